Source: an optimization exercise on an open RTL-to-GDS flow (aim: small area and a short achievable clock period). Production flows keep margins and buffers that such runs may drop.
Only simulation tests tie the RTL to the original design; equivalence was not proved.
The runs stand in the order in which they began. Some may have run side by side, so a run need not build on the results above it, and the first need not be the original design.
The series may have gaps, and a smaller design here may also do less where the tests do not look.
Power figures rest on the tool's default switching activity, not on a simulated workload.

[flow/flow/run.sh]
#!/bin/bash
# Standard ORFS layout (standard.sh: standard synthesis, floorplan,
# placement, CTS, routing) with the resizer's setup repair aimed at a
# larger slack margin, so that it sizes the critical paths for speed.
# The clock period and constraints are the standard flow's own.
set -euo pipefail
bash standard.sh SETUP_SLACK_MARGIN=10 finish > standard.log 2>&1
[flow/standard.sh]
#!/bin/bash
# synth_recipe.tcl (not shown) runs the flow's synth.tcl, then flattens the netlist and writes it again
# the make line also repeats each setting of config.mk as NAME=value (left out here)
make -C /OpenROAD-flow-scripts/flow DESIGN_CONFIG=/design/flow/config.mk WORK_HOME=/design/flow/orfs CLKGATE_MAP_FILE= SYNTH_SCRIPT=/design/flow/synth_recipe.tcl "${@:-finish}"
[flow/config.mk]
export PLATFORM = sky130hd
export DESIGN_NAME = CPU
export DESIGN_NICKNAME = CPU
export VERILOG_FILES = /design/flow/design.v
export SDC_FILE = /design/flow/constraint.sdc
export NUM_CORES = 4
export LEC_CHECK = 0
export CAP_MARGIN = 20
export CORE_MARGIN = 2
export CORE_UTILIZATION = 40
export PLACE_DENSITY = 0.6
export SLEW_MARGIN = 20
[flow/constraint.sdc]
create_clock -name core_clock -period 14.0 [get_ports {clk}]
set_input_delay 2.8000 -clock core_clock [delete_from_list [all_inputs] [get_ports {clk}]]
set_output_delay 2.8000 -clock core_clock [all_outputs]
set_load 0.01 [all_outputs]
[flow/design.v]
module controller(input  logic [5:0] op, funct,
                  input  logic       zero,
                  output logic [1:0] memtoreg, 
                  output logic       memwrite,
                  output logic [2:0] int_cause,
                  output logic       cause_write,
                  output logic       exit_kernel,
                  output logic       jump_reg,
                  input  logic       overflow,
                  input  logic       kernel_mode,
                  output logic       write_c0,
                  output logic       alusrc,
                  output logic       regdst, regwrite,
                  output logic       branch,
                  output logic       jump,
                  output logic [2:0] alucontrol);
  logic [1:0] aluop;
  maindec md
            (
                .op             (op),
                .funct          (funct),
                .kernel_mode    (kernel_mode),
                .overflow       (overflow),
                .int_cause      (int_cause),
                .cause_write    (cause_write),
                .exit_kernel    (exit_kernel),
                .jump_reg       (jump_reg),
                .write_c0       (write_c0),
                .memtoreg       (memtoreg), 
                .memwrite       (memwrite), 
                .branch         (branch),
                .alusrc         (alusrc), 
                .regdst         (regdst), 
                .regwrite       (regwrite),
                .jump           (jump),
                .aluop          (aluop)
            );
  aludec  ad(funct, aluop, alucontrol);
endmodule 
module maindec(input  logic [5:0] op,
               input  logic [5:0] funct,
               input  logic       kernel_mode,
               input  logic       overflow,
               output logic [2:0] int_cause,
               output logic       cause_write,
               output logic       exit_kernel,
               output logic       jump_reg,
               output logic       write_c0,
               output logic [1:0] memtoreg, 
               output logic       memwrite, branch, alusrc,
               output logic       regdst, regwrite,
               output logic       jump,
               output logic [1:0] aluop);
  logic [10:0] controls;
  always_comb
    if(overflow)
        int_cause = 3'b001; 
    else if((op == 6'b010000 ||
            op == 6'b111100 ||
            op == 6'b111000) && kernel_mode) 
        int_cause = 3'b010;  
    else  
        case (op)
            6'b000000: case(funct)           
                        6'b000000: int_cause = 0;  
                        6'b100000: int_cause = 0;  
                        6'b100010: int_cause = 0;  
                        6'b100100: int_cause = 0;  
                        6'b100101: int_cause = 0;  
                        6'b101010: int_cause = 0;  
                        default:   int_cause = 3'b011;  
                       endcase  
            6'b100011: int_cause = 0;  
            6'b101011: int_cause = 0;  
            6'b000100: int_cause = 0;  
            6'b001000: int_cause = 0;  
            6'b000010: int_cause = 0;  
            6'b010000: int_cause = 0;  
            6'b111100: int_cause = 0;  
            6'b111000: int_cause = 0;  
            6'b110000: int_cause = 0;  
            6'b110001: int_cause = 0;  
            default:   int_cause = 3'b011;  
        endcase
  assign cause_write = (int_cause != 0) ? 1'b1 : 1'b0;
  assign exit_kernel = (op == 6'b111000) ? 1'b1 : 1'b0;
  assign write_c0    = (op == 6'b111100) ? 1'b1 : 1'b0;
  assign {regwrite, regdst, alusrc, branch, memwrite,
          memtoreg, jump_reg, jump, aluop} = controls;
  always_comb
    case(op)
      6'b000000: controls <= 11'b11000000010;  
      6'b100011: controls <= 11'b10100010000;  
      6'b101011: controls <= 11'b00101000000;  
      6'b000100: controls <= 11'b00010000001;  
      6'b001000: controls <= 11'b10100000000;  
      6'b000010: controls <= 11'b00000000100;  
      6'b010000: if(~kernel_mode)
                    controls <= 11'b11000100000;  
                 else                                            
                    controls <= 0;
      6'b111100: if(~kernel_mode)
                    controls <= 11'b00000000000;  
                 else 
                    controls <= 0;
      6'b111000: if(~kernel_mode)
                    controls <= 11'b00000000000;  
                 else 
                    controls <= 0;
      6'b110000: controls <= 11'b00000001000;  
      6'b110001: controls <= 11'b00000000000;  
      default:   controls <= 11'b00000000000;  
    endcase
endmodule 
module aludec(input  logic [5:0] funct,
              input  logic [1:0] aluop,
              output logic [2:0] alucontrol);
  always_comb
    case(aluop)
      2'b00: alucontrol <= 3'b010;   
      2'b01: alucontrol <= 3'b110;   
      default: case(funct)           
          6'b000000: alucontrol <= 3'b011;  
          6'b100000: alucontrol <= 3'b010;  
          6'b100010: alucontrol <= 3'b110;  
          6'b100100: alucontrol <= 3'b000;  
          6'b100101: alucontrol <= 3'b001;  
          6'b101010: alucontrol <= 3'b111;  
          default:   alucontrol <= 3'bxxx;  
        endcase
    endcase
endmodule 
module alu(
           input  logic        alusrcE,
           input  logic [31:0] a, b,
           input  logic        op_add, op_sub,    
           input  logic        op_arith,          
           input  logic        op_slt, op_sll, op_and, op_or,
           input  logic        invb,              
           input  logic [4:0]  shamt,
           output logic [31:0] result,
           output logic        c31,
           output logic        ov1, ov0);
  logic        nb31, immneg, unused;
  logic [31:0] sum, bx;
  assign bx = invb ? ~b : b;
  assign {c31, sum[30:0], unused} = {1'b0, a[30:0], 1'b1} + {1'b0, bx[30:0], invb};
  assign sum[31] = a[31] ^ bx[31] ^ c31;
  assign nb31 = ~b[31] ^ (b[30:0] == 31'd0);
  assign immneg = alusrcE & b[15];
  always_comb begin
    ov1 = (op_add & (((a[31] | bx[31]) & ~immneg) | (a[31] & immneg & (a[31] ^ bx[31]))))
        | (op_sub & ((a[31] & nb31 & (a[31] ^ bx[31])) | (~a[31] & ~nb31 & (a[31] ~^ bx[31]))));
    ov0 = (op_add & (((a[31] & bx[31]) & ~immneg) | (a[31] & immneg & (a[31] ~^ bx[31]))))
        | (op_sub & ((a[31] & nb31 & (a[31] ~^ bx[31])) | (~a[31] & ~nb31 & (a[31] ^ bx[31]))));
  end
  assign result = ({32{op_sll}}   & (a << shamt))
                | ({32{op_and}}   & (a & b))
                | ({32{op_or}}    & (a | b))
                | ({32{op_arith}} & sum)
                | {31'd0, op_slt & sum[31]};
endmodule  
module regfile(input  logic        clk,
               input  logic        reset,
               input  logic        we3,
               input  logic [4:0]  ra1_next, ra2_next,
               input  logic [4:0]  wa3,
               input  logic [31:0] wd3,
               output logic [31:0] rd1, rd2);
  logic [31:0] rf[31:0];
  logic [31:1] valid, valid_next, wen;
  logic [31:1] en1, en2;
  logic [31:0] dec1, dec2;
  assign dec1 = 32'd1 << ra1_next;
  assign dec2 = 32'd1 << ra2_next;
generate
  for (genvar i = 1; i < 32; i++) begin : g_reg
    assign wen[i] = we3 && wa3 == i;
    assign valid_next[i] = valid[i] | wen[i];
    always_ff @(posedge clk)
        if (wen[i])
            rf[i] <= wd3;
    always_ff @(posedge reset, posedge clk)
        if (reset)
            valid[i] <= 1'b0;
        else
            valid[i] <= valid_next[i];
  end
endgenerate
  always_ff @(posedge clk) begin
    en1 <= dec1[31:1] & valid_next;
    en2 <= dec2[31:1] & valid_next;
  end
  always_comb begin
    rd1 = 32'd0;
    rd2 = 32'd0;
    for (int i = 1; i < 32; i++) begin
      rd1 = rd1 | ({32{en1[i]}} & rf[i]);
      rd2 = rd2 | ({32{en2[i]}} & rf[i]);
    end
  end
endmodule  
module coprocessor_0
(
    input  logic reset,
    input  logic clk,
    input  logic        write_c0M,
    input  logic [31:0] resultM,
    input  logic [4:0]  writeregM,
    input  logic [31:0] pcF,
    input  logic [2:0]  int_cause,
    input  logic        cause_write,
    input  logic [4:0]  rtD,
    output logic [31:0] c0D,
    output logic        kernel_mode, 
    input  logic        exit_kernel
);
logic [2:0]  cause_reg;
logic [31:0] epc, epc_raw;
logic [31:0] point_table;
logic        point_table_valid;
always_ff @(posedge reset, posedge clk)
    if(reset)
        kernel_mode <= 0;
    else if(exit_kernel)
        kernel_mode <= 1;
    else if(cause_write)
        kernel_mode <= 0;
always_ff @(posedge reset, posedge clk)
    if(reset)
        cause_reg <= 0;
    else if(cause_write)
        cause_reg <= int_cause;
always_ff @(posedge clk)
    if(cause_write)
        epc_raw <= pcF;
assign epc = (cause_reg == 3'd0) ? 32'd0
           : epc_raw - ((cause_reg == 3'b001) ? 32'd8 : 32'd4);
always_ff @(posedge clk)
    if(write_c0M && writeregM == 5'b00011)
        point_table <= resultM;
always_ff @(posedge reset, posedge clk)
    if(reset)
        point_table_valid <= 0;
    else if(write_c0M && writeregM == 5'b00011)
        point_table_valid <= 1;
always_comb
    case(rtD)
        5'b00000: c0D = {31'd0, kernel_mode};
        5'b00001: c0D = {29'd0, cause_reg};
        5'b00010: c0D = epc;
        5'b00011: c0D = point_table_valid ? point_table : 32'd0;
        default:  c0D = 0;
    endcase
endmodule  
module CPU
(
    input  logic        reset,
    input  logic        clk,
    output logic [31:0] pc,         
    input  logic [31:0] instr,      
    output logic [31:0] writedata,  
    output logic [31:0] aluout,     
    output logic        memwrite,   
    input  logic [31:0] readdata    
);
logic [31:0] pcF, pcplus4F;
logic stall_F;
logic regwriteD;
logic [1:0] memtoregD;
logic memwriteD;
logic [2:0] alucontrolD;
logic alusrcD;
logic regdstD;
logic jumpD;
logic [31:0] instrD, pcbranchD, signimmD, pcjumpD;
logic [4:0] rsD, rtD, rdD, writeregD;
logic branchD, equalD, pcsrcD;
logic [31:0] rd1D, rd2D;
logic squashedD;
logic [15:0] instrD_hi, instrD_lo;
assign instrD = {instrD_hi, instrD_lo};
logic kernel_mode;
logic [2:0] int_cause;
logic cause_write;
logic exit_kernel;
logic jump_regD;
logic [31:0] c0D;
logic write_c0D;
logic stall_D;
logic clearD;
logic bubble_next;
logic bypassA, bypassB;
logic regwriteE;
logic [1:0] memtoregE;
logic memwriteE;
logic alusrcE;
logic write_c0E;
logic op_addE, op_subE, op_arithE, op_sltE, op_sllE, op_andE, op_orE, invbE;
logic fA_c0E, fA_aluE, fA_rfE;       
logic fB_c0E, fB_aluE, fB_rfE;       
logic fc0_ME;                        
logic [31:0] mux_c0E;
logic c31E, ov1E, ov0E;
logic [2:0] int_causeD;
logic cause_writeD;
logic flushE;
logic overflowE;
logic [15:0] immE;
logic [31:0] signimmE, rd1E, rd2E;
logic [4:0] rtE, writeregE;
logic [31:0] srcAE, srcBE;
logic [31:0] aluoutE, writedataE;
logic [31:0] c0E;
logic regwriteM;
logic [1:0] memtoregM;
logic memwriteM;
logic write_c0M;
logic [31:0] aluoutM, writedataM, resultM;
logic [4:0] writeregM;
logic [31:0] c0M;
logic [31:0] AD_mux_out, BD_mux_out;
logic fwdAD, fwdBD;
logic fwdAE_next, fwdBE_next, c0_next;
logic sel_exc, sel_jr, sel_j, sel_br, sel_p4, sel_hold;
assign sel_exc  = cause_write;
assign sel_jr   = ~cause_write & jump_regD;
assign sel_j    = ~cause_write & jumpD;
assign sel_br   = ~cause_write & ~stall_F & pcsrcD;
assign sel_p4   = ~cause_write & ~jump_regD & ~jumpD & ~stall_F & ~pcsrcD;
assign sel_hold = ~cause_write & ~jump_regD & ~jumpD & stall_F;
always_ff @(posedge reset, posedge clk)
    if(reset)
        pcF <= 0;
    else
        pcF <= ({32{sel_exc}}  & 32'd72)    
             | ({32{sel_jr}}   & AD_mux_out)
             | ({32{sel_j}}    & pcjumpD)
             | ({32{sel_br}}   & pcbranchD)
             | ({32{sel_p4}}   & pcplus4F)
             | ({32{sel_hold}} & pcF);
assign pcplus4F = pcF + 32'd4;
assign clearD = (jump_regD && !stall_D) || jumpD || cause_write || pcsrcD;
always_ff @(posedge reset, posedge clk)
    if(reset) begin
        instrD_hi <= {6'b110001, 10'd0};  
        squashedD     <= 1'b1;
    end
    else if(clearD) begin
        instrD_hi <= {6'b110001, 10'd0};  
        squashedD     <= 1'b1;
    end
    else if(~stall_D) begin
        instrD_hi <= instr[31:16];
        squashedD     <= 1'b0;
    end
logic [4:0] raA_next, raB_next;
assign raA_next = stall_D ? instrD[25:21] : instr[25:21];
assign raB_next = stall_D ? instrD[20:16] : instr[20:16];
always_ff @(posedge clk)
    if(~stall_D)
        instrD_lo <= instr[15:0];
assign signimmD  = {{16{instrD[15]}}, instrD[15:0]};
assign pcbranchD = pcF + {signimmD[29:0], 2'b00};
assign pcjumpD   = {pcF[31:28], instrD[25:0], 2'b00};
assign rsD = instrD[25:21];
assign rtD = instrD[20:16];
assign rdD = instrD[15:11];
assign pcsrcD = equalD & branchD;
assign writeregD = regdstD ? rdD : rtD;
assign fwdAD = rsD != 0 && rsD == writeregM && regwriteM;
assign fwdBD = rtD != 0 && rtD == writeregM && regwriteM;
logic [31:0] fwdM;
assign fwdM = (memtoregM == 2'b10) ? c0M : aluoutM;
assign AD_mux_out = fwdAD ? fwdM : rd1D;
assign BD_mux_out = fwdBD ? fwdM : rd2D;
assign equalD = (AD_mux_out == BD_mux_out);
always_comb
    if (memtoregM == 2'b10)
        resultM = c0M;
    else if(memtoregM == 2'b00)
        resultM = aluoutM;
    else
        resultM = readdata;
assign bypassA = fwdAD;
assign bypassB = fwdBD;
assign bubble_next = flushE || cause_write || squashedD;
always_ff @(posedge reset, posedge clk)
    if(reset) begin
        regwriteE   <= 0;
        memtoregE   <= 0;
        memwriteE   <= 0;
        alusrcE     <= 0;
        write_c0E   <= 0;
        op_addE     <= 0;
        op_subE     <= 0;
        op_arithE   <= 0;
        op_sltE     <= 0;
        op_sllE     <= 0;
        op_andE     <= 0;
        op_orE      <= 0;
        fA_c0E      <= 0;
        fA_aluE     <= 0;
        fA_rfE      <= 0;
        fB_c0E      <= 0;
        fB_aluE     <= 0;
        fB_rfE      <= 0;
        fc0_ME      <= 0;
    end
    else if(bubble_next) begin
        regwriteE   <= 0;
        memtoregE   <= 0;
        memwriteE   <= 0;
        alusrcE     <= 0;
        write_c0E   <= 0;
        op_addE     <= 0;
        op_subE     <= 0;
        op_arithE   <= 0;
        op_sltE     <= 0;
        op_sllE     <= 0;
        op_andE     <= 0;
        op_orE      <= 0;
        fA_c0E      <= 0;
        fA_aluE     <= 0;
        fA_rfE      <= 0;
        fB_c0E      <= 0;
        fB_aluE     <= 0;
        fB_rfE      <= 0;
        fc0_ME      <= 0;
    end
    else begin
        regwriteE   <= regwriteD;
        memtoregE   <= memtoregD;
        memwriteE   <= memwriteD;
        alusrcE     <= alusrcD;
        write_c0E   <= write_c0D;
        op_addE     <= alucontrolD == 3'b010;
        op_subE     <= alucontrolD == 3'b110;
        op_arithE   <= alucontrolD[1:0] == 2'b10;
        op_sltE     <= alucontrolD == 3'b111;
        op_sllE     <= alucontrolD == 3'b011;
        op_andE     <= alucontrolD[1:0] == 2'b00;
        op_orE      <= alucontrolD[1:0] == 2'b01;
        fA_c0E      <= fwdAE_next &  c0_next;
        fA_aluE     <= fwdAE_next & ~c0_next;
        fA_rfE      <= ~fwdAE_next;
        fB_c0E      <= fwdBE_next &  c0_next;
        fB_aluE     <= fwdBE_next & ~c0_next;
        fB_rfE      <= ~fwdBE_next;
        fc0_ME      <= memtoregD == 2'b10 && write_c0E && writeregD == writeregE;
    end
assign fwdAE_next = rsD != 0 && rsD == writeregE && regwriteE;
assign fwdBE_next = rtD != 0 && rtD == writeregE && regwriteE;
assign c0_next    = memtoregE == 2'b10;
always_ff @(posedge clk) begin
    invbE     <= alucontrolD[2];
    rd1E      <= bypassA ? resultM : rd1D;
    rd2E      <= bypassB ? resultM : rd2D;
    rtE       <= rtD;
    writeregE <= writeregD;
    immE      <= instrD[15:0];
    c0E       <= (memtoregD == 2'b10 && write_c0M && writeregD == writeregM) ? c0M : c0D;
end
assign signimmE = {{16{immE[15]}}, immE};
assign mux_c0E = fc0_ME ? c0M : c0E;
assign srcAE = ({32{fA_c0E}}  & c0M)
             | ({32{fA_aluE}} & aluoutM)
             | ({32{fA_rfE}}  & rd1E);
assign writedataE = ({32{fB_c0E}}  & c0M)
                  | ({32{fB_aluE}} & aluoutM)
                  | ({32{fB_rfE}}  & rd2E);
assign srcBE = alusrcE ? signimmE : writedataE;
assign overflowE   = c31E ? ov1E : ov0E;
assign cause_write = c31E ? (ov1E | cause_writeD) : (ov0E | cause_writeD);
assign int_cause   = overflowE ? 3'b001 : int_causeD;
always_ff @(posedge reset, posedge clk)
    if(reset) begin
        regwriteM  <= 0;
        memtoregM  <= 0;
        memwriteM  <= 0;
        write_c0M  <= 0;
        aluoutM    <= 0;
        writedataM <= 0;
    end
    else if(overflowE)begin
        regwriteM  <= 0;
        memtoregM  <= 0;
        memwriteM  <= 0;
        write_c0M  <= 0;
        aluoutM    <= 0;
        writedataM <= 0;
    end
    else begin
        regwriteM  <= regwriteE;
        memtoregM  <= memtoregE;
        memwriteM  <= memwriteE;
        write_c0M  <= write_c0E;
        aluoutM    <= aluoutE;
        writedataM <= writedataE;
    end
always_ff @(posedge clk) begin
    writeregM  <= writeregE;
    c0M        <= mux_c0E;
end
always_comb
    if((rsD == rtE || rtD == rtE)
            && memtoregE == 2'b01)begin
                stall_F = 1;
                stall_D = 1;
                flushE  = 1;
    end
    else if(jump_regD && regwriteE && rsD == writeregE) begin
                stall_F = 0;
                stall_D = 1;
                flushE  = 0;
    end
    else if(branchD   && regwriteE &&
            (writeregE == rsD || writeregE == rtD))begin
                stall_F = 1;
                stall_D = 1;
                flushE  = 1;
    end
    else if(branchD   &&  memtoregM == 2'b01 &&
            (writeregM == rsD || writeregM == rtD))begin
                stall_F = 1;
                stall_D = 1;
                flushE  = 1;
    end
    else begin
        stall_F = 0;
        stall_D = 0;
        flushE  = 0;
    end
assign pc        = pcF;
assign writedata = writedataM;
assign aluout    = aluoutM;
assign memwrite  = memwriteM;
controller ctrl
    (
        .op             (instrD[31:26]),
        .funct          (instrD[5:0]),
        .int_cause      (int_causeD),
        .cause_write    (cause_writeD),
        .exit_kernel    (exit_kernel),
        .jump_reg       (jump_regD),
        .overflow       (1'b0),
        .kernel_mode    (kernel_mode),
        .write_c0       (write_c0D),
        .regwrite       (regwriteD),
        .memtoreg       (memtoregD),
        .memwrite       (memwriteD),
        .alucontrol     (alucontrolD),
        .alusrc         (alusrcD),
        .regdst         (regdstD),
        .branch         (branchD),
        .jump           (jumpD),
        .zero           (1'b0)
    );
coprocessor_0 c0
    (
        .reset          (reset),
        .clk            (clk),
        .write_c0M      (write_c0M),
        .resultM        (resultM),
        .writeregM      (writeregM),
        .pcF            (pcF),
        .int_cause      (int_cause),
        .cause_write    (cause_write),
        .rtD            (rtD),
        .c0D            (c0D),
        .kernel_mode    (kernel_mode),
        .exit_kernel    (exit_kernel)
    );
regfile rf
    (
        .clk            (clk),
        .reset          (reset),
        .we3            (regwriteM),
        .ra1_next       (raA_next),
        .ra2_next       (raB_next),
        .wa3            (writeregM),
        .wd3            (resultM),
        .rd1            (rd1D),
        .rd2            (rd2D)
    );
alu alu_i
    (
        .alusrcE        (alusrcE),
        .a              (srcAE),
        .b              (srcBE),
        .op_add         (op_addE),
        .op_sub         (op_subE),
        .op_arith       (op_arithE),
        .op_slt         (op_sltE),
        .op_sll         (op_sllE),
        .op_and         (op_andE),
        .op_or          (op_orE),
        .invb           (invbE),
        .shamt          (immE[10:6]),
        .result         (aluoutE),
        .c31            (c31E),
        .ov1            (ov1E),
        .ov0            (ov0E)
    );
endmodule  
==> results of run 1 <==
[power breakdown]
part	total [W]	internal, W	switching (W)
logic	0.00186	0.000713	0.00115
clock network	0.00445	0.00258	0.00187
registers	0.00504	0.00482	0.000227
[cell usage after synthesis, types with 73 or more instances]
cell / number / share of area
nand4_1: 168 / 0.016
a221oi_1: 99 / 0.013
xnor2_1: 112 / 0.015
dfrtp_1: 169 / 0.063
mux2i_1: 73 / 0.011
inv_1: 124 / 0.0069
xor2_1: 77 / 0.010
nand2_1: 249 / 0.014
o21ai_0: 102 / 0.0076
a22o_1: 87 / 0.011
nor2_1: 395 / 0.022
edfxtp_1: 1104 / 0.49
dfxtp_1: 190 / 0.057
nand3_1: 139 / 0.010
a21oi_1: 221 / 0.017
nor3_1: 188 / 0.014
a31oi_1: 79 / 0.0074
a222oi_1: 101 / 0.015
buf_1: 73 / 0.0041
a22oi_1: 831 / 0.093
clkbuf_1: 269 / 0.015
[area by class of cell]
cell class,count,area (µm²)
Antenna cell,16,40.0
Clock buffer,202,4330
Clock inverter,94,1160
Fill cell,14432,84600
Inverter,129,531
Multi-Input combinational cell,3545,26000
Sequential cell,1467,41500
Tap cell,2204,2760
Timing Repair Buffer,602,5790
Timing Repair inverter,11,138
[worst min-delay path by stage]
stage / slack, ns / endpoint / from / cells after the start
floorplan: 0.34 / rtE[2] / instrD_hi[2] / 0
global placement: 0.39 / c0M[21] / c0E[21] / 0
detailed placement: 0.39 / c0M[21] / c0E[21] / 0
CTS: 0.40 / c0M[21] / c0E[21] / 0
global route: 0.40 / c0M[21] / c0E[21] / 0
finish: 0.40 / c0M[21] / c0E[21] / 0
[placed cells by master, fill, tap and decap left out, types with 36 or more instances in the layout]
cell             synthesis  routed
buf_6                    4     105
nor2_4                   0      95
a22oi_1                831     819
a31oi_1                 79      49
edfxtp_1              1104    1104
buf_4                    4     350
dfxtp_2                  0      60
ha_1                    64      58
nand2_1                249     237
xor2_1                  77      74
inv_1                  124     117
a21oi_1                221     199
nand4_1                168     168
dfrtp_2                  0      68
mux2i_1                 73      68
a222oi_1               101     101
nor2_1                 395     292
mux2_2                  44      44
xnor2_1                112     104
a22o_1                  87      87
o21ai_0                102      86
nor3_1                 188     176
a21o_1                  37      36
clkbuf_16                0     165
clkdlybuf4s50_1          0      65
nand3_1                139     133
a221oi_1                99      96
dfrtp_1                169     100
and3_1                  64      62
dfxtp_1                190     127
[cells by family after synthesis]
logic type | Yosys count | share of synthesized area
and+or+nand+nor | 1397 | 0.103
DFF | 1467 | 0.616
xor gates and xnor gates | 189 | 0.0247
buffers and inverters | 496 | 0.0288
adders and majority gates | 68 | 0.0128
muxes | 129 | 0.0223
AOI/OAI and AO/OA | 1756 | 0.193
[stage by stage]
stage,cell area [µm²],utilization
floorplan,67200,-
global placement,71900,0.431
detailed placement,71900,0.431
CTS,81000,0.486
global route,82200,0.493
finish,82200,0.493
[per-layer routing]
layer  vias up  global-route usage  share of wire
met4        20               0.293           0.10
met2      6649               0.551           0.40
met3      1937               0.170           0.17
met5         -                   0         0.0015
met1     29597               0.475           0.33
li1      22875                   -              -
[timing repair]
| item | 4_1_cts | 5_1_grt |
|---|---|---|
| gates cloned | 22 | 9 |
| resized for setup | 867 | 151 |
| endpoints found under the setup margin | 404 | 567 |
| hold buffers | 0 | 0 |
| setup buffers | 189 | 43 |
| pin swaps | 128 | 43 |
==> flow_summary.toml, run 1 <==
[route]
drt_first_pass_iters = 13
drc = 0
drt_iter0_drc = 13512
via_per_inst = 7.39
via_count = 61078
avgRoutedWirePerCell_um = 42.3
detail-route-antenna-nets = 0
drt-total-wl_um = 350000

[die]
die_w_um = 413
fp.dieArea_um2 = 171000
fp.dieH_um = 413
start_util = 0.402
rows = 150
io_pins = 163
core_um2 = 167000

[setup_path]
r2r-start = "rf.en1[26]"
path_class = "reg2reg"
crit_slowest_cell = "nor2_1"
worstPathRequired_ns = 14.70
r2r_cells = 13
cp_common_cell = "nand4_1"
crit_family = "simple AND/OR/NAND/NOR gates"
r2r_end = "pcF[27]"
path_cells = "buf_4 -> a22oi_1 -> nand4_1 -> nor2_1 -> a31oi_4 -> xnor2_2 -> nand4_1 -> a2111oi_4 -> nand3_4 -> buf_12 -> and2_1 -> a222oi_1 -> o21ai_0"
crit_path_end_kind = "flip-flop"
r2r_slack_ns = 9.19
cp.arrival_ns = 5.50
worst-path-buf-inv = 2
cp-start-kind = "flip-flop"
critPathCapture = "pcF[27]"
crit_path_max_fanout = 19
crit_start = "rf.en1[26]"
crit_cells = 13
slowest_delay_ns = 0.83

[sta]
hold_violations = 0
fin_crit_ns = 4.81
worst_pin_slew_ns = 1.26
fin_tns_setup_ns = 0
drv_slew = 0
whs_ns = 0.401
setup_ws_ns = 9.19
clock_skew_ns = 0.0732
fmax_mhz = 208
period_share = 0.343
rsz0062_at_grt = "true"
relSlewSlack = 0.149
setup_viol = 0

[layout]
fin_cells = 8270
largest_reg_flops = 992
fin_nets = 6046
synthToLayoutAreaGrowth_pct = 22.7
top_register = "rf.rf"
drive_gt1_frac = 0.219

[logic_synthesis]
syn_inst = 5502
ys_types = 85
yosysWarningCount = 7
ys_seq_elements = 1467
synthArstFlopShare = 0.118
synth-edff-count = 1104
syn-num-nets = 5634
syn_avg_cell_area_um2 = 12.2
syn_area_um2 = 67000
seq_area_frac_synth = 0.616
ys.flop_type = "edfxtp_1"

[placed_design]
portBuffers = 162
place_ws_ns = 7.76
globalplace.congestion = 1.02
place_inst = 7692
dp_hpwl_um = 205000

[global_route]
grt_max_degree = 67
grt_pass1_vias = 56261
antenna_found_initial = 19
globalRouteTotalUtil = 0.392
overflow = 0
grt_first_pass_wirelength_um = 462000

[run]
maxCapViolCount = 0

[clocking]
clock-sinks = 1467
tritoncts = "built"
cts_made_buffers = 158
cts_buffer_depth = 3
insertion_delay_ns = 0.85
cts-htree-levels = 4
root_buffer = "clkbuf_16"
clkTransAtPathRegs_ns = 0.06

[worst_hold_path]
hold_class = "reg2reg"

[pwr]
vdd_ir_drop_max_mv = 0.143
p_total_w = 0.0114
p_per_area_nw_per_um2 = 138
p_leak_nw = 27.9

[run_status]
outcome = "complete, no violations"
==> run 2: changes to the inputs <==
--- a/flow/design.v
+++ b/flow/design.v
@@ -300,6 +300,7 @@
 logic fA_c0E, fA_aluE, fA_rfE;       
 logic fB_c0E, fB_aluE, fB_rfE;       
 logic fc0_ME;                        
+logic fX_c0E, fX_aluE, fX_rfE, fX_immE;  
 logic [31:0] mux_c0E;
 logic c31E, ov1E, ov0E;
 logic [2:0] int_causeD;
@@ -322,37 +323,38 @@
 logic [31:0] AD_mux_out, BD_mux_out;
 logic fwdAD, fwdBD;
 logic fwdAE_next, fwdBE_next, c0_next;
-logic sel_exc, sel_jr, sel_j, sel_br, sel_p4, sel_hold;
-assign sel_exc  = cause_write;
-assign sel_jr   = ~cause_write & jump_regD;
-assign sel_j    = ~cause_write & jumpD;
-assign sel_br   = ~cause_write & ~stall_F & pcsrcD;
-assign sel_p4   = ~cause_write & ~jump_regD & ~jumpD & ~stall_F & ~pcsrcD;
-assign sel_hold = ~cause_write & ~jump_regD & ~jumpD & stall_F;
+logic [31:0] pc_seq, pc_rest;
+logic br_taken;
+assign pc_seq   = jump_regD ? AD_mux_out :
+                  jumpD     ? pcjumpD    :
+                  stall_F   ? pcF        : pcplus4F;
+assign br_taken = pcsrcD & ~stall_F;    
+assign pc_rest  = br_taken ? pcbranchD : pc_seq;
 always_ff @(posedge reset, posedge clk)
     if(reset)
         pcF <= 0;
+    else if(cause_write)
+        pcF <= 32'd72; 
     else
-        pcF <= ({32{sel_exc}}  & 32'd72)    
-             | ({32{sel_jr}}   & AD_mux_out)
-             | ({32{sel_j}}    & pcjumpD)
-             | ({32{sel_br}}   & pcbranchD)
-             | ({32{sel_p4}}   & pcplus4F)
-             | ({32{sel_hold}} & pcF);
+        pcF <= pc_rest;
 assign pcplus4F = pcF + 32'd4;
 assign clearD = (jump_regD && !stall_D) || jumpD || cause_write || pcsrcD;
 always_ff @(posedge reset, posedge clk)
     if(reset) begin
         instrD_hi <= {6'b110001, 10'd0};  
-        squashedD     <= 1'b1;
+        squashedD <= 1'b1;
     end
-    else if(clearD) begin
+    else if(cause_write || pcsrcD) begin
         instrD_hi <= {6'b110001, 10'd0};  
-        squashedD     <= 1'b1;
+        squashedD <= 1'b1;
+    end
+    else if((jump_regD && !stall_D) || jumpD) begin
+        instrD_hi <= {6'b110001, 10'd0};  
+        squashedD <= 1'b1;
     end
     else if(~stall_D) begin
         instrD_hi <= instr[31:16];
-        squashedD     <= 1'b0;
+        squashedD <= 1'b0;
     end
 logic [4:0] raA_next, raB_next;
 assign raA_next = stall_D ? instrD[25:21] : instr[25:21];
@@ -384,7 +386,7 @@
         resultM = readdata;
 assign bypassA = fwdAD;
 assign bypassB = fwdBD;
-assign bubble_next = flushE || cause_write || squashedD;
+assign bubble_next = flushE || squashedD;    
 always_ff @(posedge reset, posedge clk)
     if(reset) begin
         regwriteE   <= 0;
@@ -406,6 +408,35 @@
         fB_aluE     <= 0;
         fB_rfE      <= 0;
         fc0_ME      <= 0;
+        fX_c0E      <= 0;
+        fX_aluE     <= 0;
+        fX_rfE      <= 0;
+        fX_immE     <= 0;
+    end
+    else if(cause_write) begin
+        regwriteE   <= 0;
+        memtoregE   <= 0;
+        memwriteE   <= 0;
+        alusrcE     <= 0;
+        write_c0E   <= 0;
+        op_addE     <= 0;
+        op_subE     <= 0;
+        op_arithE   <= 0;
+        op_sltE     <= 0;
+        op_sllE     <= 0;
+        op_andE     <= 0;
+        op_orE      <= 0;
+        fA_c0E      <= 0;
+        fA_aluE     <= 0;
+        fA_rfE      <= 0;
+        fB_c0E      <= 0;
+        fB_aluE     <= 0;
+        fB_rfE      <= 0;
+        fc0_ME      <= 0;
+        fX_c0E      <= 0;
+        fX_aluE     <= 0;
+        fX_rfE      <= 0;
+        fX_immE     <= 0;
     end
     else if(bubble_next) begin
         regwriteE   <= 0;
@@ -427,6 +458,10 @@
         fB_aluE     <= 0;
         fB_rfE      <= 0;
         fc0_ME      <= 0;
+        fX_c0E      <= 0;
+        fX_aluE     <= 0;
+        fX_rfE      <= 0;
+        fX_immE     <= 0;
     end
     else begin
         regwriteE   <= regwriteD;
@@ -448,6 +483,10 @@
         fB_aluE     <= fwdBE_next & ~c0_next;
         fB_rfE      <= ~fwdBE_next;
         fc0_ME      <= memtoregD == 2'b10 && write_c0E && writeregD == writeregE;
+        fX_c0E      <= ~alusrcD & fwdBE_next &  c0_next;
+        fX_aluE     <= ~alusrcD & fwdBE_next & ~c0_next;
+        fX_rfE      <= ~alusrcD & ~fwdBE_next;
+        fX_immE     <= alusrcD;
     end
 assign fwdAE_next = rsD != 0 && rsD == writeregE && regwriteE;
 assign fwdBE_next = rtD != 0 && rtD == writeregE && regwriteE;
@@ -469,7 +508,10 @@
 assign writedataE = ({32{fB_c0E}}  & c0M)
                   | ({32{fB_aluE}} & aluoutM)
                   | ({32{fB_rfE}}  & rd2E);
-assign srcBE = alusrcE ? signimmE : writedataE;
+assign srcBE = ({32{fX_c0E}}  & c0M)
+             | ({32{fX_aluE}} & aluoutM)
+             | ({32{fX_rfE}}  & rd2E)
+             | ({32{fX_immE}} & signimmE);
 assign overflowE   = c31E ? ov1E : ov0E;
 assign cause_write = c31E ? (ov1E | cause_writeD) : (ov0E | cause_writeD);
 assign int_cause   = overflowE ? 3'b001 : int_causeD;
--- a/flow/config.mk
+++ b/flow/config.mk
@@ -8,5 +8,7 @@
 export CAP_MARGIN = 20
 export CORE_MARGIN = 2
 export CORE_UTILIZATION = 40
+export CTS_CLUSTER_DIAMETER = 100
+export CTS_CLUSTER_SIZE = 20
 export PLACE_DENSITY = 0.6
 export SLEW_MARGIN = 20
==> flow_summary.toml, run 2 <==
[run_status]
outcome = "complete, no violations"

[setup_path]
slowest_delay_ns = 0.80
r2r_end = "pcF[3]"
cp-start-kind = "flip-flop"
path_cells = "buf_4 -> a22oi_1 -> nand4_1 -> nor2_1 -> a31oi_1 -> xnor2_1 -> nand4_1 -> nor4_4 -> nand4b_1 -> clkbuf_16 -> buf_12 -> mux2i_1 -> a211o_1"
r2r-start = "rf.en2[13]"
r2r_cells = 13
path_class = "reg2reg"
cp.arrival_ns = 5.18
worstPathRequired_ns = 14.63
r2r_slack_ns = 9.45
crit_path_max_fanout = 18
crit_path_end_kind = "flip-flop"
cp_common_cell = "nand4_1"
crit_slowest_cell = "nor2_1"

[route]
drt-total-wl_um = 356000
avgRoutedWirePerCell_um = 44.0
via_per_inst = 7.55
drt_iter0_drc = 13887
detail-route-antenna-nets = 0
drt_first_pass_iters = 12
via_count = 61140
drc = 0

[logic_synthesis]
ys_types = 84
yosysWarningCount = 7
seq_area_frac_synth = 0.611
yosysMostFrequentCell = "edfxtp_1"
synth_top_area_frac = 0.489
syn_area_um2 = 67700
synthArstFlopShare = 0.120
yosys.area.top_type = "edfxtp_1"
synthTopCellsByCount = "edfxtp_1, a22oi_1, nor2_1"
yosys-top-cells-area = "edfxtp_1, a22oi_1, dfrtp_1, dfxtp_1, nor2_1"
syn_inst = 5555
syn-num-nets = 5687
ys.flop_type = "edfxtp_1"
ys_seq_elements = 1470
synth-edff-count = 1104
syn_avg_cell_area_um2 = 12.2

[worst_hold_path]
min_to = "c0M[8]"
min_path_cells = 0
hp-start = "c0E[8]"
hold_class = "reg2reg"

[global_route]
grt_max_degree = 141
grt_pass1_vias = 55798
antenna_found_initial = 11
overflow = 0
grt_first_pass_wirelength_um = 470000
globalRouteTotalUtil = 0.393

[placed_design]
portBuffers = 162
dp_hpwl_um = 210000
dpl_cell_area_um2 = 72400
place_inst = 7717
globalplace.congestion = 1.01

[sta]
fmax_mhz = 220
drv_slew = 0
setup_viol = 0
rsz0062_at_grt = "true"
fin_tns_setup_ns = 0
clock_skew_ns = 0.0687
relSlewSlack = 0.199
worst_pin_slew_ns = 1.20
hold_violations = 0
whs_ns = 0.406
period_share = 0.325
fin_crit_ns = 4.55

[layout]
final_common_cell = "edfxtp_1"
layout_common_cells = "edfxtp_1, a22oi_1, nor2_1, buf_4, nand2_1"
drive_gt1_frac = 0.194
top_register = "rf.rf"
largest_reg_flops = 992
fin_cells = 8097
fin_area_um2 = 78900
nFillCells = 15062
post-route-util = 0.468
synthToLayoutAreaGrowth_pct = 16.5
fin_nets = 5942

[pwr]
p_leak_nw = 26.1
vdd_ir_drop_max_mv = 0.133
p_per_area_nw_per_um2 = 127

[run]
maxCapViolCount = 0

[clocking]
clkTransAtPathRegs_ns = 0.09
insertion_delay_ns = 0.80
cts-htree-levels = 3
cts_made_buffers = 86
root_buffer = "clkbuf_16"
tritoncts = "built"
clock-sinks = 1470
cts_buffer_depth = 3

[die]
start_util = 0.401
core_um2 = 169000
io_pins = 163
die_w_um = 416
rows = 151
fp.dieArea_um2 = 173000
fp.dieH_um = 416
run 2: cell count changes in the layout (fill, tap and decap cells not counted), sizes merged, moves of 30 or more:
cell    previous run  this run
buf              534       438
nor3             190       103
clkbuf           204       131
a22oi            831       898
nor4              21        84
clkinv            64        10
nor2             395       439
a22o              87        51
nand4            168       201
a221oi            99        67
mux2i             73       105
mux2              44        74
run 2: repair_timing:
| action | CTS | global route |
|---|---|---|
| hold buffers | 0 | 0 |
| endpoints found under the setup margin | 653 | 743 |
| pin swaps | 22 | 43 |
| gates resized for setup | 712 | 234 |
| gates cloned | 29 | 23 |
| buffers inserted | 117 | 52 |
run 2: layout make-up:
type,count,area (µm²),area share
well taps,2218,2780,0.0352
diodes,17,42.5,0.000539
inverters,112,477,0.00604
repair buffers,511,4740,0.0600
multi-input cells,3614,26600,0.337
flip-flops and latches,1470,41600,0.527
clock inverters,14,226,0.00287
repair inverters,15,110,0.00139
clock buffers,126,2330,0.0295
run 2: cell families (layout without fill, tap and decap cells):
logic type	count (synthesis)	count (layout)	share of synthesized area
other	0	17	0
buffers and inverters	500	778	0.0295
DFF	1470	1470	0.611
muxes	181	204	0.0324
and+or+nand+nor	1420	1426	0.104
adders and majority gates	66	66	0.0124
xor gates and xnor gates	201	201	0.0260
AOI/OAI and AO/OA	1717	1717	0.185
run 2: worst max path at each step:
| stage | startpoint | to | cells after the start |
|---|---|---|---|
| 5_1_grt | fA_c0E | fX_c0E | 15 |
| 3_5_place_dp | fX_immE | fX_aluE | 15 |
| 4_1_cts | fX_c0E | fX_aluE | 16 |
| 2_1_floorplan | reset | aluoutM[0] | 1 |
| 3_3_place_gp | fX_immE | fX_c0E | 15 |
| 6_report | rf.en2[13] | pcF[3] | 13 |
run 2: power by group:
group | total [W] | switching, W | internal (W)
registers | 0.00514 | 0.000270 | 0.00487
clock network | 0.00275 | 0.00157 | 0.00118
logic | 0.00217 | 0.00142 | 0.000752
run 2: routing by layer:
layer  up-vias  part of all wire  global-route usage
met3      1972              0.17               0.176
li1      22736                 -                   -
met1     29741              0.32               0.469
met2      6669              0.40               0.562
met4        22             0.098               0.271
met5         -            0.0023              0.0222
run 2: metrics by stage:
| stage | power, W | setup slack (ns) |
|---|---|---|
| floorplan | 0.00618 | 8.95 |
| global placement | 0.00684 | 8.31 |
| detailed placement | 0.00685 | 8.41 |
| CTS | 0.00985 | 9.63 |
| global route | 0.0103 | 9.44 |
| finish | 0.0101 | 9.45 |
run 2: critical path: cells and delay by family (launching register included):
kind / cells / cell delay (ns)
xor gates and xnor gates: 1 / 0.21
muxes: 1 / 0.11
AOI/OAI and AO/OA: 3 / 0.81
DFF: 1 / 0.66
buffers and inverters: 3 / 0.88
and+or+nand+nor: 5 / 1.68
==> run 3: changes to the inputs <==
==> flow/flow/run.sh (replaced) <==
#!/bin/bash
# Standard ORFS layout (standard.sh: standard synthesis, floorplan,
# placement, CTS, routing) with the resizer's setup repair aimed at a
# larger slack margin, so that it sizes the critical paths for speed, and
# the ports buffered with buf_2 cells.  The clock period and constraints
# are the standard flow's own.
set -euo pipefail
bash standard.sh SETUP_SLACK_MARGIN=9.7 BUFFER_PORTS_ARGS="-buffer_cell sky130_fd_sc_hd__buf_2" finish > standard.log 2>&1
--- a/flow/config.mk
+++ b/flow/config.mk
@@ -7,7 +7,7 @@
 export LEC_CHECK = 0
 export CAP_MARGIN = 20
 export CORE_MARGIN = 2
-export CORE_UTILIZATION = 40
+export CORE_UTILIZATION = 50
 export CTS_CLUSTER_DIAMETER = 100
 export CTS_CLUSTER_SIZE = 20
 export PLACE_DENSITY = 0.6
==> flow_summary.toml, run 3 <==
[logic_synthesis]
synthArstFlopShare = 0.120
syn-num-nets = 5687
yosysMostFrequentCell = "edfxtp_1"
synth-edff-count = 1104
yosys-top-cells-area = "edfxtp_1, a22oi_1, dfrtp_1, dfxtp_1, nor2_1"
syn_inst = 5555
ys_seq_elements = 1470
yosys.area.top_type = "edfxtp_1"
seq_area_frac_synth = 0.611
synthTopCellsByCount = "edfxtp_1, a22oi_1, nor2_1"
ys.flop_type = "edfxtp_1"
ys_types = 84
yosysWarningCount = 7
syn_avg_cell_area_um2 = 12.2
synth_top_area_frac = 0.489
syn_area_um2 = 67700

[pwr]
vdd_ir_drop_max_mv = 0.123
sw_frac_of_total = 0.319
p_per_area_nw_per_um2 = 134
switchingPower_w = 0.00329
p_leak_nw = 25.6
p_seq_frac = 0.500
clock_power_share = 0.267
combPwrFrac = 0.232
p_int_w = 0.00703

[placed_design]
place_inst = 7268
portBuffers = 162
globalplace.congestion = 1.03
dp_hpwl_um = 203000

[layout]
synthToLayoutAreaGrowth_pct = 13.5
fin_nets = 5838
final_common_cell = "edfxtp_1"
top_register = "rf.rf"
nFillCells = 11101
fin_cells = 7567
drive_gt1_frac = 0.179
layout_common_cells = "edfxtp_1, a22oi_1, nor2_1, nand2_1, a21oi_1"
largest_reg_flops = 992

[setup_path]
worstPathRequired_ns = 14.68
crit_path_end_kind = "flip-flop"
crit_slowest_cell = "a222oi_1"
worst-path-buf-inv = 4
crit_start = "fA_c0E"
cp.arrival_ns = 5.37
crit_path_max_fanout = 7
r2r_cells = 16
crit_family = "compound AO/OA/AOI/OAI gates"
slowest_delay_ns = 0.47
path_class = "reg2reg"
path_cells = "buf_12 -> a222oi_1 -> inv_1 -> ha_4 -> and4_1 -> a32o_2 -> or3_4 -> o311a_4 -> a221oi_4 -> nor2_4 -> a221oi_4 -> mux2_4 -> buf_16 -> nand3b_4 -> buf_12 -> nand3b_1"
r2r-start = "fA_c0E"
cp-start-kind = "flip-flop"
crit_cells = 16

[run]
maxCapViolCount = 0

[die]
fp.dieH_um = 372
rows = 135
start_util = 0.502
io_pins = 163
core_um2 = 135000
fp.dieArea_um2 = 138000
die_w_um = 372

[worst_hold_path]
min_path_cells = 0
hp-start = "c0E[17]"
hold_class = "reg2reg"

[sta]
setup_viol = 0
worst_pin_slew_ns = 1.20
clock_skew_ns = 0.0429
hold_violations = 0
relSlewSlack = 0.200
fin_tns_setup_ns = 0
drv_slew = 0
fin_crit_ns = 4.70
rsz0062_at_grt = "true"
fmax_mhz = 213
period_share = 0.335

[route]
drc = 0
drt_first_pass_iters = 13
detail-route-antenna-nets = 0
avgRoutedWirePerCell_um = 45.7
via_count = 60570
via_per_inst = 8.00
drt-total-wl_um = 345000
drt_iter0_drc = 13843

[clocking]
clkTransAtPathRegs_ns = 0.10
cts-htree-levels = 3
cts_made_buffers = 86
tritoncts = "built"
insertion_delay_ns = 0.77
root_buffer = "clkbuf_16"
clock-sinks = 1470
cts_buffer_depth = 3

[global_route]
globalRouteTotalUtil = 0.485
antenna_found_initial = 34
grt_first_pass_wirelength_um = 458000
grt_pass1_vias = 54865
overflow = 0
grt_max_degree = 141

[run_status]
outcome = "complete, no violations"
## run 3: changes by cell type in the layout (fill, tap and decap cells not counted), moves of 28 or more
cell / previous run / this run
buf_2: 26 / 162
buf_4: 298 / 202
buf_6: 90 / 20
clkdlybuf4s50_1: 64 / 0
nor2_4: 51 / 90
clkinvlp_4: 29 / 1
dfrtp_1: 93 / 121
dfrtp_2: 78 / 50
## run 3: path summary, 6_finish.rpt
path | slack (ns) | endpoint
worst max-delay path | 9.30 | instrD_hi[10]
worst min-delay path | 0.40 | c0M[17]
worst max register to register | 9.30 | instrD_hi[10]
worst min register to register | 0.40 | c0M[17]
max in group asynchronous | 10.27 | instrD_hi[1]
min in group asynchronous | 2.24 | aluoutM[29]
## run 3: per-layer routing
layer,share of wire,track usage
met1,0.33,0.595
met2,0.40,0.690
met3,0.17,0.217
met5,0.0011,0
met4,0.090,0.317
## run 3: cell type report
| cell class | count | area, µm² | share of cell area |
|---|---|---|---|
| diodes | 24 | 60.1 | 0.000781 |
| clock buffers | 132 | 2370 | 0.0308 |
| clock inverters | 12 | 170 | 0.00221 |
| inverters | 112 | 424 | 0.00552 |
| multi-input cells | 3592 | 26100 | 0.340 |
| flip-flops and latches | 1470 | 41500 | 0.540 |
| well taps | 1781 | 2230 | 0.0290 |
| repair buffers | 444 | 3960 | 0.0516 |
## run 3: power groups by stage
| stage | clock network, W | logic (W) | registers, W |
|---|---|---|---|
| detailed placement | 0 | 0.00157 | 0.00524 |
| global placement | 0 | 0.00157 | 0.00525 |
| finish | 0.00276 | 0.00240 | 0.00517 |
| CTS | 0.00272 | 0.00224 | 0.00515 |
| floorplan | 0 | 0.00105 | 0.00510 |
| global route | 0.00288 | 0.00248 | 0.00518 |
## run 3: what timing repair did
item | in CTS | in global routing
hold buffers | 0 | 0
pin swaps | 63 | 24
buffers inserted | 68 | 26
setup endpoints to repair | 278 | 187
gates resized for setup | 299 | 139
cloned | 33 | 0
## run 3: cell families (layout without fill, tap and decap cells)
family | after synthesis | count (layout) | share of synthesized area
AOI/OAI and AO/OA | 1717 | 1717 | 0.185
xor gates and xnor gates | 201 | 201 | 0.0260
DFF | 1470 | 1470 | 0.611
and+or+nand+nor | 1420 | 1427 | 0.104
muxes | 181 | 181 | 0.0324
adders and majority gates | 66 | 66 | 0.0124
other | 0 | 24 | 0
buffers and inverters | 500 | 700 | 0.0295
## run 3: through the flow
stage | total power [W] | setup slack, ns | cell area [µm²] | util | hold WS, ns
4_1_cts | 0.0101 | 9.44 | 75900 | 0.563 | 0.407
6_report | 0.0103 | 9.30 | 76900 | 0.570 | 0.399
3_5_place_dp | 0.00681 | 8.53 | 70800 | 0.525 | 0.389
5_1_grt | 0.0105 | 9.18 | 76800 | 0.569 | 0.399
3_3_place_gp | 0.00681 | 8.53 | 70800 | 0.525 | 0.386
2_1_floorplan | 0.00615 | 8.95 | 67700 | - | 0.342
==> run 4: changes to the inputs <==
--- a/flow/flow/run.sh
+++ b/flow/flow/run.sh
@@ -5,4 +5,4 @@
 # the ports buffered with buf_2 cells.  The clock period and constraints
 # are the standard flow's own.
 set -euo pipefail
-bash standard.sh SETUP_SLACK_MARGIN=9.7 BUFFER_PORTS_ARGS="-buffer_cell sky130_fd_sc_hd__buf_2" finish > standard.log 2>&1
+bash standard.sh SETUP_SLACK_MARGIN=10 BUFFER_PORTS_ARGS="-buffer_cell sky130_fd_sc_hd__buf_2" finish > standard.log 2>&1
==> flow_summary.toml, run 4 <==
[run_status]
outcome = "complete, no violations"

[route]
detail-route-antenna-nets = 0
via_count = 60969
drt_first_pass_iters = 13
avgRoutedWirePerCell_um = 45.6
via_per_inst = 8.01
drc = 0
drt_iter0_drc = 14303
drt-total-wl_um = 347000

[global_route]
globalRouteTotalUtil = 0.487
grt_max_degree = 67
grt_pass1_vias = 55491
overflow = 0
grt_first_pass_wirelength_um = 462000
antenna_found_initial = 34

[sta]
whs_ns = 0.400
hold_violations = 0
fin_crit_ns = 4.53
fin_tns_setup_ns = 0
fmax_mhz = 221
period_share = 0.323
setup_viol = 0
worst_pin_slew_ns = 1.26
drv_slew = 0
relSlewSlack = 0.156
clock_skew_ns = 0.0410
rsz0062_at_grt = "true"

[clocking]
cts-htree-levels = 3
clkTransAtPathRegs_ns = 0.10
tritoncts = "built"
insertion_delay_ns = 0.78
cts_made_buffers = 87
cts_buffer_depth = 3
root_buffer = "clkbuf_16"
cts_hold_buf = 0
clock-sinks = 1470

[logic_synthesis]
yosys.area.top_type = "edfxtp_1"
yosys-top-cells-area = "edfxtp_1, a22oi_1, dfrtp_1, dfxtp_1, nor2_1"
synthTopCellsByCount = "edfxtp_1, a22oi_1, nor2_1"
syn-num-nets = 5687
syn_area_um2 = 67700
syn_avg_cell_area_um2 = 12.2
synth-edff-count = 1104
syn_inst = 5555
yosysWarningCount = 7
synthArstFlopShare = 0.120
seq_area_frac_synth = 0.611
yosysMostFrequentCell = "edfxtp_1"
ys.flop_type = "edfxtp_1"
ys_types = 84
ys_seq_elements = 1470
synth_top_area_frac = 0.489

[worst_hold_path]
hold_class = "reg2reg"

[pwr]
p_leak_nw = 25.9
vdd_ir_drop_max_mv = 0.124
p_total_w = 0.0102
p_per_area_nw_per_um2 = 131

[setup_path]
path_cells = "buf_12 -> a22oi_1 -> nand3_1 -> xor2_1 -> ha_1 -> a21oi_1 -> nand3_1 -> a221oi_2 -> nor2_2 -> a221oi_4 -> mux2_4 -> buf_16 -> nand3b_4 -> buf_12 -> nand3b_1"
worstPathRequired_ns = 14.67
crit_slowest_cell = "a22oi_1"
cp-start-kind = "flip-flop"
cp.arrival_ns = 5.20
slowest_delay_ns = 0.63
crit_path_max_fanout = 33
worst-path-buf-inv = 3
crit_path_end_kind = "flip-flop"
crit_family = "compound AO/OA/AOI/OAI gates"
path_class = "reg2reg"

[layout]
post-route-util = 0.576
top_register = "rf.rf"
synthToLayoutAreaGrowth_pct = 14.8
layout_common_cells = "edfxtp_1, a22oi_1, nor2_1, buf_4, nand2_1"
fin_nets = 5895
fin_cells = 7610
drive_gt1_frac = 0.194
final_common_cell = "edfxtp_1"
largest_reg_flops = 992

[die]
io_pins = 163
core_um2 = 135000
rows = 135
start_util = 0.502
die_w_um = 372
fp.dieArea_um2 = 138000
fp.dieH_um = 372

[placed_design]
portBuffers = 162
dp_hpwl_um = 206000
globalplace.congestion = 1.04
place_inst = 7277

[run]
maxCapViolCount = 0
[run 4: logic make-up (layout without fill, tap and decap cells)]
group | Yosys count | after routing | synth area share
fa+ha+maj | 66 | 66 | 0.0124
other cells | 0 | 22 | 0
flops | 1470 | 1470 | 0.611
mux | 181 | 194 | 0.0324
buf+inv | 500 | 733 | 0.0295
xor+xnor | 201 | 201 | 0.0260
compound gates | 1717 | 1717 | 0.185
simple gates | 1420 | 1426 | 0.104
[run 4: layout make-up]
class | instances | area (µm²)
repair inverters | 2 | 15.0
fillers | 10981 | 57200
diodes | 22 | 55.1
well taps | 1781 | 2230
repair buffers | 486 | 4410
flip-flops and latches | 1470 | 41600
clock inverters | 13 | 191
inverters | 112 | 438
clock buffers | 120 | 2360
multi-input cells | 3604 | 26500
[run 4: worst paths after layout]
path,start,end,slack [ns],cells past startpoint
worst max-delay path,fX_c0E,instrD_hi[10],9.47,15
worst min-delay path,c0E[4],c0M[4],0.40,0
worst max register to register,fX_c0E,instrD_hi[10],9.47,15
worst min register to register,c0E[4],c0M[4],0.40,0
max in group asynchronous,reset,instrD_hi[1],10.27,4
min in group asynchronous,reset,writedataM[25],2.30,3
[run 4: power breakdown]
| group | internal, W | total (W) | switching, W |
|---|---|---|---|
| clock | 0.00120 | 0.00278 | 0.00157 |
| sequential | 0.00487 | 0.00515 | 0.000274 |
| combinational | 0.000863 | 0.00225 | 0.00139 |
[run 4: worst register-to-register path, stage by stage (launching register included)]
cell and delay (ns):
dfrtp_1 0.41, buf_12 0.18, a22oi_1 0.65, nand3_1 0.34, xor2_1 0.23, ha_1 0.39
a21oi_1 0.28, nand3_1 0.14, a221oi_2 0.21, nor2_2 0.11, a221oi_4 0.36, mux2_4 0.41
buf_16 0.19, nand3b_4 0.19, buf_12 0.16, nand3b_1 0.17
[run 4: repair_timing]
action                                  in CTS  in global routing
gates cloned                                28                  2
resized for setup                          417                118
setup buffers                              123                 19
pin swaps                                   66                 16
endpoints found under the setup margin     337                463
hold endpoints to repair                     0                  0
[run 4: metal layers]
layer  routed length, µm  track usage
met4               32200        0.326
met3               60800        0.232
met1              114000        0.596
met5                 935      0.00315
met2              139000        0.682
[run 4: through the flow]
step                      area, µm²  setup slack [ns]
after detailed placement      71000              8.56
after global routing          77700              9.43
after floorplan               68000              8.95
after CTS                     76800              9.58
after global placement        71000              8.54
final                         77700              9.47
==> run 5: changes to the inputs <==
--- a/flow/config.mk
+++ b/flow/config.mk
@@ -7,8 +7,8 @@
 export LEC_CHECK = 0
 export CAP_MARGIN = 20
 export CORE_MARGIN = 2
-export CORE_UTILIZATION = 50
+export CORE_UTILIZATION = 45
 export CTS_CLUSTER_DIAMETER = 100
 export CTS_CLUSTER_SIZE = 20
-export PLACE_DENSITY = 0.6
+export PLACE_DENSITY = 0.65
 export SLEW_MARGIN = 20
==> flow_summary.toml, run 5 <==
[run_status]
outcome = "complete, no violations"

[setup_path]
r2r-start = "rf.en2[8]"
cp.arrival_ns = 5.14
worstPathRequired_ns = 14.67
crit_path_end_kind = "flip-flop"
r2r_cells = 13
crit_path_max_fanout = 21
r2r_slack_ns = 9.53
cp-start-kind = "flip-flop"
path_class = "reg2reg"
r2r_end = "pcF[11]"

[die]
core_um2 = 150000
die_w_um = 392
fp.dieH_um = 392
start_util = 0.453
io_pins = 163
fp.dieArea_um2 = 154000
rows = 142

[sta]
fin_tns_setup_ns = 0
relSlewSlack = 0.184
drv_slew = 0
clock_skew_ns = 0.0387
period_share = 0.320
rsz0062_at_grt = "true"
fin_crit_ns = 4.47
worst_pin_slew_ns = 1.21
fmax_mhz = 224
hold_violations = 0
setup_viol = 0

[worst_hold_path]
min_to = "c0M[5]"
hp-start = "c0E[5]"
hold_class = "reg2reg"
min_path_cells = 0

[logic_synthesis]
yosys.area.top_type = "edfxtp_1"
ys_types = 84
synthTopCellsByCount = "edfxtp_1, a22oi_1, nor2_1"
ys.flop_type = "edfxtp_1"
yosysMostFrequentCell = "edfxtp_1"
synthArstFlopShare = 0.120
synth-edff-count = 1104
ys_seq_elements = 1470
seq_area_frac_synth = 0.611
yosys-top-cells-area = "edfxtp_1, a22oi_1, dfrtp_1, dfxtp_1, nor2_1"
synth_top_area_frac = 0.489
syn_inst = 5555
syn_area_um2 = 67700
syn_avg_cell_area_um2 = 12.2
syn-num-nets = 5687
yosysWarningCount = 7

[route]
detail-route-antenna-nets = 0
drc = 0
avgRoutedWirePerCell_um = 43.5
drt_iter0_drc = 13686
via_per_inst = 7.75
drt-total-wl_um = 341000
drt_first_pass_iters = 12
via_count = 60726

[layout]
post-route-util = 0.520
fin_nets = 5883
drive_gt1_frac = 0.193
layout_common_cells = "edfxtp_1, a22oi_1, nor2_1, buf_4, nand2_1"
final_common_cell = "edfxtp_1"
synthToLayoutAreaGrowth_pct = 14.9
largest_reg_flops = 992
top_register = "rf.rf"

[pwr]
switchingPower_w = 0.00324
sw_frac_of_total = 0.322
combPwrFrac = 0.221
p_total_w = 0.0100
vdd_ir_drop_max_mv = 0.145
p_per_area_nw_per_um2 = 129
p_seq_frac = 0.511
p_leak_nw = 25.9
p_int_w = 0.00680
clock_power_share = 0.269

[global_route]
antenna_found_initial = 16
grt_first_pass_wirelength_um = 458000
globalRouteTotalUtil = 0.430
overflow = 0
grt_max_degree = 69
grt_pass1_vias = 56296

[clocking]
cts_made_buffers = 85
cts-htree-levels = 3
clkTransAtPathRegs_ns = 0.09
clock-sinks = 1470
tritoncts = "built"
root_buffer = "clkbuf_16"
cts_buffer_depth = 3
insertion_delay_ns = 0.78

[placed_design]
portBuffers = 162
dp_hpwl_um = 195000
globalplace.congestion = 1.05

[run]
maxCapViolCount = 0
run 5: logic make-up after synthesis:
| family | count (synthesis) | share of synthesized area |
|---|---|---|
| XOR/XNOR | 201 | 0.0260 |
| multiplexers | 181 | 0.0324 |
| adder cells (fa/ha/maj) | 66 | 0.0124 |
| AO/OA/AOI/OAI | 1717 | 0.185 |
| AND/OR/NAND/NOR | 1420 | 0.104 |
| buffers and inverters | 500 | 0.0295 |
| flip-flops | 1470 | 0.611 |
run 5: how the worst max path moves through the flow:
stage                     depth (start not counted)  slack [ns]       from           end
after global placement                            5        8.39      reset  memtoregM[1]
after floorplan                                   1        8.95      reset    aluoutM[0]
after detailed placement                          5        8.33      reset  memtoregM[0]
after CTS                                        16        9.62     fA_c0E        pcF[3]
after global routing                             16        9.45    fX_immE       fX_aluE
final                                            13        9.53  rf.en2[8]       pcF[11]
run 5: layout make-up:
class | instances | area (µm²)
Clock inverter | 12 | 164
Antenna cell | 19 | 47.5
Multi-Input combinational cell | 3614 | 26600
Fill cell | 12663 | 71700
Inverter | 112 | 432
Tap cell | 2016 | 2520
Clock buffer | 126 | 2300
Timing Repair Buffer | 468 | 4160
Sequential cell | 1470 | 41600
run 5: metrics by stage:
stage | cell area (µm²) | worst slack (ns) | instances | hold WS [ns]
finish | 77900 | 9.53 | 7837 | 0.389
global route | 77800 | 9.45 | 7818 | 0.404
CTS | 76800 | 9.62 | 7785 | 0.406
detailed placement | 71100 | 8.33 | 7485 | 0.389
global placement | 71100 | 8.39 | 7485 | 0.385
floorplan | 68000 | 8.95 | 5555 | 0.342
run 5: worst max-delay path, stage by stage, from the launching register on:
cell and delay, ns:
dfxtp_2 0.55, buf_4 0.43, a22oi_1 0.24, nand4_1 0.11
nor2_1 0.70, a31oi_1 0.22, xnor2_1 0.23, nand4_1 0.37
nor4_4 0.38, nand4b_1 0.13, buf_4 0.19, buf_12 0.16
mux2_1 0.34, a211oi_2 0.23
run 5: timing repair:
item	in CTS	in global routing
cloned	35	0
pin swaps	61	24
setup endpoints to repair	395	452
gates resized for setup	408	137
setup buffers	127	28
hold buffers	0	0
run 5: layer usage:
| layer | global-route usage | up-vias | wire (µm) |
|---|---|---|---|
| li1 | - | 22634 | - |
| met1 | 0.508 | 29115 | 109000 |
| met2 | 0.603 | 6839 | 136000 |
| met3 | 0.205 | 2120 | 59600 |
| met4 | 0.328 | 18 | 35900 |
| met5 | 0 | - | 448 |
run 5: power groups by stage:
stage,Sequential [W],Combinational [W],Clock (W)
global route,0.00514,0.00227,0.00282
finish,0.00513,0.00221,0.00270
detailed placement,0.00526,0.00156,0
global placement,0.00526,0.00155,0
floorplan,0.00510,0.00108,0
CTS,0.00511,0.00204,0.00267
==> run 6: changes to the inputs <==
--- a/flow/config.mk
+++ b/flow/config.mk
@@ -7,7 +7,7 @@
 export LEC_CHECK = 0
 export CAP_MARGIN = 20
 export CORE_MARGIN = 2
-export CORE_UTILIZATION = 45
+export CORE_UTILIZATION = 50
 export CTS_CLUSTER_DIAMETER = 100
 export CTS_CLUSTER_SIZE = 20
 export PLACE_DENSITY = 0.65
==> flow_summary.toml, run 6 <==
[die]
rows = 135
fp.dieH_um = 372
core_um2 = 135000
die_w_um = 372
io_pins = 163
fp.dieArea_um2 = 138000
start_util = 0.502

[placed_design]
dp_hpwl_um = 200000
globalplace.congestion = 1.03
place_inst = 7266
place_ws_ns = 8.46
portBuffers = 162

[clocking]
cts_hold_buf = 0
tritoncts = "built"
clock-sinks = 1470
root_buffer = "clkbuf_16"
clkTransAtPathRegs_ns = 0.09
cts-htree-levels = 3
cts_buffer_depth = 3
insertion_delay_ns = 0.79
cts_made_buffers = 86

[layout]
drive_gt1_frac = 0.189
layout_common_cells = "edfxtp_1, a22oi_1, nor2_1, buf_4, nand2_1"
fin_nets = 5898
fin_cells = 7606
largest_reg_flops = 992
nFillCells = 10816
synthToLayoutAreaGrowth_pct = 14.4
top_register = "rf.rf"
final_common_cell = "edfxtp_1"
post-route-util = 0.574

[global_route]
grt.busiest_layer = "met2"
use_met2 = 0.666
antenna_found_initial = 20
globalRouteTotalUtil = 0.473
met3_usage = 0.211
grt_pass1_vias = 55506
grt_first_pass_wirelength_um = 451000
overflow = 0
met1_usage = 0.569
grt_max_degree = 146

[pwr]
p_int_w = 0.00703
p_total_w = 0.0103
sw_frac_of_total = 0.317
p_leak_nw = 25.9
vdd_ir_drop_max_mv = 0.126
p_per_area_nw_per_um2 = 133
switchingPower_w = 0.00326
combPwrFrac = 0.236
p_seq_frac = 0.499
clock_power_share = 0.265

[sta]
setup_ws_ns = 9.37
worst_pin_slew_ns = 1.18
fmax_mhz = 216
fin_crit_ns = 4.63
rsz0062_at_grt = "true"
relSlewSlack = 0.216
hold_violations = 0
setup_viol = 0
fin_tns_setup_ns = 0
period_share = 0.331
drv_slew = 0
clock_skew_ns = 0.0540

[logic_synthesis]
synthArstFlopShare = 0.120
yosysWarningCount = 7
syn_avg_cell_area_um2 = 12.2
syn_area_um2 = 67700
yosysMostFrequentCell = "edfxtp_1"
syn_inst = 5555
synth_top_area_frac = 0.489
synth-edff-count = 1104
synthTopCellsByCount = "edfxtp_1, a22oi_1, nor2_1"
yosys-top-cells-area = "edfxtp_1, a22oi_1, dfrtp_1, dfxtp_1, nor2_1"
syn-num-nets = 5687
ys_types = 84
seq_area_frac_synth = 0.611
ys.flop_type = "edfxtp_1"
ys_seq_elements = 1470
yosys.area.top_type = "edfxtp_1"

[setup_path]
path_class = "reg2reg"
worstPathRequired_ns = 14.65
cp-start-kind = "flip-flop"
crit_path_end_kind = "flip-flop"
crit_path_max_fanout = 6
cp.arrival_ns = 5.28

[route]
drt-total-wl_um = 339000
via_per_inst = 7.98
avgRoutedWirePerCell_um = 44.6
drc = 0
via_count = 60684
drt_iter0_drc = 14659
drt_first_pass_iters = 15
detail-route-antenna-nets = 0

[worst_hold_path]
hold_class = "reg2reg"

[run_status]
outcome = "complete, no violations"

[run]
maxCapViolCount = 0
==> run 6: routing by layer <==
metal / part of all wire / wire length, µm
met1: 0.32 / 108000
met2: 0.40 / 136000
met3: 0.17 / 58900
met4: 0.10 / 35500
met5: 0.0023 / 767
==> run 6: final timing paths <==
check / to / depth (start not counted) / slack [ns] / start
max: pcF[29] / 15 / 9.37 / fA_c0E
max reg2reg: pcF[29] / 15 / 9.37 / fA_c0E
min: c0M[11] / 0 / 0.41 / c0E[11]
max in group asynchronous: instrD_hi[1] / 3 / 10.21 / reset
min in group asynchronous: aluoutM[22] / 2 / 2.19 / reset
min reg2reg: c0M[11] / 0 / 0.41 / c0E[11]
==> run 6: power by group through the flow <==
stage | sequential [W] | combinational [W] | clock, W
after floorplan | 0.00510 | 0.00108 | 0
after global placement | 0.00525 | 0.00153 | 0
after detailed placement | 0.00526 | 0.00154 | 0
after CTS | 0.00512 | 0.00223 | 0.00268
after global routing | 0.00515 | 0.00250 | 0.00283
final | 0.00514 | 0.00243 | 0.00272
==> run 6: layout make-up <==
type	count	area (µm²)	share of cell area
clock buffers	119	2280	0.0294
flip-flops and latches	1470	41600	0.537
repair buffers	489	4550	0.0588
multi-input cells	3607	26100	0.337
clock inverters	14	234	0.00302
diodes	14	35.0	0.000452
well taps	1781	2230	0.0288
inverters	112	439	0.00567
==> run 6: what timing repair did <==
action | 4_1_cts | 5_1_grt
pin swaps | 16 | 54
setup endpoints to repair | 335 | 448
cloned | 28 | 10
setup buffers | 118 | 29
resized for setup | 278 | 189
endpoints found under the hold margin | 0 | 0
==> run 6: cell families after synthesis <==
kind of cell | Yosys count | synth area share
muxes | 181 | 0.0324
buffers and inverters | 500 | 0.0295
adders and majority gates | 66 | 0.0124
AOI/OAI and AO/OA | 1717 | 0.185
and+or+nand+nor | 1420 | 0.104
xor gates and xnor gates | 201 | 0.0260
DFF | 1470 | 0.611
==> run 6: critical path, cell delays in order (launching register included) <==
cell and delay [ns]:
dfrtp_2 0.43, buf_12 0.15, a222oi_1 0.50, inv_1 0.17
ha_4 0.26, and4_1 0.19, a32o_2 0.24, or3_4 0.34
o311a_4 0.37, a221oi_4 0.29, nor2_4 0.09, a221oi_4 0.40
mux2_4 0.44, buf_16 0.19, or3b_4 0.38, o31ai_2 0.07
==> run 6: stage by stage <==
stage	cell area (µm²)	hold slack, ns
after CTS	76100	0.394
after global placement	70900	0.386
after detailed placement	71000	0.390
after floorplan	68000	0.342
final	77500	0.408
after global routing	77500	0.401
==> run 7: changes to the inputs <==
--- a/flow/config.mk
+++ b/flow/config.mk
@@ -7,8 +7,8 @@
 export LEC_CHECK = 0
 export CAP_MARGIN = 20
 export CORE_MARGIN = 2
-export CORE_UTILIZATION = 50
+export CORE_UTILIZATION = 45
 export CTS_CLUSTER_DIAMETER = 100
 export CTS_CLUSTER_SIZE = 20
-export PLACE_DENSITY = 0.65
+export PLACE_DENSITY = 0.7
 export SLEW_MARGIN = 20
==> flow_summary.toml, run 7 <==
[logic_synthesis]
synthTopCellsByCount = "edfxtp_1, a22oi_1, nor2_1"
synthArstFlopShare = 0.120
ys.flop_type = "edfxtp_1"
syn-num-nets = 5687
synth_top_area_frac = 0.489
yosys-top-cells-area = "edfxtp_1, a22oi_1, dfrtp_1, dfxtp_1, nor2_1"
syn_area_um2 = 67700
synth-edff-count = 1104
seq_area_frac_synth = 0.611
yosysMostFrequentCell = "edfxtp_1"
syn_inst = 5555
yosysWarningCount = 7
ys_seq_elements = 1470
ys_types = 84
yosys.area.top_type = "edfxtp_1"
syn_avg_cell_area_um2 = 12.2

[global_route]
globalRouteTotalUtil = 0.420
antenna_found_initial = 23
grt_pass1_vias = 55990
grt_max_degree = 139
grt_first_pass_wirelength_um = 449000
overflow = 0

[sta]
clock_skew_ns = 0.0511
fin_tns_setup_ns = 0
whs_ns = 0.406
fin_crit_ns = 4.53
period_share = 0.324
rsz0062_at_grt = "true"
worst_pin_slew_ns = 1.30
hold_violations = 0
drv_slew = 0
relSlewSlack = 0.123
fmax_mhz = 221
setup_viol = 0

[clocking]
tritoncts = "built"
insertion_delay_ns = 0.78
cts_made_buffers = 85
clock-sinks = 1470
root_buffer = "clkbuf_16"
cts_hold_buf = 0
cts_buffer_depth = 3
clkTransAtPathRegs_ns = 0.09
cts-htree-levels = 3

[die]
fp.dieH_um = 392
rows = 142
die_w_um = 392
fp.dieArea_um2 = 154000
start_util = 0.453
io_pins = 163
core_um2 = 150000

[layout]
layout_common_cells = "edfxtp_1, a22oi_1, nor2_1, buf_4, nand2_1"
synthToLayoutAreaGrowth_pct = 14.1
final_common_cell = "edfxtp_1"
top_register = "rf.rf"
largest_reg_flops = 992
fin_nets = 5861
drive_gt1_frac = 0.182

[placed_design]
dp_hpwl_um = 193000
portBuffers = 162
globalplace.congestion = 1.05

[worst_hold_path]
hold_class = "reg2reg"
min_path_cells = 0
min_to = "c0M[2]"
hp-start = "c0E[2]"

[pwr]
p_per_area_nw_per_um2 = 129
combPwrFrac = 0.211
p_seq_frac = 0.517
sw_frac_of_total = 0.320
p_leak_nw = 25.6
p_int_w = 0.00676
vdd_ir_drop_max_mv = 0.114
clock_power_share = 0.272
switchingPower_w = 0.00318

[setup_path]
path_class = "reg2reg"
cp.arrival_ns = 5.23
crit_path_max_fanout = 8
cp-start-kind = "flip-flop"
crit_path_end_kind = "flip-flop"
worstPathRequired_ns = 14.69
r2r-start = "fA_c0E"
r2r_end = "instrD_hi[14]"
r2r_slack_ns = 9.47
r2r_cells = 16

[run]
maxCapViolCount = 0

[route]
avgRoutedWirePerCell_um = 42.7
drt-total-wl_um = 335000
detail-route-antenna-nets = 0
drt_iter0_drc = 14375
drc = 0
drt_first_pass_iters = 14
via_count = 60978
via_per_inst = 7.78

[run_status]
outcome = "complete, no violations"
[run 7: cell types whose count changed in the layout (fill, tap and decap cells not counted), moves of 8 or more]
| cell | change |
|---|---|
| buf_4 | -22 |
| diode_2 | +26 |
| nor2_1 | +15 |
| dfxtp_2 | +12 |
| nor2_4 | -9 |
| dfxtp_4 | -13 |
| clkbuf_1 | +8 |
| buf_16 | -12 |
[run 7: cell type report]
type,instances,area (µm²)
diodes,40,100
clock buffers,126,2280
clock inverters,13,209
fillers,12693,72300
inverters,112,439
multi-input cells,3614,26200
flip-flops and latches,1470,41600
well taps,2016,2520
repair buffers,446,3950
[run 7: through the flow]
stage | worst slack [ns] | util | instance area (µm²) | power, W | cells
global route | 9.39 | 0.516 | 77200 | 0.0101 | 7801
floorplan | 8.95 | - | 68000 | 0.00618 | 5555
CTS | 9.59 | 0.511 | 76500 | 0.00971 | 7778
finish | 9.47 | 0.517 | 77300 | 0.00994 | 7837
global placement | 8.35 | 0.475 | 71100 | 0.00680 | 7490
detailed placement | 8.32 | 0.476 | 71100 | 0.00681 | 7490
[run 7: worst max path at each step]
stage	start	endpoint	cells after the start
5_1_grt	fA_c0E	instrD_hi[10]	17
3_5_place_dp	fX_immE	fX_c0E	14
2_1_floorplan	reset	aluoutM[0]	1
6_report	fA_c0E	instrD_hi[14]	16
3_3_place_gp	fX_immE	fX_c0E	14
4_1_cts	fA_c0E	instrD_hi[15]	16
[run 7: critical path, stage by stage, from the launching register on]
cell      delay (ns)
dfrtp_2         0.46
buf_12          0.16
a222oi_1        0.48
inv_1           0.18
ha_4            0.25
and4_1          0.17
a32o_1          0.26
or3_4           0.35
o311a_4         0.36
a221oi_4        0.28
nor2_4          0.12
a221oi_4        0.25
buf_6           0.17
mux2_8          0.44
nand3b_4        0.21
buf_12          0.16
nand3b_1        0.15
[run 7: kinds of logic after synthesis]
logic type,share of synthesized area
AO/OA/AOI/OAI,0.185
XOR/XNOR,0.0260
adder cells (fa/ha/maj),0.0124
buffers and inverters,0.0295
flip-flops,0.611
multiplexers,0.0324
AND/OR/NAND/NOR,0.104
[run 7: power by group through the flow]
stage,logic [W],clock network (W),registers (W)
2_1_floorplan,0.00108,0,0.00510
3_3_place_gp,0.00154,0,0.00525
3_5_place_dp,0.00156,0,0.00526
4_1_cts,0.00193,0.00265,0.00512
5_1_grt,0.00216,0.00281,0.00516
6_report,0.00210,0.00270,0.00514
[run 7: what timing repair did]
action	in CTS	in global routing
setup buffers	119	8
pin swaps	48	6
gates resized for setup	363	101
gates cloned	30	5
endpoints found under the setup margin	336	458
[run 7: per-layer routing]
layer,vias to the layer above,track usage,part of all wire
met5,-,0.0163,0.0017
met4,30,0.318,0.10
met3,2226,0.205,0.18
met2,7047,0.584,0.40
met1,29089,0.496,0.31
li1,22586,-,-

-- port drivers added, routing unchanged --
The flow's constraints put no driver on any port. The routed layouts listed below were extracted and timed again, unchanged, in two steps. Step 1, drivers: a clkbuf_16 drives clk and a buf_2 each remaining input, both assumed. Step 2 adds t to the input delays and takes it off the output delays; t is the mean of the earliest and latest rising clock arrival at the registers after step 1. Input paths then give back, and output paths get back, about the clock's delay inside the block. Slacks: no drivers / after step 1 / after step 2; pairs: no drivers / after step 1.
run | t, ns | slack for setup (ns) | worst setup path after step 2 | pins driven straight from the clock port
run 1 | 0.901 | 9.195 / 9.195 / 8.995 | input to register | 1
run 2 | 0.853 | 9.455 / 9.455 / 8.729 | input to register | 1
run 3 | 0.823 | 9.305 / 9.305 / 8.960 | input to register | 1
run 4 | 0.835 | 9.474 / 9.474 / 9.131 | input to register | 1
run 5 | 0.845 | 9.526 / 9.526 / 9.377 | input to register | 1
run 6 | 0.835 | 9.365 / 9.365 / 9.227 | input to register | 1
run 7 | 0.837 | 9.466 / 9.466 / 9.168 | input to register | 1
After both steps setup and hold are still met in every run listed. For run 2, which loses most, drivers alone change the setup slack by 0.000 ns; drivers and shift together by -0.726 ns.
